Source: an optimization exercise on an open RTL-to-GDS flow (aim: small area and a short achievable clock period). Production flows keep margins and buffers that such runs may drop. Function was checked by simulation only, so behaviour that the tests miss may differ from the original. Runs are listed by start time; runs that overlapped did not see each other's results, and the first one shown may already differ from the original design. Some runs may be left out. An edit can pass the tests and still lose a function that they never use. No activity file was given, so power comes from the tool's default toggle rates.

--- design/flow/design.v ---
module ysyx_25030077_top(
  input         clock,
  input         reset,
  output [31:0] imem_addr,
  input  [31:0] imem_rdata,
  output [31:0] dmem_addr,
  output        dmem_ren,
  input  [31:0] dmem_rdata,
  output        dmem_wen,
  output [3:0]  dmem_wmask,
  output [31:0] dmem_wdata,
  output [4:0]  wb_rd,
  output [31:0] wb_data,
  output        ebreak,
  output        illegal
);
  wire [31:0] inst = imem_rdata;
  wire [6:0]  op   = inst[6:0];
  wire [2:0]  f3   = inst[14:12];
  wire [6:0]  f7   = inst[31:25];
  wire [4:0]  rd   = inst[11:7];
  wire [4:0]  rs1  = inst[19:15];
  wire [4:0]  rs2  = inst[24:20];
  wire op_imm   = op == 7'h13;
  wire op_reg   = op == 7'h33;
  wire op_lui   = op == 7'h37;
  wire op_auipc = op == 7'h17;
  wire op_jal   = op == 7'h6f;
  wire op_jalr  = op == 7'h67;
  wire op_br    = op == 7'h63;
  wire op_ld    = op == 7'h03;
  wire op_st    = op == 7'h23;
  wire op_sys   = op == 7'h73;
  wire sh_ok    = inst[31:26] == 6'h00 || (f3 == 3'd5 && inst[31:26] == 6'h10);
  wire imm_ok   = (f3 == 3'd1 || f3 == 3'd5) ? sh_ok : 1'b1;
  wire reg_ok   = (f3 == 3'd5) ? sh_ok :
                  (f3 == 3'd0) ? (f7 == 7'h00 || f7 == 7'h20) : (f7 == 7'h00);
  wire alu_i    = op_imm & imm_ok;
  wire alu_r    = op_reg & reg_ok;
  wire alu      = alu_i | alu_r;
  wire jalr     = op_jalr & (f3 == 3'd0);
  wire br       = op_br & (f3[2:1] != 2'b01);
  wire ld       = op_ld & (f3 != 3'd3) & (f3 != 3'd6) & (f3 != 3'd7);
  wire st       = op_st & (f3[2:1] != 2'b11) & (f3 != 3'd3) & ~f3[2];
  wire csr      = op_sys & (f3 == 3'd1 || f3 == 3'd2);
  wire is_ecall = inst == 32'h00000073;
  wire is_mret  = inst == 32'h30200073;
  wire is_ebrk  = inst == 32'h00100073;
  wire writes_rd = alu | op_lui | op_auipc | op_jal | jalr | ld | csr;
  wire legal     = writes_rd | br | st | is_ecall | is_mret | is_ebrk;
  assign ebreak  = is_ebrk;
  assign illegal = ~legal;
  assign wb_rd   = writes_rd ? rd : 5'd0;
  wire [31:0] imm_i = {{20{inst[31]}}, inst[31:20]};
  wire [31:0] imm_s = {{20{inst[31]}}, inst[31:25], inst[11:7]};
  wire [31:0] imm_b = {{20{inst[31]}}, inst[7], inst[30:25], inst[11:8], 1'b0};
  wire [31:0] imm_j = {{12{inst[31]}}, inst[19:12], inst[20], inst[30:21], 1'b0};
  wire [31:0] imm_u = {inst[31:12], 12'h000};
  reg  [31:0] pc;
  wire [31:0] rd_data;
  wire        rf_we = writes_rd & ~reset;
  wire [31:0] rf_wd = reset ? 32'h0 : rd_data;
  wire [32*32-1:0] rf;
  assign rf[31:0] = 32'h0;
  genvar gi;
  generate
    for (gi = 1; gi < 32; gi = gi + 1) begin : g_rf
      reg [31:0] r;
      wire en = reset | (rf_we & (rd == gi));
      always @(posedge clock) if (en) r <= rf_wd;
      assign rf[gi*32 +: 32] = r;
    end
  endgenerate
  reg [31:0] rs1_data, rs2_data;
  integer k;
  always @(*) begin
    rs1_data = 32'h0;
    rs2_data = 32'h0;
    for (k = 1; k < 32; k = k + 1) begin
      rs1_data = rs1_data | (rf[k*32 +: 32] & {32{rs1 == k}});
      rs2_data = rs2_data | (rf[k*32 +: 32] & {32{rs2 == k}});
    end
  end
  wire use_rs2 = op_reg | op_br;
  wire [31:0] opa = rs1_data;
  wire [31:0] opb = use_rs2 ? rs2_data : (op_st ? imm_s : imm_i);
  wire cmp_op = (f3 == 3'd2) | (f3 == 3'd3);
  wire inv    = op_br | ((op_reg | op_imm) & cmp_op) | (op_reg & (f3 == 3'd0) & inst[30]);
  wire [31:0] opbx = opb ^ {32{inv}};
  wire [33:0] sum_w = {1'b0, opa, 1'b1} + {1'b0, opbx, inv};
  wire [31:0] sum = sum_w[32:1];
  wire cout = sum_w[33];
  wire ltu = ~cout;
  wire lt  = (opa[31] ^ opb[31]) ? opa[31] : sum[31];
  wire [31:0] x_r = opa ^ opb;
  wire eq  = ~|x_r;
  wire shl = ~f3[2];
  function [31:0] rev32(input [31:0] v);
    integer j;
    for (j = 0; j < 32; j = j + 1) rev32[j] = v[31-j];
  endfunction
  wire [31:0] sh_in = shl ? rev32(opa) : opa;
  wire sh_fill = ~shl & inst[30] & opa[31];
  wire [63:0] sh_ext = {{32{sh_fill}}, sh_in};
  wire [31:0] sh_out = sh_ext >> opb[4:0];
  wire [31:0] pc4 = pc + 32'd4;
  wire [31:0] pc_imm = pc + (op_jal ? imm_j : op_br ? imm_b : imm_u);
  wire [31:0] ld_data = f3[1] ? dmem_rdata :
                        f3[0] ? {{16{~f3[2] & dmem_rdata[15]}}, dmem_rdata[15:0]} :
                                {{24{~f3[2] & dmem_rdata[7]}}, dmem_rdata[7:0]};
  reg [31:0] mstatus, mtvec, mepc, mcause;
  wire [11:0] caddr = inst[31:20];
  wire c_mstatus = caddr == 12'h300;
  wire c_mtvec   = caddr == 12'h305;
  wire c_mepc    = caddr == 12'h341;
  wire c_mcause  = caddr == 12'h342;
  wire [31:0] csr_rdata = ({32{c_mstatus}} & mstatus) | ({32{c_mtvec}} & mtvec) |
                          ({32{c_mepc}} & mepc) | ({32{c_mcause}} & mcause);
  wire [31:0] csr_wd = f3[0] ? rs1_data : (csr_rdata | rs1_data);
  wire [31:0] csr_wd_r = reset ? 32'h0 : csr_wd;
  wire csr_w = csr & ~reset;
  wire ecall_w = is_ecall & ~reset;
  always @(posedge clock) begin
    if (reset | (csr_w & c_mstatus)) mstatus <= csr_wd_r;
    if (reset | (csr_w & c_mtvec))   mtvec   <= csr_wd_r;
    if (reset | ecall_w | (csr_w & c_mepc))   mepc   <= ecall_w ? pc : csr_wd_r;
    if (reset | ecall_w | (csr_w & c_mcause)) mcause <= ecall_w ? 32'd11 : csr_wd_r;
  end
  wire s_add  = alu & (f3 == 3'd0);
  wire s_sll  = alu & (f3 == 3'd1);
  wire s_slt  = alu & (f3 == 3'd2);
  wire s_sltu = alu & (f3 == 3'd3);
  wire s_xor  = alu & (f3 == 3'd4);
  wire s_srl  = alu & (f3 == 3'd5);
  wire s_or   = alu & (f3 == 3'd6);
  wire s_and  = alu & (f3 == 3'd7);
  assign rd_data = ({32{s_add}}  & sum) |
                   ({32{s_sll}}  & rev32(sh_out)) |
                   ({32{s_srl}}  & sh_out) |
                   {31'h0, (s_slt & lt) | (s_sltu & ltu)} |
                   ({32{s_xor}}  & x_r) |
                   ({32{s_or}}   & (opa | opb)) |
                   ({32{s_and}}  & (opa & opb)) |
                   ({32{op_lui}} & imm_u) |
                   ({32{op_auipc}} & pc_imm) |
                   ({32{op_jal | jalr}} & pc4) |
                   ({32{ld}}     & ld_data) |
                   ({32{csr}}    & csr_rdata);
  assign wb_data = rd_data;
  wire taken = f3[0] ^ (f3[2] ? (f3[1] ? ltu : lt) : eq);
  wire [31:0] npc = is_ecall ? mtvec :
                    is_mret  ? mepc :
                    is_ebrk  ? pc :
                    (op_jal | (br & taken)) ? pc_imm :
                    jalr ? {sum[31:1], 1'b0} : pc4;
  always @(posedge clock) begin
    if (reset) pc <= 32'h80000000;
    else pc <= npc;
  end
  assign imem_addr  = pc;
  assign dmem_addr  = sum;
  assign dmem_ren   = ld;
  assign dmem_wen   = st;
  assign dmem_wmask = {{2{st & f3[1]}}, st & (f3[1] | f3[0]), st};
  assign dmem_wdata = rs2_data;
endmodule
--- design/flow/run.sh ---
#!/bin/bash
# synth_recipe.tcl (not shown) runs the flow's synth.tcl, then flattens the netlist and writes it again
# the make line also repeats each setting of config.mk as NAME=value (left out here)
make -C /OpenROAD-flow-scripts/flow DESIGN_CONFIG=/design/flow/config.mk WORK_HOME=/design/flow/orfs CLKGATE_MAP_FILE= SYNTH_SCRIPT=/design/flow/synth_recipe.tcl finish
--- design/flow/config.mk ---
export PLATFORM = sky130hd
export DESIGN_NAME = ysyx_25030077_top
export DESIGN_NICKNAME = ysyx_25030077_top
export VERILOG_FILES = /design/flow/design.v
export SDC_FILE = /design/flow/constraint.sdc
export NUM_CORES = 4
export LEC_CHECK = 0
export CAP_MARGIN = 20
export CORE_MARGIN = 2
export CORE_UTILIZATION = 30
export PLACE_DENSITY = 0.45
export SETUP_SLACK_MARGIN = 5
export SLEW_MARGIN = 20
--- design/flow/constraint.sdc ---
create_clock -name core_clock -period 17.0 [get_ports {clock}]
set_input_delay 3.4000 -clock core_clock [delete_from_list [all_inputs] [get_ports {clock}]]
set_output_delay 3.4000 -clock core_clock [all_outputs]
set_load 0.01 [all_outputs]
==> reports/results.tsv, run 1 <==
stage	metric	value	unit
placed_design	GP Congestion	1.07	
worst_setup_path	Startpoint Class	primary input	
route	First DRT Iteration DRCs	11800	
clock_tree	hold-fix buffers at CTS	0	
power_and_ir_drop	sw frac	31.0	%
floorplan	die height	456	um
sta	final worst path period need	12.37	ns
logic_synthesis	sequential fraction of the synthesis area	56.0	%
power_and_ir_drop	clock share of power	37.3	%
floorplan	CORE AREA	203000	um^2
logic_synthesis	top cells by area, synth	edfxtp_1 (55%), a22oi_1 (8.3%), and3_1 (3.4%)	
global_route	vias in the first global route	56300	
sta	hold slack final	0.598	ns
floorplan	Chip Width	456	um
sta	Rel. slew slack	14.2	%
logic_synthesis	EDFF count, synth	1120	
route	routed vias	61000	
worst_setup_path	WS Path Type	in2out	
logic_synthesis	cell with the most instances after synthesis	edfxtp_1	
placed_design	DP HPWL	261000	um
route	Via density	7.02	
placed_design	Port Buffer Count	206	
sta	max-slew violations	0	
worst_setup_path	Critical Path AT	8.97	ns
flow_run	Max Cap Viol	0	
final_layout	area grow syn2layout	28.9	%
power_and_ir_drop	sequential share of power	42.7	%
final_layout	fraction of layout cells with a size suffix above 1	23.0	%
floorplan	FP Rows	165	
sta	Peak Freq	0.0808	GHz
logic_synthesis	Ys Warns	1	
route	final wirelength	417000	um
clock_tree	clock latency on the worst-skew pair	0.82	ns
floorplan	Initial Utilization	30.2	%
global_route	pin count of the biggest net entering global routing	60	
sta	skew final	0.0705	ns
final_layout	fin nets	6083	
logic_synthesis	Synth area leader	edfxtp_1	
global_route	grt total ovfl	0	
clock_tree	CTS root buf	clkbuf_16	
logic_synthesis	Post-synth ARST share	0	%
logic_synthesis	synthesized area	61200	um^2
floorplan	IO Count	207	
global_route	first-pass GRT wire length	536000	um
outcome	outcome	complete, no violations	
sta	unrepaired setup endpoints after global routing	yes	
clock_tree	clock slew at reported path FFs	0.06	ns
worst_setup_path	CP Max Fanout	9	
route	post-route ant nets	0	
logic_synthesis	number of synthesized register bits	1152	
clock_tree	Sink Count	1152	
global_route	GRT Util Overall	38.2	%
logic_synthesis	Synth Net Count	5504	
sta	# setup viols final	0	
route	Avg WL per Cell	47.9	um
logic_synthesis	Syn Inst Count	5310	
clock_tree	Clock Tree Buf Depth	3	
worst_setup_path	CP Capture Type	primary output	
route	DR pass1 iterations	9	
global_route	initial antenna violation count	48	
power_and_ir_drop	P_sw	0.00242	W
power_and_ir_drop	Internal	0.00538	W
power_and_ir_drop	maximum vdd drop	0.0000991	V
logic_synthesis	library cells used by synthesis	100	
clock_tree	TritonCTS Buffers	132	
logic_synthesis	Yosys top cell area share	54.9	%
power_and_ir_drop	P_leak	30.4	nW
power_and_ir_drop	Logic pwr share	20.1	%
clock_tree	TritonCTS clock tree	yes	
floorplan	DIE AREA	208000	um^2
sta	Tcrit/Tclk final	72.8	%
logic_synthesis	Syn Area/Cell	11.5	um^2
sta	worst slew pin tran	1.29	ns
sta	setup TNS	0	ns
final_layout	design area	78900	um^2
route	DRC	0	
clock_tree	H-tree level count	4	
placed_design	placed inst area	68100	um^2
logic_synthesis	Post-synth top cells	edfxtp_1 (1,120), a22oi_1 (680), nand2_1 (394), clkbuf_1 (352), and3_1 (328)	
worst_setup_path	Data required, critical path	13.60	ns
power_and_ir_drop	Pwr Density	98.8	nW/um^2
logic_synthesis	dominant synthesized flop cell	edfxtp_1	
sta	Fin. Hold Viols	0	
min_path	Hold Path Class	reg2reg	
stage by stage:
| step | utilization (%) | cells | power (W) | setup WS (ns) |
|---|---|---|---|---|
| after floorplan | - | 5310 | 0.00385 | 5.12 |
| after global placement | 33.6 | 8040 | 0.00459 | 1.62 |
| after detailed placement | 33.6 | 8046 | 0.00458 | 1.74 |
| after CTS | 38.2 | 8578 | 0.00763 | 4.84 |
| after global routing | 38.9 | 8678 | 0.00791 | 4.62 |
| final | 39.0 | 8700 | 0.00780 | 4.63 |
registers in the layout, indices dropped and copies added, names as in the netlist:
register  count
mstatus      32
mcause       32
pc           32
mtvec        32
g_rf.r      992
mepc         32
cells in the final DEF, fill, tap and decap left out, types with 73 or more instances in the layout:
cell             instances
clkbuf_16              138
nor2_1                 226
a22oi_1                670
a21o_1                  86
nand4_1                133
clkdlybuf4s50_1        151
o21ai_0                 96
and3_1                 326
nand2_1                355
nand3_1                166
edfxtp_1              1120
a21oi_1                135
buf_4                  478
ha_1                   111
mux2i_1                 73
inv_1                   94
final cells by class:
class / instances / area, um^2
Sequential cell: 1152 / 34300
Tap cell: 2672 / 3340
Inverter: 101 / 382
Fill cell: 19300 / 124000
Timing Repair Buffer: 838 / 8390
Multi-Input combinational cell: 3664 / 28100
Clock buffer: 161 / 3470
Antenna cell: 36 / 90.1
Clock inverter: 76 / 877
logic make-up after synthesis:
family	synth area share [%]
buffers and inverters	3.19
XOR/XNOR	1.73
adder cells (fa/ha/maj)	2.63
AO/OA/AOI/OAI	19.8
flip-flops	56.0
AND/OR/NAND/NOR	14.1
multiplexers	2.58
worst paths after layout:
path                                     start          end  slack [ns]  cells after the start
worst max-delay path            imem_rdata[21]  wb_data[30]        4.63                     25
worst min-delay path                  mepc[30]       pc[30]        0.60                      2
worst max register to register  g_rf[28].r[15]       pc[15]        9.94                     22
worst min register to register        mepc[30]       pc[30]        0.60                      2
critical path: stages:
cell	delay, ns
buf_16	0.13
buf_4	0.16
nand2b_4	0.14
nor3_4	0.08
clkbuf_16	0.22
buf_4	0.18
a22o_1	0.19
a221oi_1	0.24
nand4_1	0.12
or4_1	0.60
o21a_1	0.38
xor2_1	0.19
ha_1	0.46
a211oi_1	0.30
nand2_1	0.22
o2111ai_4	0.30
a31oi_4	0.13
o21ai_1	0.17
nand2b_1	0.13
a311oi_2	0.38
xnor2_2	0.14
buf_6	0.17
nand2_2	0.10
nand3_4	0.17
buf_6	0.22
power groups by stage:
stage                     combinational [W]  clock [W]  sequential [W]
final                               0.00156    0.00290         0.00333
after global routing                0.00155    0.00303         0.00333
after CTS                           0.00140    0.00291         0.00332
after detailed placement            0.00120          0         0.00338
after global placement              0.00120          0         0.00338
after floorplan                    0.000508          0         0.00334
timing repair:
action,CTS,global route
pin swaps,139,76
resized for setup,573,189
cloned,16,5
buffers inserted,279,78
endpoints found under the setup margin,64,47
routing by layer:
metal	up-vias	share of wire [%]	track usage (%)
li1	22600	-	-
met1	29900	34	44.6
met2	6466	41	54.8
met3	2063	15	15.9
met4	24	11	31.3
met5	-	0.048	0
==> inputs of run 2 (changes only) <==
--- a/design/flow/design.v
+++ b/design/flow/design.v
@@ -59,7 +59,7 @@
   reg  [31:0] pc;
   wire [31:0] rd_data;
   wire        rf_we = writes_rd & ~reset;
-  wire [31:0] rf_wd = reset ? 32'h0 : rd_data;
+  wire [31:0] rf_wd = rd_data;    
   wire [32*32-1:0] rf;
   assign rf[31:0] = 32'h0;
   genvar gi;
@@ -126,6 +126,7 @@
     if (reset | ecall_w | (csr_w & c_mepc))   mepc   <= ecall_w ? pc : csr_wd_r;
     if (reset | ecall_w | (csr_w & c_mcause)) mcause <= ecall_w ? 32'd11 : csr_wd_r;
   end
+  wire nrst   = ~reset;
   wire s_add  = alu & (f3 == 3'd0);
   wire s_sll  = alu & (f3 == 3'd1);
   wire s_slt  = alu & (f3 == 3'd2);
@@ -134,18 +135,18 @@
   wire s_srl  = alu & (f3 == 3'd5);
   wire s_or   = alu & (f3 == 3'd6);
   wire s_and  = alu & (f3 == 3'd7);
-  assign rd_data = ({32{s_add}}  & sum) |
-                   ({32{s_sll}}  & rev32(sh_out)) |
-                   ({32{s_srl}}  & sh_out) |
-                   {31'h0, (s_slt & lt) | (s_sltu & ltu)} |
-                   ({32{s_xor}}  & x_r) |
-                   ({32{s_or}}   & (opa | opb)) |
-                   ({32{s_and}}  & (opa & opb)) |
-                   ({32{op_lui}} & imm_u) |
-                   ({32{op_auipc}} & pc_imm) |
-                   ({32{op_jal | jalr}} & pc4) |
-                   ({32{ld}}     & ld_data) |
-                   ({32{csr}}    & csr_rdata);
+  assign rd_data = ({32{s_add & nrst}}  & sum) |
+                   ({32{s_sll & nrst}}  & rev32(sh_out)) |
+                   ({32{s_srl & nrst}}  & sh_out) |
+                   {31'h0, nrst & ((s_slt & lt) | (s_sltu & ltu))} |
+                   ({32{s_xor & nrst}}  & x_r) |
+                   ({32{s_or & nrst}}   & (opa | opb)) |
+                   ({32{s_and & nrst}}  & (opa & opb)) |
+                   ({32{op_lui & nrst}} & imm_u) |
+                   ({32{op_auipc & nrst}} & pc_imm) |
+                   ({32{(op_jal | jalr) & nrst}} & pc4) |
+                   ({32{ld & nrst}}     & ld_data) |
+                   ({32{csr & nrst}}    & csr_rdata);
   assign wb_data = rd_data;
   wire taken = f3[0] ^ (f3[2] ? (f3[1] ? ltu : lt) : eq);
   wire [31:0] npc = is_ecall ? mtvec :
==> design/flow/flow/run.sh (new file) <==
#!/bin/bash
# The standard ORFS layout (standard.sh), with the port buffers that
# buffer_ports inserts made plain sky130_fd_sc_hd__buf_1 cells; timing repair
# resizes the ones on critical paths as usual. make's full output goes to
# standard_make.log here; ORFS keeps each step's log under orfs/logs/.
set -euo pipefail
bash standard.sh "BUFFER_PORTS_ARGS=-buffer_cell sky130_fd_sc_hd__buf_1" finish > standard_make.log 2>&1
==> design/flow/standard.sh (new file) <==
#!/bin/bash
# synth_recipe.tcl (not shown) runs the flow's synth.tcl, then flattens the netlist and writes it again
# the make line also repeats each setting of config.mk as NAME=value (left out here)
make -C /OpenROAD-flow-scripts/flow DESIGN_CONFIG=/design/flow/config.mk WORK_HOME=/design/flow/orfs CLKGATE_MAP_FILE= SYNTH_SCRIPT=/design/flow/synth_recipe.tcl "${@:-finish}"
--- a/design/flow/config.mk
+++ b/design/flow/config.mk
@@ -7,7 +7,9 @@
 export LEC_CHECK = 0
 export CAP_MARGIN = 20
 export CORE_MARGIN = 2
-export CORE_UTILIZATION = 30
-export PLACE_DENSITY = 0.45
+export CORE_UTILIZATION = 38
+export CTS_CLUSTER_DIAMETER = 70
+export CTS_CLUSTER_SIZE = 24
+export PLACE_DENSITY = 0.5
 export SETUP_SLACK_MARGIN = 5
 export SLEW_MARGIN = 20
removed: design/flow/run.sh
==> run 2 against run 1 <==
Still clean on timing, DRC and antenna. Clock-buffer cell count fell by 75. Sequential cell count is the same. Maximum frequency shrank 0.91%. Non-clock buffer count up 24. Sequential power is essentially flat. Register-to-register slack got worse by 0.16 ns. Critical endpoint unchanged.
==> reports/results.tsv, run 2 <==
stage	metric	value	unit	change
sta	# setup viols final	0		unchanged
sta	setup TNS	0	ns	unchanged
global_route	grt total ovfl	0		unchanged
logic_synthesis	EDFF count, synth	1120		unchanged
clock_tree	H-tree level count	3		-1
min_path	Hold Path Class	reg2reg		
power_and_ir_drop	clock share of power	31.1	%	-6.2 points
logic_synthesis	Yosys top cell area share	56.3	%	+1.3 points
worst_setup_path	Critical Path AT	9.09	ns	+0.12 ns
worst_setup_path	WS Path Type	in2out		
logic_synthesis	cell with the most instances after synthesis	edfxtp_1		
worst_setup_path	r2r setup slk	9.78	ns	-0.16 ns
sta	Peak Freq	0.0801	GHz	-0.91%
logic_synthesis	dominant synthesized flop cell	edfxtp_1		
global_route	vias in the first global route	53600		-4.8%
final_layout	fin nets	5895		-3.1%
global_route	first-pass GRT wire length	486000	um	-9.3%
clock_tree	Sink Count	1152		unchanged
power_and_ir_drop	sequential share of power	47.5	%	+4.8 points
clock_tree	TritonCTS Buffers	82		-38%
worst_setup_path	reg2reg end	pc[23]		
final_layout	Biggest register	g_rf.r		
flow_run	Max Cap Viol	0		unchanged
clock_tree	clock slew at reported path FFs	0.07	ns	about the same
final_layout	area grow syn2layout	24.1	%	
floorplan	Initial Utilization	38.3	%	+8.0 points
route	post-route ant nets	0		unchanged
logic_synthesis	sequential fraction of the synthesis area	57.3	%	+1.4 points
sta	Fin. Hold Viols	0		unchanged
route	Avg WL per Cell	47.9	um	about the same
power_and_ir_drop	Internal	0.00471	W	-12%
route	Via density	7.44		+6.1%
worst_setup_path	Reg2Reg Depth	21		-4.5%
clock_tree	TritonCTS clock tree	yes		
global_route	pin count of the biggest net entering global routing	57		-5.0%
worst_setup_path	Startpoint Class	primary input		
final_layout	most frequent cells in the layout	edfxtp_1 (1,120), a22oi_1 (897), nand2_1 (480)		
power_and_ir_drop	maximum vdd drop	0.0000739	V	-25%
power_and_ir_drop	P_leak	28.2	nW	-7.1%
power_and_ir_drop	Logic pwr share	21.4	%	+1.3 points
logic_synthesis	synthesized area	59800	um^2	-2.4%
sta	Tcrit/Tclk final	73.4	%	+0.67 points
sta	worst slew pin tran	1.21	ns	-0.0749 ns
min_path	worst hold endpoint	pc[8]		
logic_synthesis	Post-synth top cells	edfxtp_1 (1,120), a22oi_1 (915), nand2_1 (525), nor2_1 (332), clkbuf_1 (244)		
logic_synthesis	top cells by area, synth	edfxtp_1 (56%), a22oi_1 (11%), nand2_1 (3.3%)		
power_and_ir_drop	P_sw	0.00228	W	-6.0%
floorplan	IO Count	207		unchanged
outcome	outcome	complete, no violations		
sta	skew final	0.0479	ns	-0.0226 ns
worst_setup_path	Crit Reg-Reg Startpoint	g_rf[25].r[1]		
global_route	initial antenna violation count	30		-38%
placed_design	DP HPWL	231000	um	-11%
route	final wirelength	376000	um	-9.8%
min_path	Worst Hold Path Cells	2		unchanged
logic_synthesis	Post-synth ARST share	0	%	unchanged
floorplan	FP Rows	145		-12%
logic_synthesis	library cells used by synthesis	98		-2.0%
floorplan	CORE AREA	156000	um^2	-23%
clock_tree	CTS root buf	clkbuf_16		
logic_synthesis	Syn Inst Count	5118		-3.6%
sta	max-slew violations	0		unchanged
placed_design	dpl cells	7295		-9.3%
placed_design	Port Buffer Count	206		unchanged
logic_synthesis	Synth area leader	edfxtp_1		
worst_setup_path	CP Capture Type	primary output		
floorplan	DIE AREA	160000	um^2	-23%
logic_synthesis	number of synthesized register bits	1152		unchanged
route	routed vias	58400		-4.3%
sta	final worst path period need	12.49	ns	+0.114 ns
logic_synthesis	Ys Warns	1		unchanged
clock_tree	Clock Tree Buf Depth	3		unchanged
clock_tree	hold-fix buffers at CTS	0		unchanged
route	DR pass1 iterations	13		+4
final_layout	Post-Layout Cell Count	7849		-9.8%
logic_synthesis	Synth Net Count	5312		-3.5%
power_and_ir_drop	Pwr Density	94.2	nW/um^2	-4.7%
clock_tree	clock latency on the worst-skew pair	0.75	ns	-0.07 ns
floorplan	Chip Width	401	um	-12%
final_layout	most common cell after layout, fill and taps aside	edfxtp_1		
placed_design	GP Congestion	1.11		+3.8%
final_layout	max reg flops	992		unchanged
placed_design	placed inst area	64600	um^2	-5.1%
logic_synthesis	Syn Area/Cell	11.7	um^2	+1.3%
worst_setup_path	Data required, critical path	13.60	ns	about the same
final_layout	design area	74200	um^2	-6.0%
global_route	GRT Util Overall	44.7	%	+6.4 points
route	DRC	0		unchanged
sta	unrepaired setup endpoints after global routing	yes		
worst_setup_path	CP Max Fanout	14		+5
final_layout	fraction of layout cells with a size suffix above 1	22.4	%	-0.61 points
sta	Rel. slew slack	19.2	%	+5.0 points
floorplan	die height	401	um	-12%
final_layout	fillers	14100		-27%
min_path	Hold Crit Start	mepc[8]		
route	First DRT Iteration DRCs	11600		-2.0%
power_and_ir_drop	sw frac	32.6	%	+1.5 points
## run 2: cell types whose count changed in the layout (fill, tap and decap cells not counted), moves of 40 or more
cell             previous run  this run
clkdlybuf4s50_1           151         0
nand3_1                   166       117
clkbuf_16                 138        98
and3_1                    326        44
buf_1                       0       171
a22oi_1                   670       897
a2111oi_0                  47         7
nand2_1                   355       480
## run 2: how the worst max path moves through the flow
| stage | start | endpoint | cells after the start |
|---|---|---|---|
| global route | imem_rdata[5] | wb_data[30] | 21 |
| floorplan | imem_rdata[24] | wb_data[23] | 26 |
| finish | imem_rdata[17] | wb_data[30] | 27 |
| detailed placement | imem_rdata[23] | wb_data[30] | 28 |
| global placement | imem_rdata[21] | wb_data[30] | 27 |
| CTS | imem_rdata[24] | wb_data[30] | 31 |
## run 2: layer usage
| layer | routed length [um] | up-vias | global-route usage [%] | share of wire (%) |
|---|---|---|---|---|
| li1 | - | 21600 | - | - |
| met1 | 123000 | 28500 | 51.1 | 33 |
| met2 | 152000 | 6188 | 63.1 | 40 |
| met3 | 59300 | 2046 | 20.3 | 16 |
| met4 | 40800 | 28 | 38.3 | 11 |
| met5 | 673 | - | 0.892 | 0.18 |
## run 2: final cells by class
cell class              instances  area, um^2  area share [%]
inverters                      87         339           0.457
clock buffers                  86        2110            2.84
multi-input cells            3516       26300            35.4
repair buffers                862        7780            10.5
clock inverters                60         769            1.04
diodes                         28        70.1          0.0944
well taps                    2058        2570            3.47
flip-flops and latches       1152       34300            46.2
## run 2: power groups by stage
stage	Clock [W]	Sequential [W]	Combinational, W
finish	0.00217	0.00332	0.00149
global route	0.00228	0.00332	0.00147
CTS	0.00218	0.00331	0.00127
detailed placement	0	0.00338	0.00109
global placement	0	0.00338	0.00109
floorplan	0	0.00334	0.000491
## run 2: logic make-up after synthesis
logic type,after synthesis,share of synthesized area [%]
adders and majority gates,128,2.69
AOI/OAI and AO/OA,1686,20.8
xor gates and xnor gates,120,1.76
buffers and inverters,454,3.03
DFF,1152,57.3
muxes,127,2.84
and+or+nand+nor,1451,11.5
## run 2: critical path, stage by stage
cell      delay (ns)
buf_2           0.37
nor2b_2         0.38
and2_2          0.47
buf_4           0.50
a22oi_1         0.14
nand2_1         0.12
nor4_1          0.05
nand2_1         0.20
buf_4           0.32
ha_1            0.34
nand2_1         0.13
nor2_4          0.06
and3_4          0.18
a211o_1         0.32
a21o_1          0.20
nand3_2         0.09
nand2_2         0.07
o31a_1          0.30
o21ai_1         0.13
nand2b_1        0.14
xnor2_4         0.18
buf_12          0.15
inv_8           0.04
a221oi_4        0.29
buf_6           0.16
nand2_8         0.11
buf_6           0.16
## run 2: through the flow
stage          utilization (%)  power [W]  hold slack [ns]  setup WS, ns
3_3_place_gp              41.4    0.00447            0.489          2.04
4_1_cts                   46.1    0.00676            0.512          4.61
2_1_floorplan                -    0.00383            0.456          5.01
5_1_grt                   47.5    0.00708            0.565          4.47
6_report                  47.5    0.00699            0.512          4.51
3_5_place_dp              41.4    0.00446            0.495          2.09
## run 2: repair_timing
item / CTS / global route
gates resized for setup: 433 / 220
pin swaps: 155 / 101
endpoints found under the setup margin: 61 / 41
hold endpoints to repair: 0 / 0
buffers inserted: 241 / 102
cloned: 19 / 14
==> inputs of run 3 (changes only) <==
==> design/flow/run.sh (new file) <==
#!/bin/bash
# synth_recipe.tcl (not shown) runs the flow's synth.tcl, then flattens the netlist and writes it again
# the make line also repeats each setting of config.mk as NAME=value (left out here)
make -C /OpenROAD-flow-scripts/flow DESIGN_CONFIG=/design/flow/config.mk WORK_HOME=/design/flow/orfs CLKGATE_MAP_FILE= SYNTH_SCRIPT=/design/flow/synth_recipe.tcl finish
removed: design/flow/flow/run.sh
removed: design/flow/standard.sh
==> run 3 against run 2 <==
Combinational power is essentially flat. Register-to-register slack worse by 0.11 ns. Clock power rose by 6%. Power up 2.3%. Non-clock buffer count grew 45. Die area did not move. Worst setup slack lost 0.061 ns. Sequential power barely moved. Critical path type unchanged. Critical endpoint unchanged.
==> reports/results.tsv, run 3 <==
stage	metric	value	unit	change
clock_tree	Sink Count	1152		unchanged
power_and_ir_drop	P_leak	29.2	nW	+3.4%
power_and_ir_drop	Internal	0.00483	W	+2.7%
final_layout	most frequent cells in the layout	edfxtp_1 (1,120), a22oi_1 (903), buf_4 (530)		
clock_tree	Clock Tree Buf Depth	3		unchanged
logic_synthesis	dominant synthesized flop cell	edfxtp_1		
global_route	vias in the first global route	54000		+0.71%
global_route	initial antenna violation count	29		-3.3%
power_and_ir_drop	sequential share of power	46.5	%	-1.0 points
logic_synthesis	Post-Synth XOR/XNOR Area	1.76	%	unchanged
power_and_ir_drop	Logic pwr share	21.1	%	-0.3 points
global_route	first-pass GRT wire length	493000	um	+1.4%
placed_design	DP HPWL	246000	um	+6.3%
placed_design	GP Congestion	1.06		-4.8%
route	final wirelength	379000	um	+0.69%
logic_synthesis	Synth area leader	edfxtp_1		
logic_synthesis	Syn Inst Count	5118		unchanged
final_layout	area grow syn2layout	27.1	%	
clock_tree	CTS root buf	clkbuf_16		
route	DRC	0		unchanged
global_route	GRT Util Overall	45.5	%	+0.79 points
clock_tree	clock latency on the worst-skew pair	0.77	ns	+0.02 ns
power_and_ir_drop	Pwr Density	94.0	nW/um^2	-0.16%
final_layout	fin nets	5942		+0.80%
logic_synthesis	Synth Area in Simple Gates	11.5	%	unchanged
route	post-route ant nets	0		unchanged
sta	Peak Freq	0.0797	GHz	-0.49%
worst_setup_path	CP Max Fanout	6		-8
route	routed vias	57400		-1.7%
floorplan	Initial Utilization	38.3	%	unchanged
logic_synthesis	Post-synth top cells	edfxtp_1 (1,120), a22oi_1 (915), nand2_1 (525), nor2_1 (332), clkbuf_1 (244)		
logic_synthesis	library cells used by synthesis	98		unchanged
logic_synthesis	Syn Area/Cell	11.7	um^2	unchanged
floorplan	DIE AREA	160000	um^2	unchanged
logic_synthesis	cell with the most instances after synthesis	edfxtp_1		
sta	skew final	0.0505	ns	+0.00258 ns
logic_synthesis	compound-cell area share of the yosys netlist	20.8	%	unchanged
sta	Fin. Hold Viols	0		unchanged
global_route	pin count of the biggest net entering global routing	72		+26%
floorplan	IO Count	207		unchanged
worst_setup_path	Startpoint Class	primary input		
power_and_ir_drop	P_sw	0.00231	W	+1.4%
placed_design	placed inst area	66200	um^2	+2.4%
clock_tree	TritonCTS Buffers	86		+4.9%
floorplan	Chip Width	401	um	unchanged
power_and_ir_drop	sw frac	32.3	%	-0.26 points
power_and_ir_drop	maximum vdd drop	0.0000836	V	+13%
clock_tree	H-tree level count	3		unchanged
logic_synthesis	adder and majority gate portion of the synthesized area	2.69	%	unchanged
power_and_ir_drop	clock share of power	32.3	%	+1.2 points
sta	max-slew violations	0		unchanged
route	First DRT Iteration DRCs	10500		-9.5%
clock_tree	hold-fix buffers at CTS	0		unchanged
min_path	Hold Crit Start	mepc[8]		
sta	Tcrit/Tclk final	73.8	%	+0.36 points
sta	Rel. slew slack	17.5	%	-1.7 points
sta	setup TNS	0	ns	unchanged
worst_setup_path	Data required, critical path	13.60	ns	about the same
floorplan	CORE AREA	156000	um^2	unchanged
min_path	Worst Hold Path Cells	2		unchanged
sta	# setup viols final	0		unchanged
logic_synthesis	largest family of logic cells by synthesized area	compound AO/OA/AOI/OAI gates		
flow_run	Max Cap Viol	0		unchanged
logic_synthesis	synthesized area	59800	um^2	unchanged
worst_setup_path	CP max stage delay	0.59	ns	+0.09 ns
outcome	outcome	complete, no violations		
route	DR pass1 iterations	12		-1
final_layout	Post-Layout Cell Count	7895		+0.59%
final_layout	Biggest register	g_rf.r		
worst_setup_path	WS Path Type	in2out		
clock_tree	clock slew at reported path FFs	0.09	ns	+0.02 ns
logic_synthesis	EDFF count, synth	1120		unchanged
placed_design	Port Buffer Count	206		unchanged
worst_setup_path	crit path from	imem_rdata[20]		
final_layout	max reg flops	992		unchanged
worst_setup_path	most frequent CP cell	buf_12		
route	Avg WL per Cell	47.9	um	+0.11%
logic_synthesis	number of synthesized register bits	1152		unchanged
min_path	worst hold endpoint	pc[8]		
sta	unrepaired setup endpoints after global routing	yes		
worst_setup_path	Crit Reg-Reg Startpoint	g_rf[25].r[1]		
final_layout	fraction of layout cells with a size suffix above 1	23.3	%	+0.96 points
worst_setup_path	reg2reg end	pc[12]		
final_layout	Finished Core Util	48.6	%	+1.2 points
min_path	Hold Path Class	reg2reg		
worst_setup_path	Reg2Reg Depth	20		-4.8%
global_route	grt total ovfl	0		unchanged
logic_synthesis	Yosys top cell area share	56.3	%	unchanged
final_layout	fillers	13900		-1.7%
logic_synthesis	Synth Net Count	5312		unchanged
floorplan	die height	401	um	unchanged
route	Via density	7.27		-2.3%
worst_setup_path	CP Capture Type	primary output		
sta	worst slew pin tran	1.23	ns	+0.0165 ns
placed_design	dpl cells	7319		+0.33%
logic_synthesis	Ys Warns	1		unchanged
worst_setup_path	Slowest-stage cell, CP	or4_4		
logic_synthesis	portion of netlist area occupied by mux cells	2.84	%	unchanged
final_layout	most common cell after layout, fill and taps aside	edfxtp_1		
clock_tree	TritonCTS clock tree	yes		
logic_synthesis	sequential fraction of the synthesis area	57.3	%	unchanged
worst_setup_path	r2r setup slk	9.67	ns	-0.11 ns
final_layout	design area	76000	um^2	+2.4%
logic_synthesis	top cells by area, synth	edfxtp_1 (56%), a22oi_1 (11%), nand2_1 (3.3%)		
sta	final worst path period need	12.55	ns	+0.0611 ns
worst_setup_path	Critical Path AT	9.15	ns	+0.06 ns
floorplan	FP Rows	145		unchanged
logic_synthesis	Post-synth ARST share	0	%	unchanged
==> run 3: metal layers <==
layer	GRT usage, %	vias up	share of wire, %
met5	0	-	0.060
met4	39.9	30	12
met3	18.1	1899	14
met2	65.8	5584	41
met1	52.0	28200	33
li1	-	21700	-
==> run 3: area by class of cell <==
type	instances	area (um^2)	area share [%]
Timing Repair Buffer	907	9090	12.0
Tap cell	2058	2570	3.39
Sequential cell	1152	34300	45.1
Clock buffer	90	2210	2.91
Timing Repair inverter	1	5.00	0.00659
Antenna cell	16	40.0	0.0527
Inverter	87	347	0.456
Multi-Input combinational cell	3513	26500	34.9
Clock inverter	71	940	1.24
==> run 3: worst max-delay path by stage <==
stage | endpoint | slack [ns] | cells past startpoint
after global routing | wb_data[30] | 4.40 | 30
final | wb_data[30] | 4.45 | 30
after CTS | wb_data[30] | 4.68 | 28
after global placement | wb_data[29] | 1.04 | 23
after detailed placement | wb_data[29] | 1.58 | 24
after floorplan | wb_data[23] | 5.01 | 26
==> run 3: repair_timing <==
action	in CTS	in global routing
buffers inserted	317	68
gates resized for setup	527	166
pin swaps	173	104
setup endpoints to repair	63	45
cloned	7	6
==> run 3: power groups by stage <==
stage,clock [W],sequential (W),combinational (W)
after detailed placement,0,0.00338,0.00116
after global routing,0.00242,0.00333,0.00150
after floorplan,0,0.00334,0.000491
after global placement,0,0.00339,0.00117
final,0.00231,0.00332,0.00151
after CTS,0.00231,0.00332,0.00136
==> run 3: critical path, delay by kind of cell <==
family / cells / cell delay, ns
AOI/OAI and AO/OA: 10 / 2.26
and+or+nand+nor: 9 / 1.69
buffers and inverters: 8 / 1.08
xor gates and xnor gates: 2 / 0.43
adders and majority gates: 1 / 0.25
==> run 3: cells by family after synthesis <==
family,Yosys count
muxes,127
AOI/OAI and AO/OA,1686
DFF,1152
adders and majority gates,128
buffers and inverters,454
xor gates and xnor gates,120
and+or+nand+nor,1451
==> run 3: metrics by stage <==
stage / total power (W) / hold WS (ns) / worst slack [ns]
finish: 0.00714 / 0.527 / 4.45
global route: 0.00726 / 0.546 / 4.40
CTS: 0.00698 / 0.522 / 4.68
detailed placement: 0.00455 / 0.496 / 1.58
global placement: 0.00456 / 0.491 / 1.04
floorplan: 0.00383 / 0.456 / 5.01
==> inputs of run 4 (changes only) <==
==> design/flow/flow/run.sh (new file) <==
#!/bin/bash
# The standard ORFS layout (standard.sh), with the port buffers that
# buffer_ports inserts made plain sky130_fd_sc_hd__buf_1 cells; timing repair
# resizes the ones on critical paths as usual. make's full output goes to
# standard_make.log here; ORFS keeps each step's log under orfs/logs/.
set -euo pipefail
bash standard.sh "BUFFER_PORTS_ARGS=-buffer_cell sky130_fd_sc_hd__buf_1" finish > standard_make.log 2>&1
==> design/flow/standard.sh (new file) <==
#!/bin/bash
# synth_recipe.tcl (not shown) runs the flow's synth.tcl, then flattens the netlist and writes it again
# the make line also repeats each setting of config.mk as NAME=value (left out here)
make -C /OpenROAD-flow-scripts/flow DESIGN_CONFIG=/design/flow/config.mk WORK_HOME=/design/flow/orfs CLKGATE_MAP_FILE= SYNTH_SCRIPT=/design/flow/synth_recipe.tcl "${@:-finish}"
--- a/design/flow/config.mk
+++ b/design/flow/config.mk
@@ -7,9 +7,9 @@
 export LEC_CHECK = 0
 export CAP_MARGIN = 20
 export CORE_MARGIN = 2
-export CORE_UTILIZATION = 38
+export CORE_UTILIZATION = 45
 export CTS_CLUSTER_DIAMETER = 70
 export CTS_CLUSTER_SIZE = 24
-export PLACE_DENSITY = 0.5
+export PLACE_DENSITY = 0.55
 export SETUP_SLACK_MARGIN = 5
 export SLEW_MARGIN = 20
removed: design/flow/run.sh
==> run 4 against run 3 <==
Global-route usage grew 6.5 points. Critical endpoint is now dmem_addr[30]. Sequential share of layout area rose by 2.2 points. Maximum frequency is 0.90% lower. First-iteration DRC count up 24%. Clock-buffer cell count decreased by 1. Synthesized cell count unchanged. Wire length is 3.1% lower. Final cell count shrank 5.8%. Clock skew increased by 0.032 ns. Combinational power fell by 9%. Register-to-register slack lost 0.27 ns.
==> reports/results.tsv, run 4 <==
stage	metric	value	unit	change
logic_synthesis	Syn Inst Count	5118		unchanged
logic_synthesis	EDFF count, synth	1120		unchanged
clock_tree	clock latency on the worst-skew pair	0.78	ns	about the same
global_route	first-pass GRT wire length	475000	um	-3.6%
route	DRC	0		unchanged
outcome	outcome	complete, no violations		
logic_synthesis	sequential fraction of the synthesis area	57.3	%	unchanged
sta	unrepaired setup endpoints after global routing	yes		
clock_tree	TritonCTS clock tree	yes		
sta	final worst path period need	12.66	ns	+0.114 ns
logic_synthesis	top cells by area, synth	edfxtp_1 (56%), a22oi_1 (11%), nand2_1 (3.3%)		
route	final wirelength	367000	um	-3.1%
global_route	pin count of the biggest net entering global routing	75		+4.2%
final_layout	fillers	11100		-20%
sta	# setup viols final	0		unchanged
route	Avg WL per Cell	49.3	um	+2.8%
logic_synthesis	cell with the most instances after synthesis	edfxtp_1		
final_layout	Finished Core Util	55.1	%	+6.4 points
final_layout	fin nets	5777		-2.8%
flow_run	Max Cap Viol	0		unchanged
worst_setup_path	Slowest-stage cell, CP	buf_8		
worst_setup_path	CP top delay family	compound AO/OA/AOI/OAI gates		
placed_design	GP Congestion	1.07		+0.99%
final_layout	fraction of layout cells with a size suffix above 1	20.5	%	-2.8 points
placed_design	pre-CTS setup slack	2.67	ns	+1.08 ns
logic_synthesis	number of synthesized register bits	1152		unchanged
worst_setup_path	most frequent CP cell	buf_6		
clock_tree	CTS root buf	clkbuf_16		
min_path	Hold Path Class	reg2reg		
sta	Fin. Hold Viols	0		unchanged
logic_synthesis	library cells used by synthesis	98		unchanged
sta	Peak Freq	0.0790	GHz	-0.90%
sta	max-slew violations	0		unchanged
logic_synthesis	synthesized area	59800	um^2	unchanged
route	DR pass1 iterations	14		+2
floorplan	IO Count	207		unchanged
logic_synthesis	Post-synth ARST share	0	%	unchanged
sta	Final WS setup	4.34	ns	-0.114 ns
sta	worst slew pin tran	1.21	ns	-0.0203 ns
worst_setup_path	Data required, critical path	13.60	ns	about the same
global_route	GRT Util Overall	51.9	%	+6.5 points
logic_synthesis	Post-synth top cells	edfxtp_1 (1,120), a22oi_1 (915), nand2_1 (525), nor2_1 (332), clkbuf_1 (244)		
logic_synthesis	dominant synthesized flop cell	edfxtp_1		
logic_synthesis	Yosys top cell area share	56.3	%	unchanged
global_route	initial antenna violation count	38		+31%
power_and_ir_drop	maximum vdd drop	0.0000915	V	+9.5%
floorplan	Chip Width	368	um	-8.0%
clock_tree	H-tree level count	3		unchanged
placed_design	DP HPWL	220000	um	-11%
route	Via density	7.87		+8.2%
floorplan	die height	368	um	-8.0%
logic_synthesis	Synth Net Count	5312		unchanged
worst_setup_path	Startpoint Class	primary input		
clock_tree	Clock Tree Buf Depth	3		unchanged
placed_design	Port Buffer Count	206		unchanged
floorplan	FP Rows	133		-8.3%
global_route	grt total ovfl	0		unchanged
clock_tree	hold-fix buffers at CTS	0		unchanged
worst_setup_path	CP Capture Type	primary output		
final_layout	most frequent cells in the layout	edfxtp_1 (1,120), a22oi_1 (901), nand2_1 (486)		
logic_synthesis	Ys Warns	1		unchanged
clock_tree	TritonCTS Buffers	85		-1.2%
logic_synthesis	Synth area leader	edfxtp_1		
worst_setup_path	WS Path Type	in2out		
sta	skew final	0.0822	ns	+0.0317 ns
final_layout	most common cell after layout, fill and taps aside	edfxtp_1		
placed_design	placed inst area	64100	um^2	-3.1%
final_layout	design area	72500	um^2	-4.6%
floorplan	DIE AREA	136000	um^2	-15%
final_layout	area grow syn2layout	21.3	%	
final_layout	Biggest register	g_rf.r		
route	First DRT Iteration DRCs	13000		+24%
worst_setup_path	CP Max Fanout	25		+19
sta	setup TNS	0	ns	unchanged
power_and_ir_drop	P_leak	27.5	nW	-5.8%
floorplan	CORE AREA	132000	um^2	-16%
clock_tree	Sink Count	1152		unchanged
sta	Tcrit/Tclk final	74.5	%	+0.67 points
global_route	vias in the first global route	53200		-1.5%
sta	Rel. slew slack	19.4	%	+1.9 points
route	post-route ant nets	0		unchanged
worst_setup_path	Critical Path AT	9.26	ns	+0.11 ns
route	routed vias	58600		+2.0%
power_and_ir_drop	Pwr Density	96.0	nW/um^2	+2.1%
final_layout	max reg flops	992		unchanged
worst_setup_path	CP max stage delay	0.39	ns	-0.20 ns
worst_setup_path	worst path bufs/invs	12		+4
floorplan	Initial Utilization	45.4	%	+7.1 points
clock_tree	clock slew at reported path FFs	0.09	ns	about the same
logic_synthesis	Syn Area/Cell	11.7	um^2	unchanged
==> run 4: cells by family after synthesis <==
group / count (synthesis) / synth area share, %
mux: 127 / 2.84
flops: 1152 / 57.3
compound gates: 1686 / 20.8
fa+ha+maj: 128 / 2.69
buf+inv: 454 / 3.03
simple gates: 1451 / 11.5
xor+xnor: 120 / 1.76
==> run 4: through the flow <==
stage	total power [W]	hold slack [ns]	std cells
finish	0.00696	0.518	7441
floorplan	0.00383	0.456	5118
global placement	0.00443	0.493	6979
global route	0.00704	0.558	7408
detailed placement	0.00442	0.497	6982
CTS	0.00677	0.512	7335
==> run 4: final cells by class <==
cell class / instances / area, um^2 / share of cell area (%)
antenna: 37 / 92.6 / 0.128
clock buffer: 89 / 2190 / 3.03
clock inverter: 64 / 918 / 1.27
inverter: 87 / 334 / 0.461
multi-input combinational: 3513 / 25900 / 35.7
sequential: 1152 / 34300 / 47.3
tap: 1755 / 2200 / 3.03
timing repair buffer: 744 / 6580 / 9.08
==> run 4: what timing repair did <==
action,in CTS,in global routing
setup endpoints to repair,58,39
pin swaps,103,74
cloned,13,10
endpoints found under the hold margin,0,0
resized for setup,409,168
setup buffers,187,58
==> run 4: metal layers <==
metal / vias to the layer above / wire [um] / GRT usage, %
met5: - / 702 / 0.926
li1: 21400 / - / -
met3: 2285 / 60700 / 23.6
met1: 28100 / 115000 / 59.4
met4: 26 / 43100 / 44.6
met2: 6697 / 147000 / 73.4
==> run 4: worst reg2reg max path, delay by kind of cell, from the launching register on <==
family          cells  cell delay [ns]
mux                 1             0.89
fa+ha+maj           1             0.39
flops               1             0.42
simple gates       10             3.94
buf+inv             1             0.07
compound gates      7             1.71
==> run 4: final timing paths <==
check	slack, ns	endpoint	cells past startpoint	start
max	4.34	dmem_addr[30]	31	imem_rdata[20]
min	0.52	pc[4]	2	mepc[4]
min reg2reg	0.52	pc[4]	2	mepc[4]
max reg2reg	9.40	pc[12]	20	g_rf[25].r[31]
==> run 4: power breakdown <==
part / switching, W / total (W) / internal [W]
clock: 0.00123 / 0.00228 / 0.00105
combinational: 0.000961 / 0.00137 / 0.000404
sequential: 0.0000808 / 0.00331 / 0.00323
==> inputs of run 5 (changes only) <==
--- a/design/flow/config.mk
+++ b/design/flow/config.mk
@@ -7,9 +7,9 @@
 export LEC_CHECK = 0
 export CAP_MARGIN = 20
 export CORE_MARGIN = 2
-export CORE_UTILIZATION = 45
+export CORE_UTILIZATION = 42
 export CTS_CLUSTER_DIAMETER = 70
 export CTS_CLUSTER_SIZE = 24
-export PLACE_DENSITY = 0.55
+export PLACE_DENSITY = 0.52
 export SETUP_SLACK_MARGIN = 5
 export SLEW_MARGIN = 20
==> run 5 against run 4 <==
Still clean on timing, DRC and antenna. Cell area up 1.4%. Wire length up 0.66%. Clock power down 3%. Critical endpoint is now wb_data[21]. Largest power group unchanged. Highest routed layer unchanged.
==> reports/results.tsv, run 5 <==
stage	metric	value	unit	change
logic_synthesis	Ys Warns	1		unchanged
logic_synthesis	Synth area leader	edfxtp_1		
outcome	outcome	complete, no violations		
final_layout	Biggest register	g_rf.r		
clock_tree	clock latency on the worst-skew pair	0.75	ns	-0.03 ns
floorplan	Chip Width	381	um	+3.5%
clock_tree	H-tree level count	3		unchanged
sta	unrepaired setup endpoints after global routing	yes		
logic_synthesis	number of synthesized register bits	1152		unchanged
clock_tree	Clock Tree Buf Depth	3		unchanged
clock_tree	Sink Count	1152		unchanged
placed_design	dpl cells	7127		+2.1%
floorplan	Initial Utilization	42.3	%	-3.1 points
final_layout	most frequent cells in the layout	edfxtp_1 (1,120), a22oi_1 (895), buf_4 (491)		
flow_run	Max Cap Viol	0		unchanged
sta	setup TNS	0	ns	unchanged
placed_design	DP HPWL	228000	um	+4.0%
final_layout	max reg flops	992		unchanged
worst_setup_path	CP max stage delay	0.69	ns	+0.30 ns
sta	Fin. Hold Viols	0		unchanged
worst_setup_path	CP Capture Type	primary output		
logic_synthesis	Synth Net Count	5312		unchanged
global_route	grt total ovfl	0		unchanged
logic_synthesis	cell with the most instances after synthesis	edfxtp_1		
sta	max-slew violations	0		unchanged
min_path	Hold Path Class	reg2reg		
final_layout	area grow syn2layout	23.0	%	
sta	Rel. slew slack	18.0	%	-1.5 points
final_layout	design area	73500	um^2	+1.4%
sta	skew final	0.0622	ns	-0.0200 ns
power_and_ir_drop	maximum vdd drop	0.0000759	V	-17%
sta	# setup viols final	0		unchanged
worst_setup_path	r2r setup slk	9.67	ns	+0.27 ns
clock_tree	TritonCTS Buffers	85		unchanged
logic_synthesis	sequential fraction of the synthesis area	57.3	%	unchanged
placed_design	Port Buffer Count	206		unchanged
route	final wirelength	369000	um	+0.66%
route	post-route ant nets	0		unchanged
final_layout	most common cell after layout, fill and taps aside	edfxtp_1		
logic_synthesis	dominant synthesized flop cell	edfxtp_1		
sta	Tcrit/Tclk final	73.9	%	-0.62 points
logic_synthesis	top cells by area, synth	edfxtp_1 (56%), a22oi_1 (11%), nand2_1 (3.3%)		
logic_synthesis	Post-synth ARST share	0	%	unchanged
global_route	initial antenna violation count	35		-7.9%
sta	final worst path period need	12.56	ns	-0.105 ns
final_layout	area taken by multi-input logic gates	26200	um^2	+1.2%
power_and_ir_drop	P_leak	27.9	nW	+1.8%
final_layout	fillers	12300		+10%
final_layout	fraction of layout cells with a size suffix above 1	22.0	%	+1.5 points
worst_setup_path	Data required, critical path	13.60	ns	about the same
logic_synthesis	synthesized area	59800	um^2	unchanged
power_and_ir_drop	Pwr Density	94.8	nW/um^2	-1.3%
clock_tree	hold-fix buffers at CTS	0		unchanged
floorplan	IO Count	207		unchanged
worst_setup_path	Startpoint Class	primary input		
worst_setup_path	WS Path Type	in2out		
floorplan	FP Rows	138		+3.8%
global_route	first-pass GRT wire length	475000	um	about the same
logic_synthesis	Syn Inst Count	5118		unchanged
logic_synthesis	library cells used by synthesis	98		unchanged
sta	Peak Freq	0.0796	GHz	+0.84%
floorplan	die height	381	um	+3.5%
worst_setup_path	CP Max Fanout	16		-36%
final_layout	Post-Layout Cell Count	7674		+3.1%
floorplan	DIE AREA	145000	um^2	+7.1%
floorplan	CORE AREA	141000	um^2	+7.4%
clock_tree	CTS root buf	clkbuf_16		
clock_tree	TritonCTS clock tree	yes		
worst_setup_path	Slowest-stage cell, CP	or4_4		
worst_setup_path	Critical Path AT	9.16	ns	-0.10 ns
route	DR pass1 iterations	11		-3
logic_synthesis	Yosys top cell area share	56.3	%	unchanged
route	First DRT Iteration DRCs	12200		-5.9%
clock_tree	clock slew at reported path FFs	0.07	ns	-0.02 ns
logic_synthesis	Post-synth top cells	edfxtp_1 (1,120), a22oi_1 (915), nand2_1 (525), nor2_1 (332), clkbuf_1 (244)		
route	routed vias	58300		-0.53%
route	Avg WL per Cell	48.1	um	-2.4%
final_layout	fin nets	5882		+1.8%
global_route	vias in the first global route	52600		-1.0%
route	Via density	7.59		-3.5%
final_layout	Storage cell area	34300	um^2	unchanged
placed_design	GP Congestion	1.06		-1.2%
placed_design	placed inst area	64400	um^2	+0.50%
route	DRC	0		unchanged
global_route	pin count of the biggest net entering global routing	60		-20%
logic_synthesis	Syn Area/Cell	11.7	um^2	unchanged
logic_synthesis	EDFF count, synth	1120		unchanged
global_route	GRT Util Overall	48.6	%	-3.4 points
sta	worst slew pin tran	1.23	ns	+0.0221 ns
-- run 5: cell counts after synthesis --
No cell type changed its count.
-- run 5: worst paths after layout --
| kind | to | from | depth (start not counted) |
|---|---|---|---|
| setup / recovery | wb_data[21] | imem_rdata[21] | 30 |
| hold / removal | pc[8] | mepc[8] | 2 |
| hold reg to reg | pc[8] | mepc[8] | 2 |
| setup reg to reg | pc[19] | g_rf[25].r[1] | 19 |
-- run 5: timing repair --
action | in CTS | in global routing
resized for setup | 406 | 229
setup endpoints to repair | 61 | 37
buffers inserted | 209 | 133
endpoints found under the hold margin | 0 | 0
pin swaps | 129 | 109
gates cloned | 11 | 11
-- run 5: cell type report --
cell class	count	share of cell area [%]
sequential	1152	46.6
clock inverter	57	0.974
inverter	87	0.468
antenna	33	0.112
multi-input combinational	3514	35.6
tap	1890	3.22
timing repair buffer	848	9.92
clock buffer	93	3.04
-- run 5: metrics by stage --
step | setup WS [ns] | util, % | hold slack, ns | power, W
detailed placement | 1.94 | 45.6 | 0.503 | 0.00449
floorplan | 5.01 | - | 0.456 | 0.00383
global route | 4.41 | 51.9 | 0.564 | 0.00706
global placement | 2.10 | 45.6 | 0.502 | 0.00450
CTS | 4.71 | 50.3 | 0.517 | 0.00676
finish | 4.44 | 52.0 | 0.514 | 0.00697
-- run 5: critical path: cells and delay by family --
kind            cells  cell delay (ns)
xor+xnor            2             0.23
compound gates     10             2.21
fa+ha+maj           1             0.37
simple gates        5             1.19
buf+inv            12             1.70
-- run 5: per-layer routing --
| metal | routed length (um) | share of wire [%] | global-route usage (%) | up-vias |
|---|---|---|---|---|
| met5 | 729 | 0.20 | 0.794 | - |
| li1 | - | - | - | 21600 |
| met2 | 148000 | 40 | 67.9 | 6329 |
| met1 | 120000 | 33 | 56.4 | 28200 |
| met3 | 58300 | 16 | 21.4 | 2121 |
| met4 | 41800 | 11 | 42.3 | 22 |
-- run 5: logic make-up (layout without fill, tap and decap cells) --
family / count (synthesis) / count (layout) / share of synthesized area (%)
AND/OR/NAND/NOR: 1451 / 1453 / 11.5
buffers and inverters: 454 / 1085 / 3.03
AO/OA/AOI/OAI: 1686 / 1686 / 20.8
multiplexers: 127 / 127 / 2.84
other: 0 / 33 / 0
XOR/XNOR: 120 / 120 / 1.76
adder cells (fa/ha/maj): 128 / 128 / 2.69
flip-flops: 1152 / 1152 / 57.3
-- run 5: where the power goes --
group	switching, W	leakage, nW	internal, W
clock network	0.00115	1.42	0.00106
logic	0.00101	14.7	0.000432
registers	0.0000876	11.8	0.00323
total	0.00224	27.9	0.00472
==> inputs of run 6 (changes only) <==
--- a/design/flow/config.mk
+++ b/design/flow/config.mk
@@ -8,7 +8,7 @@
 export CAP_MARGIN = 20
 export CORE_MARGIN = 2
 export CORE_UTILIZATION = 42
-export CTS_CLUSTER_DIAMETER = 70
+export CTS_CLUSTER_DIAMETER = 80
 export CTS_CLUSTER_SIZE = 24
 export PLACE_DENSITY = 0.52
 export SETUP_SLACK_MARGIN = 5
==> run 6 against run 5 <==
Power shrank 3.7%. Clock-buffer cell count shrank 13. Maximum frequency grew 0.89%. Sequential power is essentially flat. Sequential share of layout area grew 0.72 points. Synthesized cell count is the same. Wire length shrank 0.63%. Via count shrank 1.0%. Sequential cell count is the same. Utilization shrank 0.80 points. Largest cell class unchanged. Largest power group unchanged.
==> reports/results.tsv, run 6 <==
stage	metric	value	unit	change
floorplan	FP Rows	138		unchanged
final_layout	fin nets	5831		-0.87%
floorplan	Initial Utilization	42.3	%	unchanged
clock_tree	clock latency on the worst-skew pair	0.75	ns	about the same
worst_setup_path	reg2reg end	pc[12]		
sta	unrepaired setup endpoints after global routing	yes		
floorplan	Chip Width	381	um	unchanged
sta	setup TNS	0	ns	unchanged
sta	Peak Freq	0.0804	GHz	+0.89%
power_and_ir_drop	P_sw	0.00217	W	-3.2%
clock_tree	clock slew at reported path FFs	0.10	ns	+0.03 ns
final_layout	Biggest register	g_rf.r		
logic_synthesis	number of synthesized register bits	1152		unchanged
global_route	GRT Util Overall	48.6	%	about the same
worst_setup_path	Startpoint Class	primary input		
route	final wirelength	367000	um	-0.63%
final_layout	most common cell after layout, fill and taps aside	edfxtp_1		
worst_setup_path	Slowest-stage cell, CP	nor2_4		
min_path	worst hold endpoint	pc[18]		
route	DR pass1 iterations	15		+4
final_layout	max reg flops	992		unchanged
logic_synthesis	Synth Area in Simple Gates	11.5	%	unchanged
clock_tree	TritonCTS clock tree	yes		
logic_synthesis	Yosys top cell area share	56.3	%	unchanged
power_and_ir_drop	sw frac	32.4	%	+0.19 points
route	Avg WL per Cell	48.3	um	+0.40%
placed_design	DP HPWL	228000	um	unchanged
sta	final worst path period need	12.44	ns	-0.111 ns
logic_synthesis	Post-synth top cells	edfxtp_1 (1,120), a22oi_1 (915), nand2_1 (525), nor2_1 (332), clkbuf_1 (244)		
floorplan	CORE AREA	141000	um^2	unchanged
route	First DRT Iteration DRCs	12300		+0.93%
sta	# setup viols final	0		unchanged
placed_design	dpl cells	7127		unchanged
global_route	grt total ovfl	0		unchanged
placed_design	Port Buffer Count	206		unchanged
sta	Rel. slew slack	17.4	%	-0.53 points
logic_synthesis	compound-cell area share of the yosys netlist	20.8	%	unchanged
worst_setup_path	Crit Reg-Reg Startpoint	g_rf[21].r[1]		
logic_synthesis	Post-Synth XOR/XNOR Area	1.76	%	unchanged
clock_tree	H-tree level count	3		unchanged
route	routed vias	57600		-1.0%
final_layout	Finished Core Util	51.2	%	-0.80 points
placed_design	GP Congestion	1.06		unchanged
worst_setup_path	CP Max Fanout	22		+6
logic_synthesis	dominant synthesized flop cell	edfxtp_1		
global_route	initial antenna violation count	36		+2.9%
logic_synthesis	cell with the most instances after synthesis	edfxtp_1		
sta	Tcrit/Tclk final	73.2	%	-0.65 points
worst_setup_path	Critical Path AT	9.04	ns	-0.12 ns
power_and_ir_drop	Logic pwr share	21.3	%	+0.7 points
logic_synthesis	top cells by area, synth	edfxtp_1 (56%), a22oi_1 (11%), nand2_1 (3.3%)		
floorplan	IO Count	207		unchanged
route	DRC	0		unchanged
clock_tree	TritonCTS Buffers	72		-15%
power_and_ir_drop	Pwr Density	92.7	nW/um^2	-2.2%
worst_setup_path	WS Path Type	in2out		
global_route	first-pass GRT wire length	476000	um	about the same
power_and_ir_drop	P_leak	27.4	nW	-1.9%
logic_synthesis	Synth Net Count	5312		unchanged
logic_synthesis	Syn Area/Cell	11.7	um^2	unchanged
worst_setup_path	most frequent CP cell	buf_12		
worst_setup_path	CP Capture Type	primary output		
final_layout	area grow syn2layout	21.1	%	
logic_synthesis	portion of netlist area occupied by mux cells	2.84	%	unchanged
power_and_ir_drop	sequential share of power	49.5	%	+1.8 points
logic_synthesis	adder and majority gate portion of the synthesized area	2.69	%	unchanged
flow_run	Max Cap Viol	0		unchanged
clock_tree	Sink Count	1152		unchanged
final_layout	most frequent cells in the layout	edfxtp_1 (1,120), a22oi_1 (898), nand2_1 (482)		
clock_tree	Clock Tree Buf Depth	3		unchanged
logic_synthesis	Ys Warns	1		unchanged
worst_setup_path	CP max stage delay	0.38	ns	-0.31 ns
final_layout	fraction of layout cells with a size suffix above 1	20.7	%	-1.4 points
min_path	Hold Path Class	reg2reg		
logic_synthesis	sequential fraction of the synthesis area	57.3	%	unchanged
power_and_ir_drop	maximum vdd drop	0.0000761	V	+0.17%
sta	skew final	0.0597	ns	-0.00247 ns
logic_synthesis	Post-synth ARST share	0	%	unchanged
logic_synthesis	Synth area leader	edfxtp_1		
worst_setup_path	Data required, critical path	13.60	ns	about the same
power_and_ir_drop	clock share of power	29.2	%	-2.5 points
power_and_ir_drop	Internal	0.00453	W	-4.0%
min_path	Hold Crit Start	mepc[18]		
sta	Fin. Hold Viols	0		unchanged
logic_synthesis	synthesized area	59800	um^2	unchanged
global_route	pin count of the biggest net entering global routing	60		unchanged
floorplan	die height	381	um	unchanged
sta	max-slew violations	0		unchanged
logic_synthesis	largest family of logic cells by synthesized area	compound AO/OA/AOI/OAI gates		
final_layout	Post-Layout Cell Count	7595		-1.0%
global_route	vias in the first global route	52500		-0.12%
worst_setup_path	Reg2Reg Depth	19		unchanged
worst_setup_path	r2r setup slk	9.75	ns	+0.08 ns
clock_tree	hold-fix buffers at CTS	0		unchanged
min_path	Worst Hold Path Cells	2		unchanged
route	Via density	7.59		about the same
clock_tree	CTS root buf	clkbuf_16		
sta	worst slew pin tran	1.24	ns	+0.00790 ns
logic_synthesis	EDFF count, synth	1120		unchanged
route	post-route ant nets	0		unchanged
outcome	outcome	complete, no violations		
logic_synthesis	library cells used by synthesis	98		unchanged
floorplan	DIE AREA	145000	um^2	unchanged
logic_synthesis	Syn Inst Count	5118		unchanged
final_layout	fillers	12300		+0.21%
## run 6: metal layers
metal | vias up | part of all wire [%] | global-route usage (%)
li1 | 21500 | - | -
met1 | 27900 | 33 | 56.8
met2 | 6117 | 40 | 68.1
met3 | 2106 | 16 | 21.3
met4 | 34 | 12 | 41.1
met5 | - | 0.26 | 0
## run 6: area by class of cell
| class | count | area (um^2) | area share (%) |
|---|---|---|---|
| multi-input cells | 3514 | 26000 | 36.0 |
| diodes | 25 | 62.6 | 0.0864 |
| inverters | 87 | 344 | 0.475 |
| repair buffers | 810 | 6890 | 9.51 |
| well taps | 1890 | 2360 | 3.27 |
| flip-flops and latches | 1152 | 34300 | 47.4 |
| clock buffers | 80 | 1910 | 2.63 |
| clock inverters | 37 | 518 | 0.716 |
## run 6: power groups by stage
stage          Sequential (W)  Combinational [W]  Clock (W)
4_1_cts               0.00331            0.00125    0.00196
5_1_grt               0.00333            0.00141    0.00206
6_report              0.00332            0.00143    0.00196
2_1_floorplan         0.00334           0.000491          0
3_5_place_dp          0.00338            0.00111          0
3_3_place_gp          0.00338            0.00111          0
## run 6: worst max path at each step
stage	depth (start not counted)	startpoint	slack, ns	to
floorplan	26	imem_rdata[24]	5.01	wb_data[23]
global placement	23	imem_rdata[20]	2.10	wb_data[22]
detailed placement	23	imem_rdata[20]	1.94	wb_data[22]
CTS	31	imem_rdata[21]	4.62	wb_data[30]
global route	26	imem_rdata[14]	4.44	wb_data[30]
finish	29	imem_rdata[21]	4.56	wb_data[30]
## run 6: repair_timing
action	CTS	global route
setup buffers	212	97
setup endpoints to repair	61	40
gates resized for setup	387	185
pin swaps	117	93
gates cloned	11	6
## run 6: stage by stage
step | power [W] | hold WS (ns) | instance area (um^2) | setup slack (ns)
floorplan | 0.00383 | 0.456 | 59800 | 5.01
global placement | 0.00450 | 0.502 | 64400 | 2.10
detailed placement | 0.00449 | 0.503 | 64400 | 1.94
CTS | 0.00652 | 0.523 | 70500 | 4.62
global route | 0.00680 | 0.562 | 72300 | 4.44
finish | 0.00671 | 0.523 | 72400 | 4.56
## run 6: kinds of logic after synthesis
kind of cell / Yosys count
adders and majority gates: 128
xor gates and xnor gates: 120
and+or+nand+nor: 1451
AOI/OAI and AO/OA: 1686
muxes: 127
buffers and inverters: 454
DFF: 1152
## run 6: worst max-delay path: cells and delay by family
kind	cells	cell delay (ns)
compound gates	10	2.26
simple gates	8	1.29
buf+inv	8	1.24
xor+xnor	2	0.42
fa+ha+maj	1	0.36
==> inputs of run 7 (changes only) <==
--- a/design/flow/config.mk
+++ b/design/flow/config.mk
@@ -7,9 +7,9 @@
 export LEC_CHECK = 0
 export CAP_MARGIN = 20
 export CORE_MARGIN = 2
-export CORE_UTILIZATION = 42
-export CTS_CLUSTER_DIAMETER = 80
+export CORE_UTILIZATION = 50
+export CTS_CLUSTER_DIAMETER = 70
 export CTS_CLUSTER_SIZE = 24
-export PLACE_DENSITY = 0.52
+export PLACE_DENSITY = 0.57
 export SETUP_SLACK_MARGIN = 5
 export SLEW_MARGIN = 20
==> run 7 against run 6 <==
Critical path depth is 1 lower. Maximum frequency is 0.69% higher. Utilization is 9.6 points higher. Sequential cell count stayed put. Critical endpoint is now wb_data[28]. Via count is 1.8% higher. Global-route usage is 6.6 points higher. Power hardly changed. Register-to-register slack better by 0.16 ns. Die area is 16% lower. Clock-buffer cell count stayed put. Synthesized cell count stayed put. Combinational power is 8% lower. Largest cell class unchanged.
==> reports/results.tsv, run 7 <==
stage	metric	value	unit	change
final_layout	most common cell after layout, fill and taps aside	edfxtp_1		
final_layout	Biggest register	g_rf.r		
route	Via density	8.11		+6.9%
logic_synthesis	Syn Inst Count	5118		unchanged
final_layout	area grow syn2layout	20.3	%	
power_and_ir_drop	maximum vdd drop	0.0000901	V	+18%
clock_tree	TritonCTS clock tree	yes		
worst_setup_path	CP Max Fanout	32		+45%
global_route	pin count of the biggest net entering global routing	70		+17%
clock_tree	H-tree level count	3		unchanged
sta	Fin. Hold Viols	0		unchanged
floorplan	die height	350	um	-8.3%
logic_synthesis	dominant synthesized flop cell	edfxtp_1		
global_route	first-pass GRT wire length	454000	um	-4.6%
placed_design	GP Congestion	1.09		+3.2%
sta	final worst path period need	12.36	ns	-0.0853 ns
min_path	Hold Path Class	reg2reg		
power_and_ir_drop	sequential share of power	49.4	%	about the same
clock_tree	clock slew at reported path FFs	0.09	ns	about the same
global_route	initial antenna violation count	31		-14%
floorplan	CORE AREA	118000	um^2	-16%
clock_tree	Sink Count	1152		unchanged
route	final wirelength	348000	um	-5.0%
floorplan	DIE AREA	122000	um^2	-16%
worst_setup_path	Critical Path AT	8.96	ns	-0.08 ns
logic_synthesis	top cells by area, synth	edfxtp_1 (56%), a22oi_1 (11%), nand2_1 (3.3%)		
clock_tree	clock latency on the worst-skew pair	0.74	ns	about the same
logic_synthesis	EDFF count, synth	1120		unchanged
flow_run	Max Cap Viol	0		unchanged
floorplan	Chip Width	350	um	-8.3%
logic_synthesis	Post-synth ARST share	0	%	unchanged
sta	skew final	0.0433	ns	-0.0165 ns
placed_design	Port Buffer Count	206		unchanged
logic_synthesis	cell with the most instances after synthesis	edfxtp_1		
power_and_ir_drop	Internal	0.00456	W	+0.50%
logic_synthesis	number of synthesized register bits	1152		unchanged
logic_synthesis	Synth area leader	edfxtp_1		
floorplan	Initial Utilization	50.6	%	+8.3 points
final_layout	fraction of layout cells with a size suffix above 1	20.1	%	-0.54 points
route	Avg WL per Cell	48.2	um	-0.19%
logic_synthesis	library cells used by synthesis	98		unchanged
final_layout	design area	71900	um^2	-0.68%
power_and_ir_drop	P_sw	0.00215	W	-0.96%
sta	unrepaired setup endpoints after global routing	yes		
power_and_ir_drop	Pwr Density	93.3	nW/um^2	+0.71%
route	First DRT Iteration DRCs	14000		+13%
final_layout	max reg flops	992		unchanged
clock_tree	CTS root buf	clkbuf_16		
logic_synthesis	Post-synth top cells	edfxtp_1 (1,120), a22oi_1 (915), nand2_1 (525), nor2_1 (332), clkbuf_1 (244)		
sta	worst slew pin tran	1.30	ns	+0.0590 ns
sta	# setup viols final	0		unchanged
floorplan	FP Rows	126		-8.7%
route	post-route ant nets	0		unchanged
sta	Peak Freq	0.0809	GHz	+0.69%
worst_setup_path	WS Path Type	in2out		
power_and_ir_drop	sw frac	32.1	%	-0.32 points
route	DRC	0		unchanged
global_route	vias in the first global route	52800		+0.48%
final_layout	most frequent cells in the layout	edfxtp_1 (1,120), a22oi_1 (899), nand2_1 (496)		
placed_design	DP HPWL	208000	um	-9.0%
power_and_ir_drop	Logic pwr share	19.7	%	-1.6 points
global_route	grt total ovfl	0		unchanged
outcome	outcome	complete, no violations		
final_layout	fin nets	5799		-0.55%
sta	Rel. slew slack	13.5	%	-3.9 points
power_and_ir_drop	P_leak	27.3	nW	-0.28%
clock_tree	Clock Tree Buf Depth	3		unchanged
placed_design	placed inst area	63700	um^2	-1.1%
logic_synthesis	sequential fraction of the synthesis area	57.3	%	unchanged
logic_synthesis	Syn Area/Cell	11.7	um^2	unchanged
logic_synthesis	synthesized area	59800	um^2	unchanged
worst_setup_path	CP Capture Type	primary output		
floorplan	IO Count	207		unchanged
logic_synthesis	Synth Net Count	5312		unchanged
sta	setup TNS	0	ns	unchanged
route	routed vias	58700		+1.8%
final_layout	fillers	9373		-24%
route	DR pass1 iterations	19		+4
worst_setup_path	Data required, critical path	13.60	ns	about the same
logic_synthesis	Ys Warns	1		unchanged
power_and_ir_drop	clock share of power	30.9	%	+1.7 points
sta	Tcrit/Tclk final	72.7	%	-0.50 points
clock_tree	TritonCTS Buffers	77		+6.9%
logic_synthesis	Yosys top cell area share	56.3	%	unchanged
global_route	GRT Util Overall	55.1	%	+6.6 points
worst_setup_path	Startpoint Class	primary input		
sta	max-slew violations	0		unchanged
[run 7: layout make-up]
cell class | count | area (um^2) | share of cell area (%)
antenna | 36 | 90.1 | 0.125
clock buffer | 80 | 1960 | 2.73
clock inverter | 53 | 697 | 0.969
inverter | 87 | 333 | 0.463
multi-input combinational | 3515 | 26000 | 36.2
sequential | 1152 | 34300 | 47.7
tap | 1536 | 1920 | 2.67
timing repair buffer | 772 | 6590 | 9.17
[run 7: cell families after synthesis]
group | Yosys count | share of synthesized area (%)
buffers and inverters | 454 | 3.03
muxes | 127 | 2.84
xor gates and xnor gates | 120 | 1.76
adders and majority gates | 128 | 2.69
DFF | 1152 | 57.3
AOI/OAI and AO/OA | 1686 | 20.8
and+or+nand+nor | 1451 | 11.5
[run 7: per-stage QoR]
step	worst slack [ns]	total power, W	hold WS, ns	std cells	utilization, %
2_1_floorplan	5.01	0.00383	0.456	5118	-
3_3_place_gp	2.18	0.00441	0.496	6743	53.9
3_5_place_dp	2.07	0.00441	0.502	6744	53.9
4_1_cts	4.85	0.00651	0.523	7106	59.2
5_1_grt	4.66	0.00678	0.572	7202	60.7
6_report	4.64	0.00671	0.523	7231	60.8
[run 7: what timing repair did]
| action | in CTS | in global routing |
|---|---|---|
| pin swaps | 114 | 114 |
| setup buffers | 215 | 78 |
| gates resized for setup | 323 | 210 |
| setup endpoints to repair | 63 | 32 |
| gates cloned | 14 | 7 |
| hold buffers | 0 | 0 |
[run 7: worst max-delay path: stages]
cell,delay [ns]
clkbuf_16,0.15
or3b_4,0.32
nor2_4,0.07
buf_12,0.16
buf_12,0.14
buf_4,0.14
buf_4,0.13
a22oi_1,0.17
nand2_1,0.12
nor4_1,0.43
nand4_1,0.16
buf_4,0.21
o21a_1,0.29
xor2_1,0.19
ha_1,0.48
nand4_1,0.22
nor2_2,0.21
nand2_1,0.11
nor2_1,0.18
nand3_2,0.14
nand2_2,0.09
o31a_1,0.18
buf_4,0.14
nor2_2,0.08
a221oi_4,0.41
nand2_2,0.18
buf_8,0.21
buf_1,0.17
[run 7: power by group through the flow]
stage	sequential [W]	clock, W	combinational, W
detailed placement	0.00337	0	0.00104
finish	0.00331	0.00207	0.00132
global placement	0.00337	0	0.00104
floorplan	0.00334	0	0.000491
global route	0.00332	0.00216	0.00130
CTS	0.00331	0.00205	0.00116
[run 7: per-layer routing]
layer	global-route usage (%)	vias up	part of all wire (%)
met3	27.4	2425	18
met1	63.7	27700	31
met4	50.1	17	12
met2	74.4	7069	39
met5	1.02	-	0.10
li1	-	21400	-
[run 7: worst paths after layout]
| check | from | end | slack [ns] | cells past startpoint |
|---|---|---|---|---|
| worst max-delay path | imem_rdata[24] | wb_data[28] | 4.64 | 28 |
| worst max register to register | g_rf[8].r[3] | pc[12] | 9.91 | 21 |
| worst min register to register | mepc[18] | pc[18] | 0.52 | 2 |
| worst min-delay path | mepc[18] | pc[18] | 0.52 | 2 |
==> inputs of run 8 (changes only) <==
--- a/design/flow/config.mk
+++ b/design/flow/config.mk
@@ -7,9 +7,9 @@
 export LEC_CHECK = 0
 export CAP_MARGIN = 20
 export CORE_MARGIN = 2
-export CORE_UTILIZATION = 50
-export CTS_CLUSTER_DIAMETER = 70
+export CORE_UTILIZATION = 42
+export CTS_CLUSTER_DIAMETER = 90
 export CTS_CLUSTER_SIZE = 24
-export PLACE_DENSITY = 0.57
+export PLACE_DENSITY = 0.52
 export SETUP_SLACK_MARGIN = 5
 export SLEW_MARGIN = 20
==> run 8 against run 7 <==
Sequential share of layout area grew 0.31 points. Sequential cell count stayed put. Worst setup slack lost 0.083 ns. Maximum frequency decreased by 0.67%. Clock skew down 0.0096 ns. Global-route usage decreased by 6.9 points. Sequential power about the same. Wire length increased by 4.9%. Die area grew 19%. Clock-buffer cell count shrank 13. Non-clock buffer count up 24. Critical path type unchanged.
==> reports/results.tsv, run 8 <==
stage	metric	value	unit	change
global_route	GR Util met2	68.2	%	-6.1 points
power_and_ir_drop	Pwr Density	88.2	nW/um^2	-5.5%
logic_synthesis	Yosys top cell area share	56.3	%	unchanged
floorplan	Initial Utilization	42.3	%	-8.3 points
worst_setup_path	WS Path Type	in2out		
logic_synthesis	top cells by area, synth	edfxtp_1 (56%), a22oi_1 (11%), nand2_1 (3.3%)		
clock_tree	TritonCTS clock tree	yes		
clock_tree	hold-fix buffers at CTS	0		unchanged
global_route	pin count of the biggest net entering global routing	60		-14%
logic_synthesis	Post-synth top cells	edfxtp_1 (1,120), a22oi_1 (915), nand2_1 (525), nor2_1 (332), clkbuf_1 (244)		
clock_tree	H-tree level count	2		-1
logic_synthesis	Synth Net Count	5312		unchanged
sta	Tcrit/Tclk final	73.2	%	+0.49 points
power_and_ir_drop	maximum vdd drop	0.0000869	V	-3.6%
clock_tree	clock latency on the worst-skew pair	0.74	ns	about the same
placed_design	Port Buffer Count	206		unchanged
worst_setup_path	CP max stage delay	0.57	ns	+0.09 ns
sta	setup TNS	0	ns	unchanged
clock_tree	TritonCTS Buffers	56		-27%
route	DR pass1 iterations	13		-6
worst_setup_path	CP Max Fanout	11		-66%
route	routed vias	57600		-1.9%
logic_synthesis	Syn Inst Count	5118		unchanged
route	First DRT Iteration DRCs	12100		-14%
floorplan	FP Rows	138		+9.5%
final_layout	design area	71400	um^2	-0.64%
placed_design	GP Congestion	1.06		-3.1%
logic_synthesis	Post-Synth XOR/XNOR Area	1.76	%	unchanged
clock_tree	CTS root buf	clkbuf_16		
floorplan	CORE AREA	141000	um^2	+20%
placed_design	placed inst area	64400	um^2	+1.1%
worst_setup_path	Startpoint Class	primary input		
floorplan	Chip Width	381	um	+9.0%
worst_setup_path	CP Capture Type	primary output		
sta	final worst path period need	12.44	ns	+0.0833 ns
logic_synthesis	cell with the most instances after synthesis	edfxtp_1		
sta	worst slew pin tran	1.34	ns	+0.0440 ns
sta	max-slew violations	0		unchanged
logic_synthesis	adder and majority gate portion of the synthesized area	2.69	%	unchanged
logic_synthesis	sequential fraction of the synthesis area	57.3	%	unchanged
logic_synthesis	EDFF count, synth	1120		unchanged
sta	unrepaired setup endpoints after global routing	yes		
sta	Peak Freq	0.0804	GHz	-0.67%
global_route	gr busiest metal	met2		
final_layout	most frequent cells in the layout	edfxtp_1 (1,120), a22oi_1 (899), nand2_1 (489)		
final_layout	most common cell after layout, fill and taps aside	edfxtp_1		
route	Avg WL per Cell	48.4	um	+0.44%
global_route	grt total ovfl	0		unchanged
logic_synthesis	Synth area leader	edfxtp_1		
route	DRC	0		unchanged
sta	skew final	0.0336	ns	-0.00961 ns
logic_synthesis	portion of netlist area occupied by mux cells	2.84	%	unchanged
clock_tree	Clock Tree Buf Depth	3		unchanged
floorplan	die height	381	um	+9.0%
worst_setup_path	worst path bufs/invs	11		+2
global_route	initial antenna violation count	36		+16%
route	final wirelength	366000	um	+4.9%
logic_synthesis	Syn Area/Cell	11.7	um^2	unchanged
logic_synthesis	library cells used by synthesis	98		unchanged
power_and_ir_drop	P_leak	26.9	nW	-1.5%
logic_synthesis	largest family of logic cells by synthesized area	compound AO/OA/AOI/OAI gates		
worst_setup_path	most frequent CP cell	buf_12		
flow_run	Max Cap Viol	0		unchanged
clock_tree	Sink Count	1152		unchanged
logic_synthesis	synthesized area	59800	um^2	unchanged
global_route	vias in the first global route	52300		-0.93%
final_layout	max reg flops	992		unchanged
outcome	outcome	complete, no violations		
final_layout	area grow syn2layout	19.5	%	
worst_setup_path	Slowest-stage cell, CP	or4_4		
global_route	GRT Util Overall	48.2	%	-6.9 points
global_route	M3 GR Usage	20.2	%	-7.3 points
final_layout	Biggest register	g_rf.r		
final_layout	fin nets	5801		+0.034%
final_layout	fraction of layout cells with a size suffix above 1	19.7	%	-0.42 points
sta	Fin. Hold Viols	0		unchanged
worst_setup_path	CP top delay family	compound AO/OA/AOI/OAI gates		
logic_synthesis	number of synthesized register bits	1152		unchanged
logic_synthesis	Synth Area in Simple Gates	11.5	%	unchanged
logic_synthesis	dominant synthesized flop cell	edfxtp_1		
global_route	met1 GRT Util	56.6	%	-7.1 points
route	post-route ant nets	0		unchanged
placed_design	DP HPWL	228000	um	+9.9%
sta	Rel. slew slack	10.6	%	-2.9 points
logic_synthesis	compound-cell area share of the yosys netlist	20.8	%	unchanged
worst_setup_path	Critical Path AT	9.04	ns	+0.08 ns
floorplan	DIE AREA	145000	um^2	+19%
floorplan	IO Count	207		unchanged
global_route	first-pass GRT wire length	474000	um	+4.4%
worst_setup_path	Data required, critical path	13.60	ns	about the same
min_path	Hold Path Class	reg2reg		
clock_tree	clock slew at reported path FFs	0.10	ns	about the same
route	Via density	7.62		-6.1%
logic_synthesis	Ys Warns	1		unchanged
sta	# setup viols final	0		unchanged
logic_synthesis	Post-synth ARST share	0	%	unchanged
-- run 8: metrics by stage --
| step | hold slack [ns] | power (W) | worst slack, ns | cells | utilization [%] |
|---|---|---|---|---|---|
| 2_1_floorplan | 0.456 | 0.00383 | 5.01 | 5118 | - |
| 5_1_grt | 0.563 | 0.00637 | 4.43 | 7523 | 50.5 |
| 3_5_place_dp | 0.503 | 0.00449 | 1.94 | 7127 | 45.6 |
| 3_3_place_gp | 0.502 | 0.00450 | 2.10 | 7127 | 45.6 |
| 6_report | 0.525 | 0.00630 | 4.56 | 7553 | 50.5 |
| 4_1_cts | 0.526 | 0.00612 | 4.72 | 7421 | 49.3 |
-- run 8: worst min-delay path: stages (launching register included) --
cell,delay (ns)
edfxtp_1,0.36
nand2_1,0.05
o211ai_1,0.08
-- run 8: cell families (layout without fill, tap and decap cells) --
logic type / count (synthesis) / in the layout
AOI/OAI and AO/OA: 1686 / 1686
xor gates and xnor gates: 120 / 120
adders and majority gates: 128 / 128
buffers and inverters: 454 / 961
DFF: 1152 / 1152
muxes: 127 / 127
other: 0 / 36
and+or+nand+nor: 1451 / 1453
-- run 8: layout make-up --
class / instances / area [um^2]
Sequential cell: 1152 / 34300
Multi-Input combinational cell: 3514 / 26100
Inverter: 87 / 340
Fill cell: 12400 / 70000
Clock inverter: 11 / 135
Clock buffer: 67 / 1460
Antenna cell: 36 / 90.1
Tap cell: 1890 / 2360
Timing Repair Buffer: 796 / 6700
-- run 8: path summary, 6_finish.rpt --
check / startpoint / to / slack, ns / depth (start not counted)
worst max-delay path: imem_rdata[24] / wb_data[24] / 4.56 / 32
worst max register to register: g_rf[21].r[1] / pc[16] / 9.88 / 19
worst min register to register: mepc[18] / pc[18] / 0.52 / 2
worst min-delay path: mepc[18] / pc[18] / 0.52 / 2
-- run 8: power by group --
group,internal (W),total (W),leakage [nW],switching [W]
clock network,0.000635,0.00157,0.779,0.000940
registers,0.00323,0.00332,11.8,0.0000870
logic,0.000411,0.00141,14.3,0.000995
-- run 8: what timing repair did --
item / in CTS / in global routing
setup endpoints to repair: 61 / 37
setup buffers: 207 / 88
cloned: 9 / 8
pin swaps: 121 / 104
resized for setup: 394 / 168
-- run 8: layer usage --
layer  vias to the layer above  routed length (um)
met5                         -                 624
met4                        22               41300
met3                      2025               56800
met2                      6224              147000
met1                     27900              120000
li1                      21400                   -

-- separate check: timing with driven ports --
The flow's constraints put no driver on any port. The routed layouts listed below were extracted and timed again, unchanged, in two steps.
Step 1 sets driving cells, clkbuf_16 on the clock port and buf_2 on the other inputs (assumed; they add their load-dependent delay and slew).
Step 2 also shifts input and output timing later by t, the mid clock arrival at the registers, as if the neighbouring blocks saw the same clock.
Three values: no drivers, after step 1, after step 2; two values: the first two.
run	t, ns	setup WS [ns]	hold slack, ns	worst setup path at the end	worst slew at a driven data input, ns
run 1	0.882	4.628 / 4.516 / 4.516	0.598 / 0.598 / 0.598	input to output	0.28
run 2	0.807	4.515 / 4.456 / 4.456	0.512 / 0.512 / 0.512	input to output	0.07
run 3	0.825	4.454 / 4.263 / 4.263	0.527 / 0.527 / 0.527	input to output	0.34
run 4	0.824	4.340 / 4.293 / 4.293	0.518 / 0.518 / 0.518	input to output	0.15
run 5	0.806	4.444 / 4.371 / 4.371	0.514 / 0.514 / 0.514	input to output	0.07
run 6	0.802	4.556 / 4.504 / 4.504	0.523 / 0.523 / 0.523	input to output	0.07
run 7	0.792	4.641 / 4.537 / 4.537	0.523 / 0.523 / 0.523	input to output	0.16
run 8	0.808	4.558 / 4.514 / 4.514	0.525 / 0.525 / 0.525	input to output	0.07
After both steps setup and hold are still met in every run listed. For run 3, which loses most, drivers alone change the setup slack by -0.191 ns; drivers and shift together by -0.191 ns.
